Background: an optimization exercise with open tools, aiming at a short achievable clock period and few clock cycles per item. Do not read the settings as production practice.
Where RTL was checked, it was by simulation tests only, not by an equivalence proof against the original.
Runs are listed by start time; runs that overlapped did not see each other's results, and the first one shown may already differ from the original design.
Some runs may be left out. An edit can pass the tests and still lose a function that they never use.
For runs 2 to 4, only the layout was checked, not whether the RTL still works.

### config.mk
export PLATFORM = sky130hd
export DESIGN_NAME = cpu
export DESIGN_NICKNAME = cpu
export VERILOG_FILES = /design/flow/design.v
export SDC_FILE = /design/flow/constraint.sdc
export NUM_CORES = 4
export LEC_CHECK = 0
export CAP_MARGIN = 20
export CORE_MARGIN = 2
export CORE_UTILIZATION = 40
export PLACE_DENSITY = 0.6
export SLEW_MARGIN = 20
### constraint.sdc
create_clock -name core_clock -period 8.0 [get_ports {clk}]
set_input_delay 1.6000 -clock core_clock [delete_from_list [all_inputs] [get_ports {clk}]]
set_output_delay 1.6000 -clock core_clock [all_outputs]
set_load 0.01 [all_outputs]
### design.v
`default_nettype none
module cpu(
	input clk,
	input rst,
	output reg [31:0] address,
	input [31:0] dataIn,
	output reg [31:0] dataOut,
	output reg writeEnable,
	output reg [3:0] writeMask,
	output reg transactionBegin,
	input transactionEnd
);
localparam registerImmediateOpcode = 19;
localparam luiOpcode = 55;
localparam auipcOpcode = 23;
localparam registerRegisterOpcode = 51;
localparam jalOpcode = 111;
localparam jalrOpcode = 103;
localparam branchOpcode = 99;
localparam loadOpcode = 3;
localparam storeOpcode = 35;
localparam addFunc3 = 0;
localparam subFunc3 = 0;
localparam sllFunc3 = 1;
localparam sltFunc3 = 2;
localparam sltuFunc3 = 3;
localparam xorFunc3 = 4;
localparam srlFunc3 = 5;
localparam sraFunc3 = 5;
localparam orFunc3 = 6;
localparam andFunc3 = 7;
localparam lwFunc3 = 2;
localparam lhFunc3 = 1;
localparam lbFunc3 = 0;
localparam lhuFunc3 = 5;
localparam lbuFunc3 = 4;
localparam swFunc3 = 2;
localparam shFunc3 = 1;
localparam sbFunc3 = 0;
localparam addFunc7 = 0;
localparam subFunc7 = 16;
localparam srlFunc7 = 0;
localparam sraFunc7 = 16;
localparam beqFunc3 = 0;
localparam bneFunc3 = 1;
localparam bltFunc3 = 4;
localparam bltuFunc3 = 6;
localparam bgeFunc3 = 5;
localparam bgeuFunc3 = 7;
localparam registerFileAddress = 27'h7000000;
reg [5:0] state;
reg [7:0] counter;
reg [31:0] programCounter;
reg [31:0] instruction;
reg [31:0] register1;
reg [31:0] register2;
reg branchBit;
reg [31:0] aluOut;
reg [5:0] next_state;
reg [7:0] next_counter;
reg [31:0] next_programCounter;
reg [31:0] next_instruction;
reg [31:0] next_register1;
reg [31:0] next_register2;
reg [31:0] next_address;
reg [31:0] next_dataOut;
reg next_writeEnable;
reg [3:0] next_writeMask;
reg next_branchBit;
reg next_transactionBegin;
reg [31:0] next_aluOut;
always @(posedge clk) begin
	if(rst) begin
		state <= 0;
		counter <= 0;
		programCounter <= 0;
		instruction <= 0;
		register1 <= 0;
		register2 <= 0;
		address <= 0;
		dataOut <= 0;
		writeEnable <= 0;
		writeMask <= 0;
		branchBit <= 0;
		transactionBegin <= 0;
		aluOut <= 0;
	end
	else begin
		state <= next_state;
		counter <= next_counter;
		programCounter <= next_programCounter;
		instruction <= next_instruction;
		register1 <= next_register1;
		register2 <= next_register2;
		address <= next_address;
		dataOut <= next_dataOut;
		writeEnable <= next_writeEnable;
		writeMask <= next_writeMask;
		branchBit <= next_branchBit;
		transactionBegin <= next_transactionBegin;
		aluOut <= next_aluOut;
	end
end
wire [6:0] opcode;
wire [2:0] func3;
wire [6:0] func7;
wire [4:0] rs1;
wire [4:0] rs2;
wire [4:0] rd;
wire [31:0] immediate;
wire [4:0] shiftAmount;
wire [31:0] upperImmediate;
wire [31:0] jumpOffset;
wire [31:0] branchOffset;
wire [31:0] loadOffset;
wire [31:0] storeOffset;
assign opcode = instruction[6:0];   
assign func3 = instruction[14:12];   
assign func7 = instruction[31:25];   
assign rs1 = instruction[19:15];
assign rs2 = instruction[24:20];
assign rd = instruction[11:7];
assign immediate = { {20{instruction[31]}}, instruction[31:20] };   
assign shiftAmount = instruction[24:20];   
assign upperImmediate = { instruction[31:12], 12'h000 };   
assign jumpOffset = { {12{instruction[31]}}, instruction[19:12], instruction[20], instruction[30:21], 1'b0 };   
assign branchOffset = { {20{instruction[31]}}, instruction[7], instruction[30:25], instruction[11:8], 1'b0 };   
assign loadOffset = immediate;   
assign storeOffset = { {21{instruction[31]}}, instruction[30:25], instruction[11:8], instruction[7], 1'b0 };   
localparam start = 0;
localparam instructionFetch = 1;
localparam instructionFetchWait = 2;
localparam readR1 = 3;
localparam readR1Wait = 4;
localparam readR1AndR2 = 5;
localparam readR1AndR2R1 = 6;
localparam readR1AndR2R1Wait = 7;
localparam readR1AndR2Rest = 8;
localparam readR1AndR2R2 = 9;
localparam readR1AndR2R2Wait = 10;
localparam writeBack = 11;
localparam writeBackWait = 12;
localparam advanceProgramCounter = 13;
localparam instructionDispatch = 14;
localparam instructionDispatchR1 = 15;
localparam instructionDispatchR1AndR2 = 16;
localparam registerImmediateStart = 17;
localparam loadUpperImmediateStart = 18;
localparam addUpperImmediateToPCStart = 19;
localparam registerRegisterStart = 20;
localparam jumpAndLinkStart = 21;
localparam jumpAndLinkRegisterStart = 22;
localparam jumpAndLink = 23;
localparam branchStart = 24;
localparam branchCalculateTarget = 25;
localparam branchSetProgramCounter = 26;
localparam loadStart = 27;
localparam loadMemoryAccess = 28;
localparam loadMemoryAccessWait = 29;
localparam storeStart = 30;
localparam storeMemoryAccess = 31;
localparam storeMemoryAccessWait = 32;
always @(*) begin
	next_state = state;
	next_counter = counter + 1;
	next_programCounter = programCounter;
	next_instruction = instruction;
	next_register1 = register1;
	next_register2 = register2;
	next_address = address;
	next_dataOut = dataOut;
	next_writeEnable = writeEnable;
	next_writeMask = writeMask;
	next_branchBit = branchBit;
	next_transactionBegin = transactionBegin;
	next_aluOut = aluOut;
	case(state)
		'd0 : begin  
			next_state = instructionFetch;
		end
		'd1 : begin  
			next_address = programCounter;
			next_writeEnable = 0;
			next_transactionBegin = 1;
			next_state = instructionFetchWait;
		end
		'd2 : begin  
			next_instruction = dataIn;
			next_transactionBegin = 0;
			if(transactionEnd == 1) begin
				next_state = instructionDispatch;
			end
		end
		'd3 : begin  
			if(rs1 == 0) begin
				next_register1 = 0;
				next_state = instructionDispatchR1;
			end
			else begin
				next_address = { registerFileAddress, rs1 };
				next_writeEnable = 0;
				next_transactionBegin = 1;
				next_state = readR1Wait;
			end
		end
		'd4 : begin  
			next_register1 = dataIn;
			next_transactionBegin = 0;
			if(transactionEnd == 1) begin
				next_state = instructionDispatchR1;
			end
		end
		'd5 : begin  
			next_state = readR1AndR2R1;
		end
		'd6 : begin  
			if(rs1 == 0) begin
				next_register1 = 0;
				next_state = readR1AndR2R2;
			end
			else begin
				next_address = { registerFileAddress, rs1 };
				next_writeEnable = 0;
				next_transactionBegin = 1;
				next_state = readR1AndR2R1Wait;
			end
		end
		'd7 : begin  
			next_register1 = dataIn;
			next_transactionBegin = 0;
			if(transactionEnd == 1) begin
				next_state = readR1AndR2Rest;
			end
		end
		'd8 : begin  
			next_state = readR1AndR2R2;
		end
		'd9 : begin  
			if(rs2 == 0) begin
				next_register2 = 0;
				next_state = instructionDispatchR1AndR2;
			end
			else begin
				next_address = { registerFileAddress, rs2 };
				next_writeEnable = 0;
				next_transactionBegin = 1;
				next_state = readR1AndR2R2Wait;
			end
		end
		'd10 : begin  
			next_register2 = dataIn;
			next_transactionBegin = 0;
			if(transactionEnd == 1) begin
				next_state = instructionDispatchR1AndR2;
			end
		end
		'd11 : begin  
			next_address = { registerFileAddress, rd };
			next_dataOut = aluOut;
			next_writeEnable = 1;
			next_writeMask = 4'hf;
			next_transactionBegin = 1;
			next_state = writeBackWait;
		end
		'd12 : begin  
			next_transactionBegin = 0;
			if(transactionEnd == 1) begin
				next_state = advanceProgramCounter;
			end
		end
		'd13 : begin  
			next_programCounter = programCounter + 4;
			next_state = start;
		end
		'd14 : begin  
			if(opcode == registerImmediateOpcode) begin
				next_state = readR1;
			end
			else if(opcode == luiOpcode) begin
				next_state = loadUpperImmediateStart;
			end
			else if(opcode == auipcOpcode) begin
				next_state = addUpperImmediateToPCStart;
			end
			else if(opcode == registerRegisterOpcode) begin
				next_state = readR1AndR2;
			end
			else if(opcode == jalOpcode) begin
				next_state = jumpAndLinkStart;
			end
			else if(opcode == jalrOpcode) begin
				next_state = readR1;
			end
			else if(opcode == branchOpcode) begin
				next_state = readR1AndR2;
			end
			else if(opcode == loadOpcode) begin
				next_state = readR1;
			end
			else if(opcode == storeOpcode) begin
				next_state = readR1AndR2;
			end
			else begin
				next_state = start;
			end
		end
		'd15 : begin  
			if(opcode == registerImmediateOpcode) begin
				next_state = registerImmediateStart;
			end
			else if(opcode == jalrOpcode) begin
				next_state = jumpAndLinkRegisterStart;
			end
			else if(opcode == loadOpcode) begin
				next_state = loadStart;
			end
			else begin
				next_state = start;
			end
		end
		'd16 : begin  
			if(opcode == registerRegisterOpcode) begin
				next_state = registerRegisterStart;
			end
			else if(opcode == branchOpcode) begin
				next_state = branchStart;
			end
			else if(opcode == storeOpcode) begin
				next_state = storeStart;
			end
			else begin
				next_state = start;
			end
		end
		'd17 : begin  
			if(func3 == addFunc3 && func7 == addFunc7) begin
				next_aluOut = register1 + immediate;
			end
			else if(func3 == sltFunc3) begin
				next_aluOut = register1 < immediate ? 0 : 1;
			end
			else if(func3 == sltuFunc3) begin
				next_aluOut = register1 - immediate < 128 ? 0 : 1;
			end
			else if(func3 == andFunc3) begin
				next_aluOut = register1 & immediate;
			end
			else if(func3 == orFunc3) begin
				next_aluOut = register1 | immediate;
			end
			else if(func3 == xorFunc3) begin
				next_aluOut = register1 ^ immediate;
			end
			else if(func3 == sllFunc3) begin
				next_aluOut = register1 << shiftAmount;
			end
			else if(func3 == srlFunc3 && func7 == srlFunc7) begin
				next_aluOut = register1 >> shiftAmount;
			end
			else if(func3 == sraFunc3 && func7 == sraFunc7) begin
				next_aluOut = register1 >>> shiftAmount;
			end
			else begin
				next_aluOut = 0;
			end
			next_state = writeBack;
		end
		'd18 : begin  
			next_aluOut = upperImmediate;
			next_state = writeBack;
		end
		'd19 : begin  
			next_aluOut = upperImmediate + programCounter;
			next_state = writeBack;
		end
		'd20 : begin  
			if(func3 == addFunc3 && func7 == addFunc7) begin
				next_aluOut = register1 + register2;
			end
			else if(func3 == sltFunc3) begin
				next_aluOut = register1 < register2 ? 0 : 1;
			end
			else if(func3 == sltuFunc3) begin
				next_aluOut = register1 - register2 < 128 ? 0 : 1;
			end
			else if(func3 == andFunc3) begin
				next_aluOut = register1 & register2;
			end
			else if(func3 == orFunc3) begin
				next_aluOut = register1 | register2;
			end
			else if(func3 == xorFunc3) begin
				next_aluOut = register1 ^ register2;
			end
			else if(func3 == subFunc3 && func7 == subFunc7) begin
				next_aluOut = register1 - register2;
			end
			else if(func3 == sllFunc3) begin
				next_aluOut = register1 << register2[4:0];
			end
			else if(func3 == srlFunc3 && func7 == srlFunc7) begin
				next_aluOut = register1 >> register2[4:0];
			end
			else if(func3 == sraFunc3 && func7 == sraFunc7) begin
				next_aluOut = register1 >>> register2[4:0];
			end
			else begin
				next_aluOut = 0;
			end
			next_state = writeBack;
		end
		'd21 : begin  
			next_aluOut = programCounter + jumpOffset;
			next_state = jumpAndLink;
		end
		'd22 : begin  
			next_aluOut = register1 + jumpOffset;
			next_state = jumpAndLink;
		end
		'd23 : begin  
			next_programCounter = aluOut;
			next_aluOut = programCounter;
			next_state = writeBack;
		end
		'd24 : begin  
			next_aluOut = register1 - register2;
			next_state = branchCalculateTarget;
		end
		'd25 : begin  
			if(func3 == beqFunc3) begin
				next_branchBit = (aluOut == 0);
			end
			else if(func3 == bneFunc3) begin
				next_branchBit = (aluOut != 0);
			end
			else if(func3 == bltFunc3) begin
				next_branchBit = aluOut[31];
			end
			else if(func3 == bltuFunc3) begin
				next_branchBit = aluOut[31];  
			end
			else if(func3 == bgeFunc3) begin
				next_branchBit = aluOut[31] && (aluOut != 0);
			end
			else if(func3 == bgeuFunc3) begin
				next_branchBit = aluOut[31] && (aluOut != 0);   
			end
			else begin
				next_branchBit = 0;
			end
			next_aluOut = programCounter + branchOffset;
			next_state = branchSetProgramCounter;
		end
		'd26 : begin  
			next_programCounter = branchBit ? programCounter + 4 : aluOut;
			next_state = start;
		end
		'd27 : begin  
			next_aluOut = register1 + loadOffset;
			next_state = loadMemoryAccess;
		end
		'd28 : begin  
			next_address = aluOut;
			next_writeEnable = 0;
			next_transactionBegin = 1;
			next_state = loadMemoryAccessWait;
		end
		'd29 : begin  
			if(func3 == lbFunc3) begin
				next_aluOut = { 24'h000000, dataIn[7:0] };
			end
			else if(func3 == lhFunc3) begin
				next_aluOut = { 16'h0000, dataIn[15:0] };
			end
			else if(func3 == lbuFunc3) begin
				next_aluOut = { {24{dataIn[7]}}, dataIn[7:0] };
			end
			else if(func3 == lhuFunc3) begin
				next_aluOut = { {16{dataIn[15]}}, dataIn[15:0] };
			end
			else if(func3 == lwFunc3) begin
				next_aluOut = dataIn;
			end
			else begin
				next_aluOut = dataIn;
			end
			next_transactionBegin = 0;
			if(transactionEnd == 1) begin
				next_state = writeBack;
			end
		end
		'd30 : begin  
			next_aluOut = register1 + storeOffset;
			next_state = storeMemoryAccess;
		end
		'd31 : begin  
			next_address = aluOut;
			next_dataOut = register2;
			next_writeEnable = 1;
			if(func3 == sbFunc3) begin
				next_writeMask = 1;
			end
			else if(func3 == shFunc3) begin
				next_writeMask = 3;
			end
			else if(func3 == swFunc3) begin
				next_writeMask = 15;
			end
			else begin
				next_writeMask = 0;
			end
			next_transactionBegin = 1;
			next_state = storeMemoryAccessWait;
		end
		'd32 : begin  
			next_transactionBegin = 0;
			if(transactionEnd == 1) begin
				next_state = advanceProgramCounter;
			end
		end
	endcase
end
endmodule
### run.sh
#!/bin/bash
# synth_recipe.tcl (not shown) runs the flow's synth.tcl, then flattens the netlist and writes it again
# the make line also repeats each setting of config.mk as NAME=value (left out here)
make -C /OpenROAD-flow-scripts/flow DESIGN_CONFIG=/design/flow/config.mk WORK_HOME=/design/flow/orfs CLKGATE_MAP_FILE= SYNTH_SCRIPT=/design/flow/synth_recipe.tcl finish
==> flow_summary.json, run 1 <==
{
  "status": "complete, no violations",
  "clk_latency_ns": 0.63,
  "hp-class": "register to register",
  "postRouteAntennaNets": 0,
  "grt_pass1_vias": 35395,
  "syn_to_final_growth_pct": 9.37,
  "ys_warn_count": 1,
  "synthFlopType": "dfxtp_1",
  "crit_type": "register to register",
  "dp_hpwl_mm": 136,
  "finalMaxSlewViolations": 0,
  "tightest_slew_ns": 1.33,
  "crit_path_top_delay_cell": "a2111oi_1",
  "syn_area_um2": 32500,
  "row_count": 104,
  "vias_per_cell": 7.17,
  "synth_edf_count": 0,
  "overflow": 0,
  "min-delay-start": "instruction[1]",
  "finalHoldViolations": 0,
  "startpoint": "state[3]",
  "synth_cell_types": 93,
  "fin_nets": 4720,
  "fin_cells": 5506,
  "critical_path.startpoint_type": "register",
  "clockRootBuffer": "clkbuf_16",
  "drtIter0Drc": 6356,
  "finClkSkew_ns": 0.0543,
  "crit_path_cell_trace": "clkinv_1 -> nor2_1 -> nand2_1 -> mux2_2 -> ha_1 -> inv_1 -> fa_1 -> nand2b_1 -> a21o_1 -> a31o_2 -> a2111oi_1 -> o21a_1 -> o21a_1 -> nor2_1 -> o311a_1 -> nor4_1 -> a2111oi_0 -> a311oi_1",
  "async_flop_share_pct": 0,
  "critPathMaxFanout": 24,
  "clk_pin_slew_ns": 0.07,
  "drive_gt1_share_pct": 9.06,
  "grt_max_degree": 98,
  "fin_crit_ns": 6.41,
  "rsz0062_at_grt": "no",
  "fin_crit_sh_pct": 80.1,
  "synth_top_area_share_pct": 14.5,
  "fin_area_um2": 35500,
  "fp.dieH_um": 289,
  "required_ns": 8.50,
  "wl_mm": 185,
  "setup_viol_count_final": 0,
  "gr-usage-all-layers_pct": 42.7,
  "setup_tns_ns": 0,
  "postCtsHoldBufs": 0,
  "synth_seq_cells": 236,
  "ctsLongestPathBuffers": 3,
  "firstDrtPassIters": 9,
  "r2r_start": "state[3]",
  "wl_per_cell_um": 33.7,
  "htree_levels": 1,
  "dp_cells": 5445,
  "cts_tree": "yes",
  "core_region_area_um2": 80400,
  "synth_top_cell_by_area": "dfxtp_1",
  "max_freq_mhz": 156,
  "cp.arrival_ns": 6.90,
  "maxSlewHeadroom_pct": 10.6,
  "grt_first_pass_wirelength_mm": 261,
  "rrSetupSlack_ns": 1.59,
  "io_pins": 105,
  "synth_cells": 4520,
  "slowest_delay_ns": 0.95,
  "placed_area_um2": 34600,
  "drv_cap": 0,
  "die_w_um": 289,
  "drcViolationCount": 0,
  "start_util_pct": 40.4,
  "post_cts_buffers": 0,
  "clock_sinks": 236,
  "antenna_found_initial": 16,
  "endpoint_kind": "register",
  "seq_area_frac_synth_pct": 14.5,
  "vias": 39480,
  "cts_made_buffers": 29,
  "post_cts_resized": 0,
  "die_area_um2": 83500,
  "syn_nets": 4824,
  "gp_congestion": 1.16,
  "syn_avg_cell_area_um2": 7.19,
  "ys_top_cells_by_area": "dfxtp_1 15%, ha_1 10%, mux4_2 8.4%",
  "place.port_buffers": 104
}
-- worst paths after layout --
check,cells past startpoint,end
worst max-delay path,18,aluOut[25]
worst min-delay path,2,instruction[1]
worst max register to register,18,aluOut[25]
worst min register to register,2,instruction[1]
-- area by class of cell --
type	instances	area (µm²)
multi-input cells	3738	25800
clock buffers	42	825
flip-flops and latches	236	4750
diodes	8	20.0
clock inverters	11	113
well taps	1060	1330
inverters	168	631
repair buffers	243	2090
fillers	8436	44900
-- cell usage in the layout, fill, tap and decap left out, types with 92 or more instances in the layout --
| cell type | netlist | final |
|---|---|---|
| o21ai_0 | 343 | 343 |
| mux4_2 | 121 | 121 |
| buf_4 | 2 | 139 |
| nand2_1 | 473 | 473 |
| a22oi_1 | 126 | 126 |
| xnor2_1 | 105 | 105 |
| a211oi_1 | 94 | 93 |
| ha_1 | 263 | 263 |
| inv_1 | 160 | 159 |
| a21oi_1 | 421 | 419 |
| dfxtp_1 | 236 | 224 |
| nor3_1 | 98 | 92 |
| clkdlybuf4s50_1 | 0 | 103 |
| nor2_1 | 549 | 541 |
-- through the flow --
| stage | setup slack, ns | hold slack [ns] | util [%] |
|---|---|---|---|
| after floorplan | 2.89 | 0.436 | - |
| after global placement | 2.06 | 0.446 | 43.0 |
| after detailed placement | 1.91 | 0.449 | 43.0 |
| after CTS | 1.86 | 0.458 | 44.1 |
| after global routing | 1.38 | 0.496 | 44.1 |
| final | 1.59 | 0.456 | 44.2 |
-- critical path, delay by kind of cell (launching register included) --
kind	cells	cell delay, ns
AOI/OAI and AO/OA	8	2.48
adders and majority gates	2	0.58
buffers and inverters	2	0.58
DFF	1	0.92
muxes	1	0.37
and+or+nand+nor	5	1.35
-- Yosys cell counts, types with 11 or more instances --
library cell / instances
nor2_1: 549
nand2_1: 473
a21oi_1: 421
o21ai_0: 343
clkbuf_1: 316
ha_1: 263
dfxtp_1: 236
inv_1: 160
a22oi_1: 126
mux4_2: 121
xnor2_1: 105
nor3_1: 98
a211oi_1: 94
nand3_1: 84
mux2i_1: 83
a221oi_1: 78
a21o_1: 60
o22ai_1: 51
a31oi_1: 50
nor4_1: 47
o211ai_1: 46
xor2_1: 42
a311oi_1: 41
nand2b_1: 39
nand4_1: 39
nor2b_1: 36
o21bai_1: 34
o221ai_1: 34
buf_1: 33
buf_2: 25
o31ai_1: 25
a2111oi_0: 23
and3_1: 23
o21a_1: 19
mux2_2: 18
or3_1: 18
o2111ai_1: 16
or2_2: 14
or4_1: 14
a22o_1: 13
a32o_1: 12
and2_1: 12
a221o_1: 11
a32oi_1: 11
-- sequential cells by signal, summed over array words and instances, names as in the netlist --
name	cells
branchBit	1
address	32
writeEnable	1
register1	32
transactionBegin	1
state	6
dataOut	32
instruction	32
programCounter	32
writeMask	3
register2	32
aluOut	32
-- per-layer routing --
layer	part of all wire, %	track usage [%]	up-vias
li1	-	-	16701
met1	38	55.0	18812
met2	40	60.9	3165
met3	13	12.6	786
met4	8.7	29.6	16
met5	0.052	0	-
-- kinds of logic (layout without fill, tap and decap cells) --
family	count (synthesis)	in the layout	synth area share, %
fa+ha+maj	269	269	10.5
simple gates	1480	1480	20.3
mux	222	222	11.6
xor+xnor	147	147	3.96
other cells	0	8	0
flops	236	236	14.5
buf+inv	546	464	6.46
compound gates	1620	1620	32.7
Testbench counts, summed over its fixed seeds: cycles 524,533, transactions 96,000.
Power of run 1 is not shown: the default activity estimate is doubtful for this run.
==> inputs of run 2 (changes only) <==
==> design.v (replaced) <==
`default_nettype none
module cpu(
	input clk,
	input rst,
	output reg [31:0] address,
	input [31:0] dataIn,
	output reg [31:0] dataOut,
	output reg writeEnable,
	output reg [3:0] writeMask,
	output reg transactionBegin,
	input transactionEnd
);
localparam [6:0] OPIMM = 7'd19;
localparam [6:0] LUI   = 7'd55;
localparam [6:0] AUIPC = 7'd23;
localparam [6:0] OP    = 7'd51;
localparam [6:0] JAL   = 7'd111;
localparam [6:0] JALR  = 7'd103;
localparam [6:0] BR    = 7'd99;
localparam [6:0] LD    = 7'd3;
localparam [6:0] ST    = 7'd35;
localparam [26:0] RF   = 27'h7000000;    
reg phF, phA, phB, phM, phW, phX;
reg [31:0] pc;      
reg [31:0] pc4;     
reg [31:0] pcB;     
reg [31:0] jt;      
reg [31:0] ir;      
reg [31:0] r1;      
reg [31:0] imm;     
reg [31:0] moff;    
wire [6:0] op  = ir[6:0];
wire [2:0] f3  = ir[14:12];
wire [6:0] f7  = ir[31:25];
wire [4:0] rs2 = ir[24:20];
wire [4:0] rd  = ir[11:7];
wire iOPIMM = op == OPIMM;
wire iAUIPC = op == AUIPC;
wire iOP    = op == OP;
wire iJAL   = op == JAL;
wire iJALR  = op == JALR;
wire iBR    = op == BR;
wire iLD    = op == LD;
wire iST    = op == ST;
wire [31:0] Bimm = { {20{ir[31]}}, ir[7], ir[30:25], ir[11:8], 1'b0 };
wire [31:0] Jimm = { {12{ir[31]}}, ir[19:12], ir[20], ir[30:21], 1'b0 };
wire [31:0] Uimm = { ir[31:12], 12'h000 };
wire [31:0] rdAddr = { RF, rd };
wire [6:0] dop  = dataIn[6:0];
wire [4:0] drs1 = dataIn[19:15];
wire [4:0] drs2 = dataIn[24:20];
wire [4:0] drd  = dataIn[11:7];
wire [31:0] dI  = { {20{dataIn[31]}}, dataIn[31:20] };
wire [31:0] dS2 = { {20{dataIn[31]}}, dataIn[30:25], dataIn[11:7], 1'b0 };
wire [31:0] a = phA ? dataIn : r1;
wire [31:0] b = phB ? dataIn : imm;
wire [32:0] diff = {1'b0, a} - {1'b0, b};
wire [31:0] sum = a + b;
wire lt = diff[32];
wire smallDiff = diff[31:7] == 25'd0;
wire [4:0] sh = b[4:0];
wire [31:0] maddr = a + moff;
reg [31:0] alu;
always @(*) begin
	case (f3)
		3'd0: alu = (f7 == 7'd0) ? sum : (iOP && f7 == 7'd16) ? diff[31:0] : 32'd0;
		3'd1: alu = a << sh;
		3'd2: alu = {31'd0, ~lt};
		3'd3: alu = {31'd0, ~smallDiff};
		3'd4: alu = a ^ b;
		3'd5: alu = (f7 == 7'd0 || f7 == 7'd16) ? a >> sh : 32'd0;
		3'd6: alu = a | b;
		default: alu = a & b;
	endcase
end
reg flag;
always @(*) begin
	case (f3)
		3'd0: flag = a == b;
		3'd1: flag = a != b;
		3'd2, 3'd3: flag = 1'b0;
		default: flag = diff[31];
	endcase
end
reg [3:0] smask;
always @(*) begin
	case (f3)
		3'd0: smask = 4'b0001;
		3'd1: smask = 4'b0011;
		3'd2: smask = 4'b1111;
		default: smask = 4'b0000;
	endcase
end
reg [31:0] ldata;
always @(*) begin
	case (f3)
		3'd0: ldata = { 24'd0, dataIn[7:0] };
		3'd1: ldata = { 16'd0, dataIn[15:0] };
		3'd4: ldata = { {24{dataIn[7]}}, dataIn[7:0] };
		3'd5: ldata = { {16{dataIn[15]}}, dataIn[15:0] };
		default: ldata = dataIn;
	endcase
end
wire [31:0] pcB_now = pc + Bimm;
wire [31:0] brTarget = phX ? pcB_now : pcB;
reg nF, nA, nB, nM, nW, nX;
reg nbeg, nwe;
reg [3:0] nwm;
reg [31:0] naddr, ndout;
task automatic exec;
	begin
		if (iOPIMM || iOP) begin
			nW = 1; nbeg = 1; naddr = rdAddr; ndout = alu; nwe = 1; nwm = 4'hf;
		end
		else if (iLD) begin
			nM = 1; nbeg = 1; naddr = maddr; nwe = 0;
		end
		else if (iST) begin
			nM = 1; nbeg = 1; naddr = maddr; ndout = b; nwe = 1; nwm = smask;
		end
		else if (iBR) begin
			nF = 1; nbeg = 1; naddr = flag ? pc4 : brTarget; nwe = 0;
		end
		else if (iJALR) begin
			nW = 1; nbeg = 1; naddr = rdAddr; ndout = pc; nwe = 1; nwm = 4'hf;
		end
		else begin
			nF = 1; nbeg = 1; naddr = pc; nwe = 0;
		end
	end
endtask
always @(*) begin
	nF = 0; nA = 0; nB = 0; nM = 0; nW = 0; nX = 0;
	nbeg = 0; nwe = 0; nwm = 4'hf;
	naddr = rdAddr;
	ndout = alu;
	if (phF) begin
		if (dop == OPIMM || dop == LD || dop == JALR || dop == OP || dop == BR || dop == ST) begin
			if (drs1 != 5'd0) begin
				nA = 1; nbeg = 1; naddr = { RF, drs1 }; nwe = 0;
			end
			else if (dop == LD) begin
				nM = 1; nbeg = 1; naddr = dI; nwe = 0;
			end
			else if (dop == JALR) begin
				nW = 1; nbeg = 1; naddr = { RF, drd }; ndout = pc; nwe = 1;
			end
			else if (dop == OPIMM) begin
				nX = 1;
			end
			else if (drs2 != 5'd0) begin
				nB = 1; nbeg = 1; naddr = { RF, drs2 }; nwe = 0;
			end
			else begin
				nX = 1;
			end
		end
		else if (dop == LUI) begin
			nW = 1; nbeg = 1; naddr = { RF, drd }; ndout = { dataIn[31:12], 12'h000 }; nwe = 1;
		end
		else if (dop == JAL) begin
			nW = 1; nbeg = 1; naddr = { RF, drd }; ndout = pc; nwe = 1;
		end
		else if (dop == AUIPC) begin
			nX = 1;
		end
		else begin
			nF = 1; nbeg = 1; naddr = pc; nwe = 0;
		end
	end
	else if (phA) begin
		if ((iOP || iBR || iST) && rs2 != 5'd0) begin
			nB = 1; nbeg = 1; naddr = { RF, rs2 }; nwe = 0;
		end
		else exec;
	end
	else if (phB) begin
		exec;
	end
	else if (phX) begin
		if (iAUIPC) begin
			nW = 1; nbeg = 1; naddr = rdAddr; ndout = pc + Uimm; nwe = 1;
		end
		else exec;
	end
	else if (phM) begin
		if (iLD) begin
			nW = 1; nbeg = 1; naddr = rdAddr; ndout = ldata; nwe = 1;
		end
		else begin
			nF = 1; nbeg = 1; naddr = pc4; nwe = 0;
		end
	end
	else begin  
		nF = 1; nbeg = 1; naddr = (iJAL || iJALR) ? jt + 32'd4 : pc4; nwe = 0;
	end
end
always @(posedge clk) begin
	if (rst) begin
		phF <= 1; phA <= 0; phB <= 0; phM <= 0; phW <= 0; phX <= 0;
		transactionBegin <= 1;
		address <= 0;
		dataOut <= 0;
		writeEnable <= 0;
		writeMask <= 0;
		pc <= 0;
		pc4 <= 0;
		pcB <= 0;
		jt <= 0;
		ir <= 0;
		r1 <= 0;
		imm <= 0;
		moff <= 0;
	end
	else begin
		address <= naddr;
		dataOut <= ndout;
		writeEnable <= nwe;
		writeMask <= nwm;
		if (transactionBegin) begin
			transactionBegin <= 0;
		end
		else if (phX || transactionEnd) begin
			transactionBegin <= nbeg;
			phF <= nF; phA <= nA; phB <= nB; phM <= nM; phW <= nW; phX <= nX;
		end
		if (transactionBegin && phF) pc <= address;
		pc4 <= pc + 32'd4;
		pcB <= pcB_now;
		jt <= (iJAL ? pc : r1) + Jimm;
		if (phF) begin
			ir <= dataIn;
			r1 <= 0;
			imm <= (dop == OPIMM) ? dI : 32'd0;
			moff <= (dop == ST) ? dS2 : dI;
		end
		if (phA) r1 <= dataIn;
	end
end
endmodule
==> flow_summary.json, run 2 <==
{
  "core_region_area_um2": 77500,
  "finClkSkew_ns": 0.0774,
  "grt_pass1_vias": 34100,
  "wl_per_cell_um": 33.7,
  "setup_tns_ns": 0,
  "setup_viol_count_final": 0,
  "max_freq_mhz": 150,
  "firstDrtPassIters": 8,
  "critPathMaxFanout": 11,
  "hp-class": "register to register",
  "cts_made_buffers": 38,
  "fin_crit_sh_pct": 83.3,
  "drive_gt1_share_pct": 8.57,
  "syn_area_um2": 31300,
  "r2r_cells": 14,
  "maxSlewHeadroom_pct": 14.7,
  "cts_tree": "yes",
  "wl_mm": 182,
  "synth_top_cell_by_area": "dfxtp_1",
  "crit_type": "input pin to register",
  "io_pins": 105,
  "gp_congestion": 1.08,
  "vias_per_cell": 6.90,
  "synthTopCellsByCount": "483 x nor2_1, 434 x nand2_1, 433 x a21oi_1",
  "r2r_start": "phA",
  "clock_sinks": 289,
  "drtIter0Drc": 5813,
  "postCtsHoldBufs": 0,
  "nFillCells": 8019,
  "drcViolationCount": 0,
  "grt_max_degree": 86,
  "critical_path.startpoint_type": "input pin",
  "ctsLongestPathBuffers": 3,
  "fin_nets": 4587,
  "rrSetupSlack_ns": 1.77,
  "post-place-ws_ns": 0.949,
  "syn_to_final_growth_pct": 11.9,
  "vias": 37379,
  "antenna_found_initial": 12,
  "cp.arrival_ns": 7.11,
  "synth_top_area_share_pct": 18.5,
  "overflow": 0,
  "cp-endpoint": "address[27]",
  "clk_pin_slew_ns": 0.06,
  "fp.dieH_um": 284,
  "row_count": 102,
  "syn_nets": 4607,
  "status": "complete, no violations",
  "die_area_um2": 80600,
  "die_w_um": 284,
  "grt_first_pass_wirelength_mm": 256,
  "async_flop_share_pct": 0,
  "final_common_cell": "nor2_1",
  "synth_seq_cells": 289,
  "synth.most_common_cell": "nor2_1",
  "postRouteAntennaNets": 0,
  "dp_hpwl_mm": 138,
  "synthFlopType": "dfxtp_1",
  "rsz0062_at_grt": "no",
  "htree_levels": 2,
  "min-delay-start": "pc[10]",
  "seq_area_frac_synth_pct": 18.5,
  "synth_edf_count": 0,
  "post_cts_resized": 0,
  "start_util_pct": 40.4,
  "endpoint_kind": "register",
  "drv_cap": 0,
  "layout_setup_ws_ns": 1.34,
  "finalMaxSlewViolations": 0,
  "clockRootBuffer": "clkbuf_16",
  "required_ns": 8.45,
  "ys_top_cells_by_area": "dfxtp_1 18%, ha_1 8.3%, mux2i_1 7.1%",
  "fin_crit_ns": 6.66,
  "gr-usage-all-layers_pct": 43.3,
  "place.port_buffers": 104,
  "tightest_slew_ns": 1.26,
  "ys_warn_count": 1,
  "timing.rr.end": "address[27]",
  "syn_avg_cell_area_um2": 7.19,
  "finalHoldViolations": 0,
  "post_cts_buffers": 0,
  "clk_latency_ns": 0.63,
  "synth_cell_types": 102,
  "startpoint": "dataIn[4]",
  "synth_cells": 4357,
  "final_cell_mix": "476 x nor2_1, 434 x nand2_1, 432 x a21oi_1"
}
## run 2: changes by cell type in the layout (fill, tap and decap cells not counted), sizes merged, moves of 38 or more
cell and delta:
mux2 +52, o21ai -103, nor2 -64, mux4 -114, ha -54, a22oi -55, dfxtp +53, mux2i +140
nand2 -38
## run 2: cell type report
class,instances,area (µm²),share of cell area (%)
Clock inverter,17,231,0.661
Inverter,150,563,1.61
Sequential cell,289,5800,16.5
Timing Repair Buffer,269,2290,6.53
Tap cell,1040,1300,3.71
Multi-Input combinational cell,3589,23700,67.7
Antenna cell,11,27.5,0.0786
Clock buffer,52,1090,3.12
## run 2: per-stage QoR
step                      std cells  util [%]  area, µm²  hold WS [ns]
after global placement         5336      43.5      33700         0.444
after floorplan                4357         -      31300         0.436
after CTS                      5406      45.2      35000         0.466
final                          5417      45.2      35000         0.463
after global routing           5407      45.2      35000         0.489
after detailed placement       5337      43.5      33700         0.456
## run 2: worst max-delay path, cell delays in order
cell	delay [ns]
clkdlybuf4s50_1	0.63
mux2i_1	0.90
ha_1	0.45
inv_2	0.11
a2111oi_4	0.49
a21oi_2	0.16
a31oi_1	0.63
a211o_1	0.36
and4_4	0.30
or3_1	0.60
nand2_1	0.41
o221ai_1	0.32
a211oi_1	0.11
## run 2: worst min path at each step
stage | to | slack [ns] | cells after the start
after global routing | pc[10] | 0.49 | 2
after detailed placement | pc[17] | 0.46 | 2
after CTS | pc[10] | 0.47 | 2
after global placement | pc[9] | 0.44 | 2
final | pc[10] | 0.46 | 2
after floorplan | imm[30] | 0.44 | 2
## run 2: layer usage
metal | vias up | routed length (µm) | GRT usage, %
li1 | 16055 | - | -
met1 | 17711 | 69800 | 55.5
met2 | 2893 | 70900 | 60.3
met3 | 708 | 25600 | 15.0
met4 | 12 | 16100 | 30.2
met5 | - | 69 | 0
## run 2: kinds of logic after synthesis
family          share of synthesized area [%]
compound gates                           31.1
xor+xnor                                 4.47
fa+ha+maj                                8.73
buf+inv                                  6.03
flops                                    18.5
mux                                      10.2
simple gates                             21.0
Power of run 2 is not shown: the default activity estimate is doubtful for this run.
==> inputs of run 3 (changes only) <==
--- a/config.mk
+++ b/config.mk
@@ -5,8 +5,11 @@
 export SDC_FILE = /design/flow/constraint.sdc
 export NUM_CORES = 4
 export LEC_CHECK = 0
+export ABC_CLOCK_PERIOD_IN_PS = 2500
 export CAP_MARGIN = 20
 export CORE_MARGIN = 2
 export CORE_UTILIZATION = 40
 export PLACE_DENSITY = 0.6
+export SETUP_SLACK_MARGIN = 5
 export SLEW_MARGIN = 20
+export TNS_END_PERCENT = 100
==> flow_summary.json, run 3 <==
{
  "fin_cells": 5772,
  "cts_made_buffers": 38,
  "synth_cells": 4357,
  "final_common_cell": "nor2_1",
  "htree_levels": 2,
  "drive_gt1_share_pct": 30.6,
  "fin_crit_ns": 4.71,
  "grt_max_degree": 90,
  "wl_per_cell_um": 33.8,
  "setup_viol_count_final": 0,
  "gp_congestion": 1.15,
  "gr-usage-all-layers_pct": 45.7,
  "rrSetupSlack_ns": 3.43,
  "place.port_buffers": 104,
  "io_pins": 105,
  "seq_area_um2": 5870,
  "hp-class": "register to register",
  "cp.arrival_ns": 5.13,
  "seq_area_frac_synth_pct": 18.5,
  "firstDrtPassIters": 10,
  "clock_sinks": 289,
  "status": "complete, no violations",
  "clk_pin_slew_ns": 0.06,
  "nFillCells": 7224,
  "die_area_um2": 80600,
  "crit_type": "input pin to register",
  "ys_top_cells_by_area": "dfxtp_1 18%, ha_1 8.3%, mux2i_1 7.1%",
  "rsz0062_at_grt": "yes",
  "r2r_start": "phB",
  "synthTopCellsByCount": "483 x nor2_1, 434 x nand2_1, 433 x a21oi_1",
  "final_cell_mix": "444 x nor2_1, 421 x buf_4, 412 x nand2_1",
  "critPathMaxFanout": 6,
  "fin_crit_sh_pct": 58.9,
  "syn_nets": 4607,
  "drtIter0Drc": 6219,
  "timing.rr.end": "dataOut[24]",
  "vias_per_cell": 7.00,
  "wl_met3_mm": 29.2,
  "setup_tns_ns": 0,
  "dp_cells": 5324,
  "syn_to_final_growth_pct": 38.9,
  "fp.dieH_um": 284,
  "overflow": 0,
  "drt-met1-wl_mm": 71.0,
  "syn_area_um2": 31300,
  "synthFlopType": "dfxtp_1",
  "die_w_um": 284,
  "grt_first_pass_wirelength_mm": 270,
  "antenna_found_initial": 8,
  "hold_path_depth": 2,
  "maxSlewHeadroom_pct": 7.96,
  "top_layer_used": "met5",
  "synth_top_cell_by_area": "dfxtp_1",
  "endpoint_kind": "register",
  "tightest_slew_ns": 1.36,
  "cts_tree": "yes",
  "clk_latency_ns": 0.63,
  "synth_top_area_share_pct": 18.5,
  "syn_avg_cell_area_um2": 7.19,
  "max_freq_mhz": 212,
  "dr_wl_met2_mm": 75.1,
  "grt_pass1_vias": 36697,
  "multi_input_area_um2": 28600,
  "ctsLongestPathBuffers": 3,
  "clockRootBuffer": "clkbuf_16",
  "postCtsHoldBufs": 0,
  "ys_warn_count": 1,
  "synth_cell_types": 102,
  "async_flop_share_pct": 0,
  "wl_mm": 195,
  "r2r_cells": 18,
  "critical_path.startpoint_type": "input pin",
  "fin_nets": 4952,
  "core_region_area_um2": 77500,
  "synth_seq_cells": 289,
  "drv_cap": 0,
  "required_ns": 8.42,
  "synth.most_common_cell": "nor2_1",
  "finClkSkew_ns": 0.0512,
  "vias": 40419,
  "finalMaxSlewViolations": 0,
  "row_count": 102,
  "drcViolationCount": 0,
  "min-delay-start": "address[17]",
  "synth_edf_count": 0,
  "dp_hpwl_mm": 138,
  "postRouteAntennaNets": 0,
  "min_to": "pc[17]",
  "start_util_pct": 40.4,
  "finalHoldViolations": 0
}
## run 3: cell types whose count changed in the layout (fill, tap and decap cells not counted), sizes merged, moves of 5 or more
cell           delta
clkinvlp          +9
clkdlybuf4s50   -102
inv              -12
clkdlybuf4s15     +5
dlygate4sd2      +70
buf             +386
diode             -7
bufbuf            +5
## run 3: layout make-up
| type | count | area share, % |
|---|---|---|
| well taps | 1040 | 2.99 |
| flip-flops and latches | 289 | 13.5 |
| clock buffers | 52 | 2.44 |
| multi-input cells | 3589 | 65.6 |
| diodes | 4 | 0.0230 |
| inverters | 150 | 1.49 |
| clock inverters | 14 | 0.569 |
| repair buffers | 634 | 13.4 |
## run 3: cells by family after synthesis
| kind of cell | count (synthesis) | share of synthesized area, % |
|---|---|---|
| mux | 300 | 10.2 |
| flops | 289 | 18.5 |
| buf+inv | 479 | 6.03 |
| simple gates | 1436 | 21.0 |
| fa+ha+maj | 215 | 8.73 |
| compound gates | 1478 | 31.1 |
| xor+xnor | 160 | 4.47 |
## run 3: what timing repair did
action,in CTS,in global routing
cloned,9,0
pin swaps,243,181
setup endpoints to repair,262,106
resized for setup,973,320
setup buffers,253,115
## run 3: through the flow
step / worst slack [ns] / cell area [µm²] / utilization, % / hold WS [ns]
2_1_floorplan: 2.82 / 32100 / - / 0.436
3_3_place_gp: 0.910 / 34100 / 44.1 / 0.445
3_5_place_dp: 0.944 / 34100 / 44.1 / 0.452
4_1_cts: 3.44 / 41200 / 53.2 / 0.458
5_1_grt: 3.24 / 43500 / 56.2 / 0.473
6_report: 3.29 / 43500 / 56.2 / 0.452
## run 3: worst max-delay path by stage
| stage | from | to | slack (ns) | depth (start not counted) |
|---|---|---|---|---|
| after detailed placement | dataIn[0] | dataOut[24] | 0.94 | 15 |
| final | dataIn[0] | dataOut[16] | 3.29 | 15 |
| after floorplan | dataIn[0] | address[8] | 2.82 | 18 |
| after CTS | dataIn[0] | dataOut[24] | 3.44 | 16 |
| after global placement | dataIn[0] | dataOut[24] | 0.91 | 15 |
| after global routing | dataIn[20] | address[31] | 3.24 | 15 |
## run 3: layer usage
layer  up-vias  track usage (%)
li1      16809                -
met1     19083             56.8
met2      3520             63.6
met3       995             17.6
met4        12             33.5
met5         -            0.179
## run 3: worst max-delay path: stages
cell	delay (ns)
buf_12	0.11
mux2i_4	0.21
inv_6	0.07
ha_4	0.17
fa_2	0.38
o21bai_4	0.19
a221o_1	0.28
nand3_2	0.14
a311oi_4	0.47
o21ai_0	0.14
nand2_1	0.17
nand3_2	0.14
a31oi_4	0.31
o221ai_2	0.13
o211ai_1	0.61
Power of run 3 is not shown: the default activity estimate is doubtful for this run.
==> inputs of run 4 (changes only) <==
--- a/design.v
+++ b/design.v
@@ -29,6 +29,7 @@
 reg [31:0] r1;      
 reg [31:0] imm;     
 reg [31:0] moff;    
+reg [31:0] saddr;   
 wire [6:0] op  = ir[6:0];
 wire [2:0] f3  = ir[14:12];
 wire [6:0] f7  = ir[31:25];
@@ -52,36 +53,64 @@
 wire [4:0] drd  = dataIn[11:7];
 wire [31:0] dI  = { {20{dataIn[31]}}, dataIn[31:20] };
 wire [31:0] dS2 = { {20{dataIn[31]}}, dataIn[30:25], dataIn[11:7], 1'b0 };
-wire [31:0] a = phA ? dataIn : r1;
-wire [31:0] b = phB ? dataIn : imm;
-wire [32:0] diff = {1'b0, a} - {1'b0, b};
-wire [31:0] sum = a + b;
-wire lt = diff[32];
-wire smallDiff = diff[31:7] == 25'd0;
-wire [4:0] sh = b[4:0];
-wire [31:0] maddr = a + moff;
-reg [31:0] alu;
-always @(*) begin
-	case (f3)
-		3'd0: alu = (f7 == 7'd0) ? sum : (iOP && f7 == 7'd16) ? diff[31:0] : 32'd0;
-		3'd1: alu = a << sh;
-		3'd2: alu = {31'd0, ~lt};
-		3'd3: alu = {31'd0, ~smallDiff};
-		3'd4: alu = a ^ b;
-		3'd5: alu = (f7 == 7'd0 || f7 == 7'd16) ? a >> sh : 32'd0;
-		3'd6: alu = a | b;
-		default: alu = a & b;
-	endcase
-end
-reg flag;
-always @(*) begin
-	case (f3)
-		3'd0: flag = a == b;
-		3'd1: flag = a != b;
-		3'd2, 3'd3: flag = 1'b0;
-		default: flag = diff[31];
-	endcase
-end
+function smallDiff;
+	input [31:0] a;
+	input [31:0] b;
+	reg [31:0] y;
+	reg [7:0] lo;
+	reg [31:0] p;
+	reg [31:0] o;
+	begin
+		y = ~b;
+		lo = {1'b0, a[6:0]} + {1'b0, y[6:0]} + 8'd1;
+		p = a ^ y;
+		o = a | y;
+		smallDiff = (lo[7] == p[7]) && (p[31:8] == o[30:7]);
+	end
+endfunction
+function [31:0] aluF;
+	input [31:0] a;
+	input [31:0] b;
+	input [2:0] f3;
+	input [6:0] f7;
+	input isOP;
+	begin
+		case (f3)
+			3'd0: aluF = (f7 == 7'd0) ? a + b : (isOP && f7 == 7'd16) ? a - b : 32'd0;
+			3'd1: aluF = a << b[4:0];
+			3'd2: aluF = {31'd0, ~(a < b)};
+			3'd3: aluF = {31'd0, ~smallDiff(a, b)};
+			3'd4: aluF = a ^ b;
+			3'd5: aluF = (f7 == 7'd0 || f7 == 7'd16) ? a >> b[4:0] : 32'd0;
+			3'd6: aluF = a | b;
+			default: aluF = a & b;
+		endcase
+	end
+endfunction
+function flagF;
+	input [31:0] a;
+	input [31:0] b;
+	input [2:0] f3;
+	reg [31:0] d;
+	begin
+		d = a - b;
+		case (f3)
+			3'd0: flagF = a == b;
+			3'd1: flagF = a != b;
+			3'd2, 3'd3: flagF = 1'b0;
+			default: flagF = d[31];
+		endcase
+	end
+endfunction
+wire [31:0] aluA = aluF(dataIn, imm, f3, f7, iOP);
+wire [31:0] aluB = aluF(r1, dataIn, f3, f7, iOP);
+wire [31:0] aluX = aluF(r1, imm, f3, f7, iOP);
+wire flagA = flagF(dataIn, imm, f3);
+wire flagB = flagF(r1, dataIn, f3);
+wire flagX = flagF(r1, imm, f3);
+wire [31:0] maddrA = dataIn + moff;
+wire [31:0] maddrX = r1 + moff;
+wire [31:0] pcB_now = pc + Bimm;
 reg [3:0] smask;
 always @(*) begin
 	case (f3)
@@ -101,39 +130,15 @@
 		default: ldata = dataIn;
 	endcase
 end
-wire [31:0] pcB_now = pc + Bimm;
-wire [31:0] brTarget = phX ? pcB_now : pcB;
 reg nF, nA, nB, nM, nW, nX;
 reg nbeg, nwe;
 reg [3:0] nwm;
 reg [31:0] naddr, ndout;
-task automatic exec;
-	begin
-		if (iOPIMM || iOP) begin
-			nW = 1; nbeg = 1; naddr = rdAddr; ndout = alu; nwe = 1; nwm = 4'hf;
-		end
-		else if (iLD) begin
-			nM = 1; nbeg = 1; naddr = maddr; nwe = 0;
-		end
-		else if (iST) begin
-			nM = 1; nbeg = 1; naddr = maddr; ndout = b; nwe = 1; nwm = smask;
-		end
-		else if (iBR) begin
-			nF = 1; nbeg = 1; naddr = flag ? pc4 : brTarget; nwe = 0;
-		end
-		else if (iJALR) begin
-			nW = 1; nbeg = 1; naddr = rdAddr; ndout = pc; nwe = 1; nwm = 4'hf;
-		end
-		else begin
-			nF = 1; nbeg = 1; naddr = pc; nwe = 0;
-		end
-	end
-endtask
 always @(*) begin
 	nF = 0; nA = 0; nB = 0; nM = 0; nW = 0; nX = 0;
 	nbeg = 0; nwe = 0; nwm = 4'hf;
 	naddr = rdAddr;
-	ndout = alu;
+	ndout = pc;
 	if (phF) begin
 		if (dop == OPIMM || dop == LD || dop == JALR || dop == OP || dop == BR || dop == ST) begin
 			if (drs1 != 5'd0) begin
@@ -169,30 +174,74 @@
 		end
 	end
 	else if (phA) begin
+		nbeg = 1;
 		if ((iOP || iBR || iST) && rs2 != 5'd0) begin
-			nB = 1; nbeg = 1; naddr = { RF, rs2 }; nwe = 0;
-		end
-		else exec;
+			nB = 1; naddr = { RF, rs2 }; nwe = 0;
+		end
+		else if (iOPIMM || iOP) begin
+			nW = 1; naddr = rdAddr; ndout = aluA; nwe = 1;
+		end
+		else if (iLD) begin
+			nM = 1; naddr = maddrA; nwe = 0;
+		end
+		else if (iST) begin
+			nM = 1; naddr = maddrA; ndout = 32'd0; nwe = 1; nwm = smask;
+		end
+		else if (iBR) begin
+			nF = 1; naddr = flagA ? pc4 : pcB; nwe = 0;
+		end
+		else if (iJALR) begin
+			nW = 1; naddr = rdAddr; ndout = pc; nwe = 1;
+		end
+		else begin
+			nF = 1; naddr = pc; nwe = 0;
+		end
 	end
 	else if (phB) begin
-		exec;
+		nbeg = 1;
+		if (iST) begin
+			nM = 1; naddr = saddr; ndout = dataIn; nwe = 1; nwm = smask;
+		end
+		else if (iBR) begin
+			nF = 1; naddr = flagB ? pc4 : pcB; nwe = 0;
+		end
+		else if (iOP) begin
+			nW = 1; naddr = rdAddr; ndout = aluB; nwe = 1;
+		end
+		else begin
+			nF = 1; naddr = pc; nwe = 0;
+		end
 	end
 	else if (phX) begin
+		nbeg = 1;
 		if (iAUIPC) begin
-			nW = 1; nbeg = 1; naddr = rdAddr; ndout = pc + Uimm; nwe = 1;
-		end
-		else exec;
+			nW = 1; naddr = rdAddr; ndout = pc + Uimm; nwe = 1;
+		end
+		else if (iOPIMM || iOP) begin
+			nW = 1; naddr = rdAddr; ndout = aluX; nwe = 1;
+		end
+		else if (iST) begin
+			nM = 1; naddr = maddrX; ndout = imm; nwe = 1; nwm = smask;
+		end
+		else if (iBR) begin
+			nF = 1; naddr = flagX ? pc4 : pcB_now; nwe = 0;
+		end
+		else begin
+			nF = 1; naddr = pc; nwe = 0;
+		end
 	end
 	else if (phM) begin
+		nbeg = 1;
 		if (iLD) begin
-			nW = 1; nbeg = 1; naddr = rdAddr; ndout = ldata; nwe = 1;
-		end
-		else begin
-			nF = 1; nbeg = 1; naddr = pc4; nwe = 0;
+			nW = 1; naddr = rdAddr; ndout = ldata; nwe = 1;
+		end
+		else begin
+			nF = 1; naddr = pc4; nwe = 0;
 		end
 	end
 	else begin  
-		nF = 1; nbeg = 1; naddr = (iJAL || iJALR) ? jt + 32'd4 : pc4; nwe = 0;
+		nbeg = 1;
+		nF = 1; naddr = (iJAL || iJALR) ? jt + 32'd4 : pc4; nwe = 0;
 	end
 end
 always @(posedge clk) begin
@@ -211,6 +260,7 @@
 		r1 <= 0;
 		imm <= 0;
 		moff <= 0;
+		saddr <= 0;
 	end
 	else begin
 		address <= naddr;
@@ -227,6 +277,7 @@
 		if (transactionBegin && phF) pc <= address;
 		pc4 <= pc + 32'd4;
 		pcB <= pcB_now;
+		saddr <= maddrX;
 		jt <= (iJAL ? pc : r1) + Jimm;
 		if (phF) begin
 			ir <= dataIn;
--- a/config.mk
+++ b/config.mk
@@ -8,8 +8,8 @@
 export ABC_CLOCK_PERIOD_IN_PS = 2500
 export CAP_MARGIN = 20
 export CORE_MARGIN = 2
-export CORE_UTILIZATION = 40
-export PLACE_DENSITY = 0.6
+export CORE_UTILIZATION = 25
+export PLACE_DENSITY = 0.45
 export SETUP_SLACK_MARGIN = 5
 export SLEW_MARGIN = 20
 export TNS_END_PERCENT = 100
==> flow_summary.json, run 4 <==
{
  "die_area_um2": 214000,
  "critPathMaxFanout": 17,
  "syn_to_final_growth_pct": 39.6,
  "syn_nets": 7782,
  "antenna_found_initial": 64,
  "seq_area_um2": 6660,
  "final_cell_mix": "752 x nor2_1, 655 x buf_4, 597 x a21oi_1",
  "clk_latency_ns": 0.78,
  "finalMaxSlewViolations": 0,
  "clock_sinks": 321,
  "timing.hold.ws_ns": 0.482,
  "gp_congestion": 1.05,
  "overflow": 0,
  "synth_cells": 7214,
  "async_flop_share_pct": 0,
  "drtIter0Drc": 11036,
  "row_count": 168,
  "tightest_slew_ns": 1.29,
  "status": "complete, no violations",
  "finalHoldViolations": 0,
  "drt-met1-wl_mm": 160,
  "postCtsHoldBufs": 0,
  "wl_per_cell_um": 42.8,
  "cts_made_buffers": 50,
  "synthTopCellsByCount": "800 x nor2_1, 740 x a21oi_1, 534 x nand2_1",
  "gr-usage-all-layers_pct": 40.0,
  "drv_cap": 0,
  "fin_crit_ns": 4.73,
  "fin_crit_sh_pct": 59.1,
  "ys_warn_count": 1,
  "synth_top_cell_by_area": "ha_1",
  "fin_nets": 8266,
  "maxSlewHeadroom_pct": 13.6,
  "max_freq_mhz": 211,
  "postRouteAntennaNets": 0,
  "seq_area_frac_synth_pct": 12.2,
  "finClkSkew_ns": 0.0904,
  "dr_wl_met2_mm": 186,
  "drcViolationCount": 0,
  "ctsLongestPathBuffers": 3,
  "endpoint_kind": "register",
  "setup_viol_count_final": 0,
  "io_pins": 105,
  "hp-class": "register to register",
  "syn_avg_cell_area_um2": 7.29,
  "ys_top_cells_by_area": "ha_1 12%, dfxtp_1 12%, a21oi_1 7.0%",
  "cts_tree": "yes",
  "wl_met3_mm": 54.6,
  "synth_edf_count": 0,
  "start_util_pct": 25.1,
  "grt_pass1_vias": 65003,
  "setup_tns_ns": 0,
  "wl_mm": 453,
  "nFillCells": 22083,
  "syn_area_um2": 52600,
  "clockRootBuffer": "clkbuf_16",
  "cp.arrival_ns": 5.32,
  "htree_levels": 2,
  "core_region_area_um2": 209000,
  "fp.dieH_um": 463,
  "post-place-ws_ns": 1.14,
  "vias": 70764,
  "grt_max_degree": 163,
  "die_w_um": 463,
  "clk_pin_slew_ns": 0.07,
  "final_common_cell": "nor2_1",
  "rsz0062_at_grt": "yes",
  "grt_first_pass_wirelength_mm": 593,
  "top_layer_used": "met5",
  "critical_path.startpoint_type": "register",
  "layout_setup_ws_ns": 3.27,
  "place.port_buffers": 104,
  "synthFlopType": "dfxtp_1",
  "firstDrtPassIters": 8,
  "synth_cell_types": 101,
  "crit_type": "register to register",
  "vias_per_cell": 6.69,
  "multi_input_area_um2": 49500,
  "dp_hpwl_mm": 310,
  "synth_seq_cells": 321,
  "required_ns": 8.59,
  "synth.most_common_cell": "nor2_1",
  "drive_gt1_share_pct": 30.5,
  "synth_top_area_share_pct": 12.4
}
-- run 4: changes by cell type after synthesis, sizes merged, moves of 66 or more --
cell and change:
nor2 +315, ha +313, a21oi +308, o21ai +278
clkbuf +226, mux4 +156, nor3 +122, a21o +106
nand2 +99, inv +84, buf +67, xor2 +66
-- run 4: path summary, 6_finish.rpt --
kind	end	start	cells past startpoint	slack [ns]
setup / recovery	address[30]	r1[20]	14	3.27
hold / removal	pc[12]	address[12]	2	0.48
setup reg to reg	address[30]	r1[20]	14	3.27
hold reg to reg	pc[12]	address[12]	2	0.48
-- run 4: per-stage QoR --
step	cells	util [%]	area (µm²)
finish	10571	35.1	73400
global route	10545	35.0	73300
CTS	10336	33.2	69400
detailed placement	9844	27.8	58200
global placement	9842	27.8	58100
floorplan	7214	-	53500
-- run 4: layout make-up --
| cell class | instances | share of cell area [%] |
|---|---|---|
| clock inverters | 18 | 0.276 |
| multi-input cells | 6039 | 67.5 |
| clock buffers | 73 | 1.99 |
| flip-flops and latches | 321 | 9.07 |
| inverters | 235 | 1.49 |
| diodes | 29 | 0.0989 |
| repair buffers | 1048 | 14.8 |
| well taps | 2805 | 4.78 |
| repair inverters | 3 | 0.0460 |
-- run 4: what timing repair did --
item | 4_1_cts | 5_1_grt
gates resized for setup | 1483 | 514
pin swaps | 360 | 289
gates cloned | 34 | 8
setup endpoints to repair | 247 | 127
setup buffers | 367 | 192
-- run 4: worst max-delay path, stage by stage, from the launching register on --
cell       delay (ns)
dfxtp_4          0.61
inv_1            0.26
ha_1             0.41
nor4_2           0.33
nand2_1          0.16
or4b_1           0.60
a211oi_4         0.49
o211ai_1         0.29
and3_4           0.30
buf_12           0.14
buf_16           0.14
o311ai_2         0.21
nor3_1           0.09
or3_1            0.34
o2bb2ai_1        0.13
-- run 4: cells by family (layout without fill, tap and decap cells) --
logic type / Yosys count / count (layout) / synth area share [%]
flops: 321 / 321 / 12.2
xor+xnor: 291 / 291 / 4.85
fa+ha+maj: 533 / 533 / 12.8
other cells: 0 / 29 / 0
mux: 460 / 460 / 12.8
simple gates: 2195 / 2198 / 19.2
compound gates: 2557 / 2557 / 31.7
buf+inv: 857 / 1377 / 6.38
-- run 4: routing by layer --
metal	GRT usage (%)	vias up
met3	12.5	2025
met4	36.3	32
li1	-	27990
met5	0	-
met1	46.6	34626
met2	58.6	6091
Power of run 4 is not shown: the default activity estimate is doubtful for this run.
==> inputs of run 5 (changes only) <==
--- a/design.v
+++ b/design.v
@@ -28,7 +28,9 @@
 reg [31:0] ir;      
 reg [31:0] r1;      
 reg [31:0] imm;     
-reg [31:0] moff;    
+reg [31:0] opA;     
+reg [31:0] r1x;     
+reg [31:0] r1s;     
 reg [31:0] saddr;   
 wire [6:0] op  = ir[6:0];
 wire [2:0] f3  = ir[14:12];
@@ -52,20 +54,13 @@
 wire [4:0] drs2 = dataIn[24:20];
 wire [4:0] drd  = dataIn[11:7];
 wire [31:0] dI  = { {20{dataIn[31]}}, dataIn[31:20] };
-wire [31:0] dS2 = { {20{dataIn[31]}}, dataIn[30:25], dataIn[11:7], 1'b0 };
 function smallDiff;
 	input [31:0] a;
 	input [31:0] b;
-	reg [31:0] y;
-	reg [7:0] lo;
-	reg [31:0] p;
-	reg [31:0] o;
+	reg [32:0] d;
 	begin
-		y = ~b;
-		lo = {1'b0, a[6:0]} + {1'b0, y[6:0]} + 8'd1;
-		p = a ^ y;
-		o = a | y;
-		smallDiff = (lo[7] == p[7]) && (p[31:8] == o[30:7]);
+		d = {1'b0, a} - {1'b0, b};
+		smallDiff = d[31:7] == 25'd0;
 	end
 endfunction
 function [31:0] aluF;
@@ -88,28 +83,76 @@
 	end
 endfunction
 function flagF;
-	input [31:0] a;
-	input [31:0] b;
+	input eq;
+	input neg;
 	input [2:0] f3;
-	reg [31:0] d;
 	begin
-		d = a - b;
 		case (f3)
-			3'd0: flagF = a == b;
-			3'd1: flagF = a != b;
+			3'd0: flagF = eq;
+			3'd1: flagF = ~eq;
 			3'd2, 3'd3: flagF = 1'b0;
-			default: flagF = d[31];
+			default: flagF = neg;
 		endcase
 	end
 endfunction
-wire [31:0] aluA = aluF(dataIn, imm, f3, f7, iOP);
-wire [31:0] aluB = aluF(r1, dataIn, f3, f7, iOP);
-wire [31:0] aluX = aluF(r1, imm, f3, f7, iOP);
-wire flagA = flagF(dataIn, imm, f3);
-wire flagB = flagF(r1, dataIn, f3);
-wire flagX = flagF(r1, imm, f3);
-wire [31:0] maddrA = dataIn + moff;
-wire [31:0] maddrX = r1 + moff;
+function [31:0] rev;
+	input [31:0] x;
+	integer i;
+	begin
+		for (i = 0; i < 32; i = i + 1) rev[i] = x[31 - i];
+	end
+endfunction
+wire [31:0] Iimm  = { {20{ir[31]}}, ir[31:20] };
+wire [31:0] S2imm = { {20{ir[31]}}, ir[30:25], ir[11:7], 1'b0 };
+wire f7ok = f7 == 7'd0 || f7 == 7'd16;
+wire subB = iBR || (iOP && (f3 == 3'd2 || f3 == 3'd3 || (f3 == 3'd0 && f7 == 7'd16)));
+wire dsubB = (dop == BR) || (dop == OP && (dataIn[14:12] == 3'd2 || dataIn[14:12] == 3'd3 ||
+             (dataIn[14:12] == 3'd0 && dataIn[31:25] == 7'd16)));
+wire [4:0] shamtA = iOPIMM ? ir[24:20] : 5'd0;
+wire bZero = iOPIMM ? (ir[31:20] == 12'd0) : 1'b1;
+wire [32:0] sumA = {1'b0, dataIn} + {1'b0, opA};
+wire [31:0] pA = dataIn ^ opA;
+wire [31:0] oA = dataIn | opA;
+wire [7:0] loA = {1'b0, dataIn[6:0]} + {1'b0, opA[6:0]};
+wire smallA = (loA[7] == pA[7]) && (pA[31:8] == oA[30:7]);    
+wire [31:0] shlA = dataIn << shamtA;
+wire [31:0] shrA = dataIn >> shamtA;
+reg [31:0] aluA;
+always @(*) begin
+	case (f3)
+		3'd0: aluA = (f7 == 7'd0 || (iOP && f7 == 7'd16)) ? sumA[31:0] : 32'd0;
+		3'd1: aluA = shlA;
+		3'd2: aluA = {31'd0, sumA[32] | bZero};
+		3'd3: aluA = {31'd0, ~smallA};
+		3'd4: aluA = pA;
+		3'd5: aluA = f7ok ? shrA : 32'd0;
+		3'd6: aluA = oA;
+		default: aluA = dataIn & opA;
+	endcase
+end
+wire flagA = flagF(dataIn == 32'd0, dataIn[31], f3);
+wire [32:0] sumB = {1'b0, r1x} + {1'b0, dataIn};
+wire [31:0] pB = r1x ^ dataIn;
+wire [31:0] gB = r1x & dataIn;
+wire [7:0] loB = {1'b0, r1x[6:0]} + {1'b0, dataIn[6:0]};
+wire onesB = (loB[7] == ~pB[7]) && (gB[30:7] == ~pB[31:8]);    
+wire [31:0] shB = r1s << dataIn[4:0];
+reg [31:0] aluB;
+always @(*) begin
+	case (f3)
+		3'd0: aluB = (f7 == 7'd0) ? sumB[31:0] : (f7 == 7'd16) ? ~sumB[31:0] : 32'd0;
+		3'd1: aluB = shB;
+		3'd2: aluB = {31'd0, ~sumB[32]};
+		3'd3: aluB = {31'd0, ~onesB};
+		3'd4: aluB = r1 ^ dataIn;
+		3'd5: aluB = f7ok ? rev(shB) : 32'd0;
+		3'd6: aluB = r1 | dataIn;
+		default: aluB = r1 & dataIn;
+	endcase
+end
+wire flagB = flagF(r1 == dataIn, ~sumB[31], f3);
+wire [31:0] aluX = aluF(32'd0, imm, f3, f7, iOP);
+wire flagX = flagF(imm == 32'd0, imm[31], f3);
 wire [31:0] pcB_now = pc + Bimm;
 reg [3:0] smask;
 always @(*) begin
@@ -182,10 +225,10 @@
 			nW = 1; naddr = rdAddr; ndout = aluA; nwe = 1;
 		end
 		else if (iLD) begin
-			nM = 1; naddr = maddrA; nwe = 0;
+			nM = 1; naddr = sumA[31:0]; nwe = 0;
 		end
 		else if (iST) begin
-			nM = 1; naddr = maddrA; ndout = 32'd0; nwe = 1; nwm = smask;
+			nM = 1; naddr = sumA[31:0]; ndout = 32'd0; nwe = 1; nwm = smask;
 		end
 		else if (iBR) begin
 			nF = 1; naddr = flagA ? pc4 : pcB; nwe = 0;
@@ -221,7 +264,7 @@
 			nW = 1; naddr = rdAddr; ndout = aluX; nwe = 1;
 		end
 		else if (iST) begin
-			nM = 1; naddr = maddrX; ndout = imm; nwe = 1; nwm = smask;
+			nM = 1; naddr = S2imm; ndout = 32'd0; nwe = 1; nwm = smask;
 		end
 		else if (iBR) begin
 			nF = 1; naddr = flagX ? pc4 : pcB_now; nwe = 0;
@@ -259,7 +302,9 @@
 		ir <= 0;
 		r1 <= 0;
 		imm <= 0;
-		moff <= 0;
+		opA <= 0;
+		r1x <= 0;
+		r1s <= 0;
 		saddr <= 0;
 	end
 	else begin
@@ -277,15 +322,24 @@
 		if (transactionBegin && phF) pc <= address;
 		pc4 <= pc + 32'd4;
 		pcB <= pcB_now;
-		saddr <= maddrX;
+		saddr <= r1 + S2imm;
+		if (iOPIMM) opA <= (f3 == 3'd2 || f3 == 3'd3) ? 32'd0 - Iimm : Iimm;
+		else if (iLD) opA <= Iimm;
+		else if (iST) opA <= S2imm;
+		else opA <= 32'd0;
 		jt <= (iJAL ? pc : r1) + Jimm;
 		if (phF) begin
 			ir <= dataIn;
 			r1 <= 0;
 			imm <= (dop == OPIMM) ? dI : 32'd0;
-			moff <= (dop == ST) ? dS2 : dI;
+			r1x <= {32{dsubB}};
+			r1s <= 0;
+		end
+		if (phA) begin
+			r1 <= dataIn;
+			r1x <= subB ? ~dataIn : dataIn;
+			r1s <= (f3 == 3'd5) ? rev(dataIn) : dataIn;
 		end
-		if (phA) r1 <= dataIn;
 	end
 end
 endmodule
==> flow_summary.json, run 5 <==
{
  "synth_top_family_by_area": "compound AO/OA/AOI/OAI gates",
  "endpoint_kind": "register",
  "postCtsHoldBufs": 0,
  "required_ns": 8.55,
  "io_pins": 105,
  "synthTopCellsByCount": "564 x nand2_1, 551 x a21oi_1, 514 x nor2_1",
  "dp_cells": 7720,
  "final_common_cell": "nand2_1",
  "r2r_cells": 13,
  "setup_viol_count_final": 0,
  "firstDrtPassIters": 10,
  "fp.dieH_um": 411,
  "synth_edf_count": 0,
  "max_freq_mhz": 245,
  "nFillCells": 17159,
  "fin_area_um2": 58600,
  "place.port_buffers": 104,
  "gp_congestion": 1.06,
  "synthFlopType": "dfxtp_1",
  "synth_seq_cells": 386,
  "start_util_pct": 25.2,
  "fin_crit_sh_pct": 51.1,
  "ctsLongestPathBuffers": 3,
  "finClkSkew_ns": 0.0583,
  "status": "complete, no violations",
  "clockRootBuffer": "clkbuf_16",
  "drv_cap": 0,
  "vias": 53699,
  "seq_area_frac_synth_pct": 18.6,
  "htree_levels": 2,
  "drtIter0Drc": 8712,
  "setup_tns_ns": 0,
  "rsz0062_at_grt": "yes",
  "hp-class": "register to register",
  "synth_cell_types": 87,
  "grt_max_degree": 83,
  "synth_xor_area_share_pct": 5.81,
  "synth_cells": 5656,
  "synth-compound-area-share_pct": 30.4,
  "fin_crit_ns": 4.09,
  "core_region_area_um2": 165000,
  "die_area_um2": 169000,
  "drcViolationCount": 0,
  "async_flop_share_pct": 0,
  "final_cell_mix": "536 x nand2_1, 481 x nor2_1, 476 x buf_4",
  "dp_hpwl_mm": 208,
  "synthMuxAreaShare_pct": 10.2,
  "syn_nets": 6001,
  "antenna_found_initial": 28,
  "gr-usage-all-layers_pct": 34.3,
  "clock_sinks": 386,
  "wl_per_cell_um": 37.1,
  "grt_pass1_vias": 48826,
  "cts_made_buffers": 55,
  "drive_gt1_share_pct": 28.9,
  "vias_per_cell": 6.48,
  "fin_cells": 8291,
  "postRouteAntennaNets": 0,
  "synthSimpleGateAreaFrac_pct": 18.9,
  "fin_nets": 6387,
  "placed_area_um2": 45900,
  "grt_first_pass_wirelength_mm": 410,
  "hold_path_depth": 2,
  "synth_top_cell_by_area": "dfxtp_1",
  "synth_top_area_share_pct": 18.6,
  "cp.arrival_ns": 4.64,
  "finalHoldViolations": 0,
  "timing.hold.ws_ns": 0.460,
  "tightest_slew_ns": 1.25,
  "ys_warn_count": 1,
  "critical_path.startpoint_type": "register",
  "syn_to_final_growth_pct": 41.3,
  "clk_latency_ns": 0.72,
  "yosys.area_share.adder_pct": 9.89,
  "overflow": 0,
  "die_w_um": 411,
  "maxSlewHeadroom_pct": 16.4,
  "finalMaxSlewViolations": 0,
  "clk_pin_slew_ns": 0.06,
  "crit_type": "register to register",
  "cts_tree": "yes",
  "syn_area_um2": 41500,
  "syn_avg_cell_area_um2": 7.33,
  "row_count": 149,
  "critPathMaxFanout": 7,
  "synth.most_common_cell": "nand2_1",
  "ys_top_cells_by_area": "dfxtp_1 19%, ha_1 8.4%, a21oi_1 6.6%",
  "wl_mm": 307
}
## run 5: changes by cell type in the layout (fill, tap and decap cells not counted), moves of 44 or more
cell,change
a211oi_1,-53
a21o_1,-67
a21oi_1,-127
a21oi_2,-44
buf_4,-179
dfxtp_1,+99
ha_1,-210
mux4_2,-124
nand2b_1,-44
nor2_1,-271
nor3_1,-50
o21ai_0,-83
xor2_1,-47
## run 5: what timing repair did
| action | in CTS | in global routing |
|---|---|---|
| gates cloned | 23 | 4 |
| setup endpoints to repair | 301 | 173 |
| gates resized for setup | 1151 | 446 |
| buffers inserted | 281 | 146 |
| pin swaps | 258 | 263 |
## run 5: final timing paths
| path | slack, ns | end | startpoint |
|---|---|---|---|
| setup / recovery | 3.91 | address[26] | r1[15] |
| hold reg to reg | 0.46 | pc[26] | address[26] |
| setup reg to reg | 3.91 | address[26] | r1[15] |
| hold / removal | 0.46 | pc[26] | address[26] |
## run 5: cells by family after synthesis
| family | Yosys count |
|---|---|
| AND/OR/NAND/NOR | 1717 |
| buffers and inverters | 666 |
| multiplexers | 364 |
| AO/OA/AOI/OAI | 1938 |
| adder cells (fa/ha/maj) | 310 |
| flip-flops | 386 |
| XOR/XNOR | 275 |
## run 5: layout make-up
cell class | count | area [µm²] | share of cell area [%]
Timing Repair Buffer | 798 | 8410 | 14.4
Inverter | 192 | 868 | 1.48
Antenna cell | 15 | 37.5 | 0.0640
Multi-Input combinational cell | 4608 | 36800 | 62.8
Tap cell | 2189 | 2740 | 4.67
Timing Repair inverter | 1 | 7.51 | 0.0128
Clock inverter | 29 | 368 | 0.628
Sequential cell | 386 | 7840 | 13.4
Clock buffer | 73 | 1560 | 2.66
## run 5: layer usage
metal,track usage [%],up-vias,part of all wire (%)
met3,14.4,1345,14
li1,-,21793,-
met5,1.19,-,0.19
met2,48.4,4342,39
met4,24.1,30,9.4
met1,41.7,26189,37
## run 5: per-stage QoR
stage | setup slack (ns) | utilization (%)
6_report | 3.91 | 35.6
3_5_place_dp | 1.63 | 27.9
5_1_grt | 3.91 | 35.5
3_3_place_gp | 1.41 | 27.9
2_1_floorplan | 3.56 | -
4_1_cts | 3.95 | 33.5
## run 5: worst max-delay path, cell delays in order (launching register included)
cell	delay, ns
dfxtp_1	0.76
inv_1	0.46
ha_4	0.37
nor4_4	0.36
nand4_1	0.27
o21a_1	0.26
o21ai_2	0.17
nand2_1	0.09
o31a_4	0.24
buf_6	0.16
buf_8	0.13
mux2_4	0.30
a221oi_2	0.23
o22ai_1	0.12
Testbench counts for the RTL of run 5, summed over its fixed seeds: cycles 242,681, transactions 96,000.
Power of run 5 is not shown: the default activity estimate is doubtful for this run.
==> inputs of run 6 (changes only) <==
==> design.v (replaced) <==
`default_nettype none
module cpu(
	input clk,
	input rst,
	output reg [31:0] address,
	input [31:0] dataIn,
	output reg [31:0] dataOut,
	output reg writeEnable,
	output reg [3:0] writeMask,
	output reg transactionBegin,
	input transactionEnd
);
localparam [6:0] OPIMM = 7'd19;
localparam [6:0] LUI   = 7'd55;
localparam [6:0] AUIPC = 7'd23;
localparam [6:0] OP    = 7'd51;
localparam [6:0] JAL   = 7'd111;
localparam [6:0] JALR  = 7'd103;
localparam [6:0] BR    = 7'd99;
localparam [6:0] LD    = 7'd3;
localparam [6:0] ST    = 7'd35;
localparam [26:0] RF   = 27'h7000000;    
reg phF, phA, phB, phM, phW, phZ, phY;
reg [31:0] pc;      
reg [31:0] pc4;     
reg [31:0] pcB;     
reg [31:0] jbase;   
reg [31:0] j4;      
reg [31:0] eaddr;   
reg [31:0] t1, t0;  
reg sx7, sx15;      
reg [31:0] ir;      
reg [31:0] r1;      
reg [31:0] r1s;     
reg [31:0] imm;     
reg [31:0] r2x;     
reg zcin;           
reg brFlag;         
wire [6:0] op  = ir[6:0];
wire [2:0] f3  = ir[14:12];
wire [6:0] f7  = ir[31:25];
wire [4:0] rs2 = ir[24:20];
wire [4:0] rd  = ir[11:7];
wire iOPIMM = op == OPIMM;
wire iAUIPC = op == AUIPC;
wire iOP    = op == OP;
wire iJAL   = op == JAL;
wire iJALR  = op == JALR;
wire iBR    = op == BR;
wire iLD    = op == LD;
wire iST    = op == ST;
wire [31:0] Bimm  = { {20{ir[31]}}, ir[7], ir[30:25], ir[11:8], 1'b0 };
wire [31:0] Jimm  = { {12{ir[31]}}, ir[19:12], ir[20], ir[30:21], 1'b0 };
wire [31:0] Uimm  = { ir[31:12], 12'h000 };
wire [31:0] S2imm = { {20{ir[31]}}, ir[30:25], ir[11:7], 1'b0 };
wire [31:0] rdAddr = { RF, rd };
wire f7ok = f7 == 7'd0 || f7 == 7'd16;
wire zOp = f3 == 3'd0 || f3 == 3'd2 || f3 == 3'd3;
wire subOp = f3 == 3'd2 || f3 == 3'd3 || (f3 == 3'd0 && f7 == 7'd16);
wire [6:0] dop  = dataIn[6:0];
wire [2:0] df3  = dataIn[14:12];
wire [4:0] drs1 = dataIn[19:15];
wire [4:0] drs2 = dataIn[24:20];
wire [4:0] drd  = dataIn[11:7];
wire [31:0] dI  = { {20{dataIn[31]}}, dataIn[31:20] };
wire [31:0] dS2 = { {20{dataIn[31]}}, dataIn[30:25], dataIn[11:7], 1'b0 };
wire dImmSub = dop == OPIMM && (df3 == 3'd2 || df3 == 3'd3);
wire dOpSub = (dop == OP && (df3 == 3'd2 || df3 == 3'd3 || (df3 == 3'd0 && dataIn[31:25] == 7'd16))) ||
              dop == BR;
function [31:0] rev;
	input [31:0] x;
	integer i;
	begin
		for (i = 0; i < 32; i = i + 1) rev[i] = x[31 - i];
	end
endfunction
function flagF;
	input eq;
	input neg;
	input [2:0] f3;
	begin
		case (f3)
			3'd0: flagF = eq;
			3'd1: flagF = ~eq;
			3'd2, 3'd3: flagF = 1'b0;
			default: flagF = neg;
		endcase
	end
endfunction
wire logicOp = f3 == 3'd4 || f3 == 3'd6 || f3 == 3'd7;
function [63:0] logicT;    
	input [31:0] k;
	input [2:0] f3;
	begin
		case (f3)
			3'd4: logicT = {~k, k};
			3'd6: logicT = {32'hffffffff, k};
			default: logicT = {k, 32'd0};
		endcase
	end
endfunction
wire flagA = flagF(dataIn == 32'd0, dataIn[31], f3);
wire [31:0] dB = r1 - dataIn;
wire flagB = flagF(r1 == dataIn, dB[31], f3);
wire [31:0] perBit = (dataIn & t1) | (~dataIn & t0) |
                     ({32{sx7 & dataIn[7]}} & 32'hffffff00) | ({32{sx15 & dataIn[15]}} & 32'hffff0000);
wire [33:0] zfull = {1'b0, r1, 1'b1} + {1'b0, r2x, zcin};
wire [31:0] zsum = zfull[32:1];
wire zcout = zfull[33];
wire [31:0] zp = r1 ^ r2x;
wire [31:0] zo = r1 | r2x;
wire [7:0] zlo = {1'b0, r1[6:0]} + {1'b0, r2x[6:0]} + {7'd0, zcin};
wire zsmall = (zlo[7] == zp[7]) && (zp[31:8] == zo[30:7]);
wire [31:0] zsh = r1s << (iOPIMM ? ir[24:20] : r2x[4:0]);
reg [31:0] aluZ;
always @(*) begin
	case (f3)
		3'd0: aluZ = (f7 == 7'd0 || (iOP && f7 == 7'd16)) ? zsum : 32'd0;
		3'd1: aluZ = zsh;
		3'd2: aluZ = {31'd0, zcout};
		3'd3: aluZ = {31'd0, ~zsmall};
		3'd5: aluZ = f7ok ? rev(zsh) : 32'd0;
		3'd4, 3'd6: aluZ = imm;
		default: aluZ = 32'd0;
	endcase
end
reg [3:0] smask;
always @(*) begin
	case (f3)
		3'd0: smask = 4'b0001;
		3'd1: smask = 4'b0011;
		3'd2: smask = 4'b1111;
		default: smask = 4'b0000;
	endcase
end
wire [31:0] pcB_now = pc + Bimm;
reg nF, nA, nB, nM, nW, nZ, nY;
reg nbeg, nwe;
reg [3:0] nwm;
reg [31:0] naddr, ndout;
reg [31:0] ea, zaddr, zdata;
reg [63:0] tt;
always @(*) begin
	nF = 0; nA = 0; nB = 0; nM = 0; nW = 0; nZ = 0; nY = 0;
	nbeg = 1; nwe = 0; nwm = 4'hf;
	if (phF) begin
		if (dop == OPIMM || dop == LD || dop == JALR || dop == OP || dop == BR || dop == ST) begin
			if (drs1 != 5'd0) nA = 1;
			else if (dop == LD) nM = 1;
			else if (dop == JALR) begin nW = 1; nwe = 1; end
			else if (dop != OPIMM && drs2 != 5'd0) nB = 1;
			else begin nZ = 1; nbeg = 0; end
		end
		else if (dop == LUI || dop == JAL) begin nW = 1; nwe = 1; end
		else if (dop == AUIPC) begin nZ = 1; nbeg = 0; end
		else nF = 1;
	end
	else if (phA) begin
		if ((iOP || iBR || iST) && rs2 != 5'd0) nB = 1;
		else if (((iOPIMM || iOP) && logicOp) || iJALR) begin nW = 1; nwe = 1; end
		else if (iBR) begin
			nY = ~f3[1] | f3[2]; nF = ~nY; nbeg = nF;
		end
		else begin nZ = 1; nbeg = 0; end
	end
	else if (phB) begin
		if (iST) begin nM = 1; nwe = 1; nwm = smask; end
		else if (iBR) begin nY = ~f3[1] | f3[2]; nF = ~nY; nbeg = nF; end
		else if (logicOp) begin nW = 1; nwe = 1; end
		else begin nZ = 1; nbeg = 0; end
	end
	else if (phZ) begin
		if (iLD) nM = 1;
		else if (iST) begin nM = 1; nwe = 1; nwm = smask; end
		else if (iBR) nF = 1;
		else begin nW = 1; nwe = 1; end
	end
	else if (phM) begin
		if (iLD) begin nW = 1; nwe = 1; end
		else nF = 1;
	end
	else nF = 1;    
	if (phF) begin
		if (dop == OPIMM || dop == LD || dop == JALR || dop == OP || dop == BR || dop == ST) begin
			if (drs1 != 5'd0) naddr = { RF, drs1 };
			else if (dop == LD) naddr = dI;
			else if (dop == JALR) naddr = { RF, drd };
			else naddr = { RF, drs2 };
		end
		else if (dop == LUI || dop == JAL) naddr = { RF, drd };
		else naddr = pc;
	end
	else if (phZ) naddr = zaddr;
	else if (phY) naddr = brFlag ? pc4 : pcB;
	else if (phW && (iJAL || iJALR)) naddr = jbase + j4;
	else naddr = eaddr;
	if (phF) ndout = (dop == LUI) ? { dataIn[31:12], 12'h000 } : pc;
	else if (phZ) ndout = zdata;
	else ndout = perBit;
	if (iLD || iST) zaddr = zsum;
	else if (iBR) zaddr = (f3 == 3'd0) ? pc4 : pcB_now;    
	else zaddr = rdAddr;
	if (iAUIPC) zdata = pc + Uimm;
	else if (iST) zdata = 32'd0;
	else zdata = aluZ;
	if (phA) ea = ((iOP || iBR || iST) && rs2 != 5'd0) ? { RF, rs2 } : iBR ? pcB_now : rdAddr;
	else if (phB) ea = iST ? r1 + S2imm : iBR ? pcB_now : rdAddr;
	else if (phM) ea = iLD ? rdAddr : pc4;
	else ea = pc4;
	if (phA) tt = iJALR ? {pc, pc} : logicT(imm, f3);
	else if (phB) tt = iST ? {32'hffffffff, 32'd0} : logicT(r1, f3);
	else begin
		case (f3)
			3'd0, 3'd4: tt = {32'h000000ff, 32'd0};
			3'd1, 3'd5: tt = {32'h0000ffff, 32'd0};
			default: tt = {32'hffffffff, 32'd0};
		endcase
	end
end
always @(posedge clk) begin
	if (rst) begin
		phF <= 1; phA <= 0; phB <= 0; phM <= 0; phW <= 0; phZ <= 0; phY <= 0;
		transactionBegin <= 1;
		address <= 0;
		dataOut <= 0;
		writeEnable <= 0;
		writeMask <= 0;
		pc <= 0;
		pc4 <= 0;
		pcB <= 0;
		jbase <= 0;
		j4 <= 0;
		eaddr <= 0;
		t1 <= 0;
		t0 <= 0;
		sx7 <= 0;
		sx15 <= 0;
		ir <= 0;
		r1 <= 0;
		r1s <= 0;
		imm <= 0;
		r2x <= 0;
		zcin <= 0;
		brFlag <= 0;
	end
	else begin
		address <= naddr;
		dataOut <= ndout;
		writeEnable <= nwe;
		writeMask <= nwm;
		if (transactionBegin) begin
			transactionBegin <= 0;
		end
		else if (phZ || phY || transactionEnd) begin
			transactionBegin <= nbeg;
			phF <= nF; phA <= nA; phB <= nB; phM <= nM; phW <= nW; phZ <= nZ; phY <= nY;
		end
		if (transactionBegin && phF) pc <= address;
		pc4 <= pc + 32'd4;
		pcB <= pcB_now;
		jbase <= iJAL ? pc : r1;
		j4 <= Jimm + 32'd4;
		eaddr <= ea;
		{t1, t0} <= tt;
		sx7 <= phM && iLD && f3 == 3'd4;
		sx15 <= phM && iLD && f3 == 3'd5;
		brFlag <= phA ? flagA : flagB;
		if (phF) begin
			ir <= dataIn;
			r1 <= 0;
			r1s <= 0;
			imm <= (dop == OPIMM) ? dI : 32'd0;
			if (dop == OPIMM) r2x <= dImmSub ? ~dI : dI;
			else if (dop == LD) r2x <= dI;
			else if (dop == ST) r2x <= dS2;
			else r2x <= {32{dOpSub}};
			zcin <= dImmSub | dOpSub;
		end
		if (phA) begin
			r1 <= dataIn;
			r1s <= (f3 == 3'd5) ? rev(dataIn) : dataIn;
		end
		if (phB) r2x <= subOp ? ~dataIn : dataIn;
	end
end
endmodule
==> flow_summary.json, run 6 <==
{
  "dp_hpwl_mm": 135,
  "seq_area_frac_synth_pct": 27.5,
  "clk_pin_slew_ns": 0.07,
  "final_cell_mix": "494 x nand2_1, 396 x nor2_1, 374 x dfxtp_1",
  "synth.most_common_cell": "nand2_1",
  "syn_to_final_growth_pct": 36.7,
  "syn_area_um2": 33700,
  "nFillCells": 13886,
  "synth_cell_types": 96,
  "die_w_um": 371,
  "wl_per_cell_um": 30.5,
  "rsz0062_at_grt": "yes",
  "syn_nets": 4638,
  "maxSlewHeadroom_pct": 25.8,
  "ys_top_cells_by_area": "dfxtp_1 28%, ha_1 7.4%, a21oi_1 6.5%",
  "ctsLongestPathBuffers": 3,
  "critical_path.startpoint_type": "register",
  "synth_top_cell_by_area": "dfxtp_1",
  "timing.hold.ws_ns": 0.436,
  "antenna_found_initial": 12,
  "gr-usage-all-layers_pct": 27.5,
  "vias": 37292,
  "final_common_cell": "nand2_1",
  "required_ns": 8.55,
  "synth_edf_count": 0,
  "clk_latency_ns": 0.71,
  "critPathMaxFanout": 7,
  "drcViolationCount": 0,
  "ys_warn_count": 1,
  "clockRootBuffer": "clkbuf_16",
  "synthTopCellsByCount": "521 x nand2_1, 464 x dfxtp_1, 438 x a21oi_1",
  "row_count": 134,
  "start_util_pct": 25.2,
  "drtIter0Drc": 4326,
  "synthFlopType": "dfxtp_1",
  "hp-class": "register to register",
  "grt_max_degree": 131,
  "io_pins": 105,
  "setup_viol_count_final": 0,
  "max_freq_mhz": 284,
  "seq_area_um2": 9490,
  "tightest_slew_ns": 1.11,
  "dp_cells": 6077,
  "vias_per_cell": 5.76,
  "fin_crit_sh_pct": 44.0,
  "cts_tree": "yes",
  "finClkSkew_ns": 0.0256,
  "gp_congestion": 1.02,
  "fp.dieH_um": 371,
  "fin_cells": 6474,
  "drv_cap": 0,
  "synth_cells": 4399,
  "firstDrtPassIters": 5,
  "synth_top_area_share_pct": 27.5,
  "place.port_buffers": 104,
  "postRouteAntennaNets": 0,
  "clock_sinks": 464,
  "placed_area_um2": 37100,
  "cts_made_buffers": 59,
  "die_area_um2": 138000,
  "htree_levels": 2,
  "crit_type": "register to register",
  "status": "complete, no violations",
  "finalMaxSlewViolations": 0,
  "setup_tns_ns": 0,
  "async_flop_share_pct": 0,
  "fin_nets": 4888,
  "overflow": 0,
  "postCtsHoldBufs": 0,
  "multi_input_area_um2": 26300,
  "endpoint_kind": "register",
  "core_region_area_um2": 134000,
  "grt_pass1_vias": 35239,
  "wl_mm": 197,
  "finalHoldViolations": 0,
  "cp.arrival_ns": 4.08,
  "syn_avg_cell_area_um2": 7.67,
  "grt_first_pass_wirelength_mm": 272,
  "fin_crit_ns": 3.52,
  "fin_area_um2": 46100,
  "drive_gt1_share_pct": 27.1,
  "synth_seq_cells": 464
}
run 6: cell count changes after synthesis, sizes merged, moves of 49 or more:
cell	change
a21oi	-113
o21ai	-110
clkbuf	-92
mux2i	-91
nor2	-87
ha	-81
dfxtp	+78
nor3	-67
o211ai	-66
a221oi	-60
mux2	-52
nand3	-52
o221ai	-50
inv	-49
run 6: layout make-up:
| cell class | instances | area share [%] |
|---|---|---|
| repair buffers | 532 | 11.6 |
| inverters | 137 | 1.31 |
| well taps | 1768 | 4.80 |
| multi-input cells | 3455 | 57.0 |
| clock inverters | 34 | 1.06 |
| flip-flops and latches | 464 | 20.6 |
| clock buffers | 78 | 3.69 |
| diodes | 6 | 0.0326 |
run 6: cells by family after synthesis:
kind of cell             after synthesis  synth area share (%)
buffers and inverters                481                  5.68
XOR/XNOR                             243                  6.31
AND/OR/NAND/NOR                     1392                  18.4
AO/OA/AOI/OAI                       1398                  26.3
adder cells (fa/ha/maj)              204                  7.68
flip-flops                           464                  27.5
multiplexers                         217                  8.08
run 6: per-layer routing:
layer	track usage, %	up-vias	wire length, µm
met5	0.280	-	104
met4	15.6	14	12600
met3	5.83	525	17800
met2	43.0	2030	87300
met1	35.0	18359	79600
li1	-	16364	-
run 6: critical path, cell delays in order (launching register included):
cell and delay, ns:
dfxtp_4 0.36, nor4bb_4 0.27, buf_4 0.18, nand2_8 0.10
mux2i_4 0.31, buf_12 0.16, buf_16 0.13, mux4_2 0.59
a221oi_4 0.27, mux2_4 0.20, o22ai_2 0.13, a221oi_2 0.52
a21oi_1 0.14
run 6: timing repair:
action                     4_1_cts  5_1_grt
gates resized for setup        925      287
gates cloned                    10        2
setup endpoints to repair      380      147
buffers inserted               203       64
pin swaps                      197      184
run 6: final timing paths:
check | slack [ns] | cells past startpoint | end | start
max | 4.48 | 12 | dataOut[22] | ir[2]
min | 0.44 | 2 | pc[13] | address[13]
max reg2reg | 4.48 | 12 | dataOut[22] | ir[2]
min reg2reg | 0.44 | 2 | pc[13] | address[13]
run 6: through the flow:
stage / setup slack, ns / util (%)
CTS: 4.52 / 33.1
detailed placement: 2.92 / 27.8
finish: 4.48 / 34.5
floorplan: 4.46 / -
global route: 4.45 / 34.5
global placement: 2.91 / 27.8
Testbench counts for the RTL of run 6, summed over its fixed seeds: cycles 257,999, transactions 96,000.
Power of run 6 is not shown: the default activity estimate is doubtful for this run.
==> inputs of run 7 (changes only) <==
--- a/design.v
+++ b/design.v
@@ -20,7 +20,8 @@
 localparam [6:0] LD    = 7'd3;
 localparam [6:0] ST    = 7'd35;
 localparam [26:0] RF   = 27'h7000000;    
-reg phF, phA, phB, phM, phW, phZ, phY;
+reg phF, phA, phB, phM, phW, phZ, phY, phP;
+reg fresh;          
 reg [31:0] pc;      
 reg [31:0] pc4;     
 reg [31:0] pcB;     
@@ -35,6 +36,7 @@
 reg [31:0] imm;     
 reg [31:0] r2x;     
 reg zcin;           
+reg [4:0] zsa;      
 reg brFlag;         
 wire [6:0] op  = ir[6:0];
 wire [2:0] f3  = ir[14:12];
@@ -57,6 +59,9 @@
 wire f7ok = f7 == 7'd0 || f7 == 7'd16;
 wire zOp = f3 == 3'd0 || f3 == 3'd2 || f3 == 3'd3;
 wire subOp = f3 == 3'd2 || f3 == 3'd3 || (f3 == 3'd0 && f7 == 7'd16);
+wire [31:0] Iimm = { {20{ir[31]}}, ir[31:20] };
+wire immSub = iOPIMM && (f3 == 3'd2 || f3 == 3'd3);
+wire opSub = (iOP && subOp) || iBR;
 wire [6:0] dop  = dataIn[6:0];
 wire [2:0] df3  = dataIn[14:12];
 wire [4:0] drs1 = dataIn[19:15];
@@ -64,9 +69,6 @@
 wire [4:0] drd  = dataIn[11:7];
 wire [31:0] dI  = { {20{dataIn[31]}}, dataIn[31:20] };
 wire [31:0] dS2 = { {20{dataIn[31]}}, dataIn[30:25], dataIn[11:7], 1'b0 };
-wire dImmSub = dop == OPIMM && (df3 == 3'd2 || df3 == 3'd3);
-wire dOpSub = (dop == OP && (df3 == 3'd2 || df3 == 3'd3 || (df3 == 3'd0 && dataIn[31:25] == 7'd16))) ||
-              dop == BR;
 function [31:0] rev;
 	input [31:0] x;
 	integer i;
@@ -111,7 +113,7 @@
 wire [31:0] zo = r1 | r2x;
 wire [7:0] zlo = {1'b0, r1[6:0]} + {1'b0, r2x[6:0]} + {7'd0, zcin};
 wire zsmall = (zlo[7] == zp[7]) && (zp[31:8] == zo[30:7]);
-wire [31:0] zsh = r1s << (iOPIMM ? ir[24:20] : r2x[4:0]);
+wire [31:0] zsh = r1s << zsa;
 reg [31:0] aluZ;
 always @(*) begin
 	case (f3)
@@ -134,14 +136,14 @@
 	endcase
 end
 wire [31:0] pcB_now = pc + Bimm;
-reg nF, nA, nB, nM, nW, nZ, nY;
+reg nF, nA, nB, nM, nW, nZ, nY, nP;
 reg nbeg, nwe;
 reg [3:0] nwm;
 reg [31:0] naddr, ndout;
 reg [31:0] ea, zaddr, zdata;
 reg [63:0] tt;
 always @(*) begin
-	nF = 0; nA = 0; nB = 0; nM = 0; nW = 0; nZ = 0; nY = 0;
+	nF = 0; nA = 0; nB = 0; nM = 0; nW = 0; nZ = 0; nY = 0; nP = 0;
 	nbeg = 1; nwe = 0; nwm = 4'hf;
 	if (phF) begin
 		if (dop == OPIMM || dop == LD || dop == JALR || dop == OP || dop == BR || dop == ST) begin
@@ -149,7 +151,7 @@
 			else if (dop == LD) nM = 1;
 			else if (dop == JALR) begin nW = 1; nwe = 1; end
 			else if (dop != OPIMM && drs2 != 5'd0) nB = 1;
-			else begin nZ = 1; nbeg = 0; end
+			else begin nP = 1; nbeg = 0; end
 		end
 		else if (dop == LUI || dop == JAL) begin nW = 1; nwe = 1; end
 		else if (dop == AUIPC) begin nZ = 1; nbeg = 0; end
@@ -179,6 +181,7 @@
 		if (iLD) begin nW = 1; nwe = 1; end
 		else nF = 1;
 	end
+	else if (phP) begin nZ = 1; nbeg = 0; end
 	else nF = 1;    
 	if (phF) begin
 		if (dop == OPIMM || dop == LD || dop == JALR || dop == OP || dop == BR || dop == ST) begin
@@ -219,7 +222,9 @@
 end
 always @(posedge clk) begin
 	if (rst) begin
-		phF <= 1; phA <= 0; phB <= 0; phM <= 0; phW <= 0; phZ <= 0; phY <= 0;
+		phF <= 1; phA <= 0; phB <= 0; phM <= 0; phW <= 0; phZ <= 0; phY <= 0; phP <= 0;
+		fresh <= 0;
+		zsa <= 0;
 		transactionBegin <= 1;
 		address <= 0;
 		dataOut <= 0;
@@ -251,9 +256,9 @@
 		if (transactionBegin) begin
 			transactionBegin <= 0;
 		end
-		else if (phZ || phY || transactionEnd) begin
+		else if (phZ || phY || phP || transactionEnd) begin
 			transactionBegin <= nbeg;
-			phF <= nF; phA <= nA; phB <= nB; phM <= nM; phW <= nW; phZ <= nZ; phY <= nY;
+			phF <= nF; phA <= nA; phB <= nB; phM <= nM; phW <= nW; phZ <= nZ; phY <= nY; phP <= nP;
 		end
 		if (transactionBegin && phF) pc <= address;
 		pc4 <= pc + 32'd4;
@@ -270,17 +275,24 @@
 			r1 <= 0;
 			r1s <= 0;
 			imm <= (dop == OPIMM) ? dI : 32'd0;
-			if (dop == OPIMM) r2x <= dImmSub ? ~dI : dI;
-			else if (dop == LD) r2x <= dI;
-			else if (dop == ST) r2x <= dS2;
-			else r2x <= {32{dOpSub}};
-			zcin <= dImmSub | dOpSub;
+			zsa <= (dop == OPIMM) ? dataIn[24:20] : 5'd0;
 		end
 		if (phA) begin
 			r1 <= dataIn;
 			r1s <= (f3 == 3'd5) ? rev(dataIn) : dataIn;
 		end
-		if (phB) r2x <= subOp ? ~dataIn : dataIn;
+		fresh <= phF && transactionEnd;
+		if (fresh) begin
+			if (iOPIMM) r2x <= immSub ? ~Iimm : Iimm;
+			else if (iLD) r2x <= Iimm;
+			else if (iST) r2x <= S2imm;
+			else r2x <= {32{opSub}};
+			zcin <= immSub | opSub;
+		end
+		if (phB) begin
+			r2x <= subOp ? ~dataIn : dataIn;
+			zsa <= dataIn[4:0];
+		end
 	end
 end
 endmodule
==> flow_summary.json, run 7 <==
{
  "status": "complete, no violations",
  "clk_pin_slew_ns": 0.06,
  "fin_crit_sh_pct": 38.9,
  "critical_path.startpoint_type": "input pin",
  "drcViolationCount": 0,
  "drive_gt1_share_pct": 23.9,
  "syn_area_um2": 33900,
  "synthMuxAreaShare_pct": 7.35,
  "synth-compound-area-share_pct": 26.7,
  "endpoint_kind": "register",
  "tightest_slew_ns": 1.28,
  "ys_top_cells_by_area": "dfxtp_1 28%, ha_1 7.3%, a21oi_1 6.7%",
  "ys_warn_count": 1,
  "drtIter0Drc": 4398,
  "syn_to_final_growth_pct": 30.3,
  "synthTopCellsByCount": "571 x nand2_1, 471 x dfxtp_1, 457 x a21oi_1",
  "final_common_cell": "nand2_1",
  "synth.most_common_cell": "nand2_1",
  "setup_viol_count_final": 0,
  "gp_congestion": 0.964,
  "clk_latency_ns": 0.71,
  "min-delay-start": "address[11]",
  "firstDrtPassIters": 6,
  "maxSlewHeadroom_pct": 13.7,
  "synth_top_area_share_pct": 27.8,
  "die_area_um2": 139000,
  "wl_mm": 188,
  "start_util_pct": 25.1,
  "rrSetupSlack_ns": 4.95,
  "path_buf_inv": 3,
  "grt_pass1_vias": 34072,
  "hold_path_depth": 2,
  "crit_type": "input pin to register",
  "async_flop_share_pct": 0,
  "gr-usage-all-layers_pct": 26.0,
  "vias_per_cell": 5.69,
  "postCtsHoldBufs": 0,
  "max_freq_mhz": 321,
  "r2r_start": "r1[2]",
  "timing.rr.end": "dataOut[5]",
  "synth_top_family_by_area": "compound AO/OA/AOI/OAI gates",
  "syn_nets": 4660,
  "r2r_cells": 10,
  "crit_path_cell_trace": "clkdlybuf4s15_1 -> buf_8 -> buf_4 -> nand2_1 -> nor4_1 -> o31ai_1 -> a21oi_1",
  "synth_seq_cells": 471,
  "vias": 36390,
  "finClkSkew_ns": 0.0339,
  "cp.arrival_ns": 3.72,
  "finalMaxSlewViolations": 0,
  "io_pins": 105,
  "overflow": 0,
  "core_region_area_um2": 135000,
  "synth_top_cell_by_area": "dfxtp_1",
  "hp-class": "register to register",
  "min_to": "pc[11]",
  "yosys.area_share.adder_pct": 7.63,
  "finalHoldViolations": 0,
  "critPathMaxFanout": 5,
  "antenna_found_initial": 7,
  "cts_made_buffers": 59,
  "dp_hpwl_mm": 133,
  "synth_edf_count": 0,
  "synth_cell_types": 100,
  "synthSimpleGateAreaFrac_pct": 18.7,
  "wl_per_cell_um": 29.4,
  "required_ns": 8.60,
  "crit_path_top_delay_cell": "nor4_1",
  "ctsLongestPathBuffers": 3,
  "setup_tns_ns": 0,
  "fin_crit_ns": 3.12,
  "clockRootBuffer": "clkbuf_16",
  "synth_xor_area_share_pct": 6.24,
  "path_delay_family": "simple AND/OR/NAND/NOR gates",
  "place.port_buffers": 104,
  "cts_tree": "yes",
  "htree_levels": 2,
  "grt_max_degree": 173,
  "final_cell_mix": "551 x nand2_1, 407 x a21oi_1, 395 x nor2_1",
  "seq_area_frac_synth_pct": 27.8,
  "rsz0062_at_grt": "yes",
  "drv_cap": 0,
  "clock_sinks": 471,
  "slowest_delay_ns": 1.04,
  "grt_first_pass_wirelength_mm": 261,
  "fp.dieH_um": 372,
  "fin_nets": 4799,
  "syn_avg_cell_area_um2": 7.68,
  "die_w_um": 372,
  "row_count": 135,
  "synthFlopType": "dfxtp_1",
  "synth_cells": 4421,
  "postRouteAntennaNets": 0
}
-- run 7: timing repair --
action | 4_1_cts | 5_1_grt
cloned | 2 | 4
pin swaps | 92 | 116
gates resized for setup | 731 | 264
hold endpoints to repair | 0 | 0
setup endpoints to repair | 325 | 135
setup buffers | 115 | 69
-- run 7: layout make-up --
cell class / instances / area, µm²
antenna: 2 / 5.00
clock buffer: 80 / 1720
clock inverter: 29 / 423
fill: 14222 / 90900
inverter: 134 / 567
multi-input combinational: 3462 / 25500
sequential: 471 / 9650
tap: 1781 / 2230
timing repair buffer: 432 / 4160
-- run 7: worst max path at each step --
stage,startpoint,slack [ns],depth (start not counted),endpoint
detailed placement,dataIn[1],2.58,9,address[2]
CTS,ir[6],4.94,9,address[4]
finish,dataIn[4],4.88,7,phZ
floorplan,dataIn[27],4.63,10,brFlag
global route,r1[2],4.87,12,address[13]
global placement,dataIn[0],2.61,9,address[4]
-- run 7: logic make-up (layout without fill, tap and decap cells) --
| logic type | after synthesis | in the layout |
|---|---|---|
| fa+ha+maj | 204 | 204 |
| buf+inv | 488 | 675 |
| mux | 202 | 202 |
| flops | 471 | 471 |
| compound gates | 1396 | 1396 |
| simple gates | 1418 | 1418 |
| other cells | 0 | 2 |
| xor+xnor | 242 | 242 |
-- run 7: worst register-to-register path: stages (launching register included) --
cell and delay (ns):
dfxtp_2 0.32, buf_8 0.14, ha_4 0.26, a211oi_4 0.36
a21oi_1 0.12, nor2_1 0.26, xor2_1 0.64, o221ai_1 0.23
o21ai_1 0.31, a21o_1 0.18, a21oi_1 0.08
-- run 7: routing by layer --
metal	routed length, µm	global-route usage, %	part of all wire [%]	vias to the layer above
met1	79900	34.9	43	17945
met3	15200	4.35	8.1	423
met4	11700	13.7	6.2	4
li1	-	-	-	16258
met2	80900	39.8	43	1760
met5	27	0	0.014	-
-- run 7: metrics by stage --
stage | hold WS (ns) | utilization (%) | instances | setup slack (ns) | area [µm²]
final | 0.450 | 32.7 | 6391 | 4.88 | 44200
after global routing | 0.466 | 32.7 | 6390 | 4.87 | 44200
after CTS | 0.458 | 31.4 | 6316 | 4.94 | 42400
after detailed placement | 0.449 | 27.6 | 6090 | 2.58 | 37300
after global placement | 0.460 | 27.6 | 6090 | 2.61 | 37300
after floorplan | 0.453 | - | 4421 | 4.63 | 34500
Testbench counts for the RTL of run 7, summed over its fixed seeds: cycles 259,151, transactions 96,000.
Power of run 7 is not shown: the default activity estimate is doubtful for this run.
==> inputs of run 8 (changes only) <==
==> flow/run.sh (new file) <==
#!/bin/bash
# The standard layout (standard.sh: ORFS synthesis to final layout),
# with ORFS's timing repair aimed further below the clock period: the repair
# margin SETUP_SLACK_MARGIN is raised from 5 ns to 6 ns. Everything else,
# including the synthesis, the clock period and the constraints, is the
# standard flow's. The full output of the flow goes to flow.log.
set -euo pipefail
sed 's/SETUP_SLACK_MARGIN=[0-9.]*/SETUP_SLACK_MARGIN=6/' standard.sh > standard_margin.sh
grep -q 'SETUP_SLACK_MARGIN=6' standard_margin.sh
bash standard_margin.sh > flow.log 2>&1
==> standard.sh (new file) <==
#!/bin/bash
# synth_recipe.tcl (not shown) runs the flow's synth.tcl, then flattens the netlist and writes it again
# the make line also repeats each setting of config.mk as NAME=value (left out here)
make -C /OpenROAD-flow-scripts/flow DESIGN_CONFIG=/design/flow/config.mk WORK_HOME=/design/flow/orfs CLKGATE_MAP_FILE= SYNTH_SCRIPT=/design/flow/synth_recipe.tcl "${@:-finish}"
removed: run.sh
==> flow_summary.json, run 8 <==
{
  "setup_viol_count_final": 0,
  "finalMaxSlewViolations": 0,
  "gp_congestion": 0.988,
  "drcViolationCount": 0,
  "syn_nets": 4660,
  "seq_area_frac_synth_pct": 27.8,
  "synth_cells": 4421,
  "clk_pin_slew_ns": 0.06,
  "syn_avg_cell_area_um2": 7.68,
  "overflow": 0,
  "cp.arrival_ns": 3.71,
  "row_count": 135,
  "postCtsHoldBufs": 0,
  "clockRootBuffer": "clkbuf_16",
  "finClkSkew_ns": 0.0339,
  "required_ns": 8.61,
  "die_area_um2": 139000,
  "ys_warn_count": 1,
  "ys_top_cells_by_area": "dfxtp_1 28%, ha_1 7.3%, a21oi_1 6.7%",
  "ctsLongestPathBuffers": 3,
  "syn_area_um2": 33900,
  "synth_cell_types": 100,
  "drive_gt1_share_pct": 42.5,
  "cts_made_buffers": 60,
  "antenna_found_initial": 11,
  "fin_nets": 5152,
  "maxSlewHeadroom_pct": 31.3,
  "fin_crit_ns": 3.10,
  "endpoint_kind": "register",
  "drtIter0Drc": 4629,
  "synth_edf_count": 0,
  "cts_tree": "yes",
  "dp_hpwl_mm": 134,
  "critical_path.startpoint_type": "input pin",
  "wl_per_cell_um": 30.9,
  "synth.most_common_cell": "nand2_1",
  "nFillCells": 13501,
  "htree_levels": 2,
  "start_util_pct": 25.1,
  "max_freq_mhz": 323,
  "fp.dieH_um": 372,
  "wl_mm": 208,
  "syn_to_final_growth_pct": 56.3,
  "synthFlopType": "dfxtp_1",
  "fin_crit_sh_pct": 38.7,
  "grt_pass1_vias": 36391,
  "grt_first_pass_wirelength_mm": 282,
  "clock_sinks": 471,
  "critPathMaxFanout": 3,
  "grt_max_degree": 74,
  "gr-usage-all-layers_pct": 28.5,
  "clk_latency_ns": 0.72,
  "final_common_cell": "nand2_1",
  "setup_tns_ns": 0,
  "rsz0062_at_grt": "yes",
  "vias_per_cell": 5.80,
  "tightest_slew_ns": 1.03,
  "io_pins": 105,
  "synth_seq_cells": 471,
  "synth_top_cell_by_area": "dfxtp_1",
  "finalHoldViolations": 0,
  "synthTopCellsByCount": "571 x nand2_1, 471 x dfxtp_1, 457 x a21oi_1",
  "hp-class": "register to register",
  "place.port_buffers": 104,
  "postRouteAntennaNets": 0,
  "core_region_area_um2": 135000,
  "crit_type": "input pin to register",
  "drv_cap": 0,
  "die_w_um": 372,
  "async_flop_share_pct": 0,
  "final_cell_mix": "502 x nand2_1, 390 x buf_4, 366 x nor2_1",
  "synth_top_area_share_pct": 27.8,
  "status": "complete, no violations",
  "vias": 39087,
  "firstDrtPassIters": 6
}
[run 8: cell count changes in the layout (fill, tap and decap cells not counted), moves of 41 or more]
| cell | change |
|---|---|
| buf_4 | +142 |
| buf_12 | +62 |
| buf_6 | +182 |
| a21oi_1 | -140 |
| o21ai_0 | -57 |
| nand2_1 | -49 |
| dlygate4sd2_1 | -43 |
| nor3_1 | -41 |
| a21oi_2 | +110 |
| dfxtp_4 | +51 |
| dfxtp_1 | -59 |
[run 8: worst max-delay path, cell delays in order]
cell	delay (ns)
buf_6	0.07
buf_12	0.10
inv_6	0.04
ha_4	0.25
nand4_1	0.20
nor4_4	0.30
buf_4	0.19
nand4_1	0.09
nor4_2	0.29
xnor2_1	0.09
or3_1	0.30
a31oi_1	0.17
[run 8: cell type report]
type                    instances  area [µm²]  share of cell area (%)
clock inverters                24         367                   0.691
repair buffers                783        8800                    16.6
inverters                     134         624                    1.18
diodes                          2        5.00                 0.00943
clock buffers                  85        1760                    3.32
well taps                    1781        2230                    4.20
multi-input cells            3463       29400                    55.5
flip-flops and latches        471        9850                    18.6
[run 8: final timing paths]
path                                   from         to  slack (ns)  cells after the start
worst max-delay path             dataIn[26]     brFlag        4.90                     12
worst min-delay path            address[13]     pc[13]        0.45                      2
worst max register to register        ir[8]  eaddr[31]        4.91                     14
worst min register to register  address[13]     pc[13]        0.45                      2
[run 8: through the flow]
stage               hold WS [ns]  area (µm²)  setup slack (ns)  cells  util [%]
finish                     0.452       53100              4.90   6743      39.3
global route               0.471       53000              4.80   6741      39.3
CTS                        0.465       49700              4.77   6576      36.8
detailed placement         0.469       38200              3.07   6079      28.3
global placement           0.466       38200              3.16   6079      28.3
floorplan                  0.449       36500              4.63   4421         -
[run 8: logic make-up (layout without fill, tap and decap cells)]
logic type	Yosys count	after routing	synth area share, %
compound gates	1396	1396	26.7
flops	471	471	27.8
simple gates	1418	1419	18.7
fa+ha+maj	204	204	7.63
buf+inv	488	1026	5.68
mux	202	202	7.35
other cells	0	2	0
xor+xnor	242	242	6.24
[run 8: repair_timing]
item                                    in CTS  in global routing
endpoints found under the setup margin     538                432
cloned                                      24                  8
buffers inserted                           364                157
pin swaps                                  367                296
resized for setup                         1809                441
[run 8: layer usage]
metal  track usage [%]  part of all wire, %  vias up
li1                  -                    -    16986
met5                 0                0.033        -
met1              36.5                   40    19161
met4              18.0                  8.1       10
met2              43.5                   43     2270
met3              5.87                  9.2      660
Power of run 8 is not shown: the default activity estimate is doubtful for this run.
==> inputs of run 9 (changes only) <==
==> flow/run.sh (replaced) <==
#!/bin/bash
# The standard layout (standard.sh: ORFS synthesis to final layout),
# with ORFS's timing repair aimed further below the clock period: the repair
# margin SETUP_SLACK_MARGIN is raised from 5 ns to 8 ns. Everything else,
# including the synthesis, the clock period and the constraints, is the
# standard flow's. The full output of the flow goes to flow.log.
set -euo pipefail
sed 's/SETUP_SLACK_MARGIN=[0-9.]*/SETUP_SLACK_MARGIN=8/' standard.sh > standard_margin.sh
grep -q 'SETUP_SLACK_MARGIN=8' standard_margin.sh
bash standard_margin.sh > flow.log 2>&1
==> flow_summary.json, run 9 <==
{
  "clk_pin_slew_ns": 0.06,
  "synth-compound-area-share_pct": 26.7,
  "clock_sinks": 471,
  "wl_mm": 226,
  "die_area_um2": 139000,
  "rsz0062_at_grt": "yes",
  "place.port_buffers": 104,
  "fin_area_um2": 56700,
  "clk_latency_ns": 0.71,
  "ctsLongestPathBuffers": 3,
  "finClkSkew_ns": 0.0292,
  "syn_nets": 4660,
  "endpoint_kind": "register",
  "wl_per_cell_um": 32.9,
  "row_count": 135,
  "seq_area_frac_synth_pct": 27.8,
  "final_cell_mix": "468 x nand2_1, 378 x buf_4, 331 x dfxtp_1",
  "wl_met3_mm": 21.3,
  "htree_levels": 2,
  "nFillCells": 12968,
  "fin_cells": 6862,
  "vias": 40804,
  "synth.most_common_cell": "nand2_1",
  "syn_area_um2": 33900,
  "cts_made_buffers": 59,
  "crit_type": "register to register",
  "required_ns": 8.58,
  "top_layer_used": "met5",
  "setup_viol_count_final": 0,
  "synthSimpleGateAreaFrac_pct": 18.7,
  "finalHoldViolations": 0,
  "synthMuxAreaShare_pct": 7.35,
  "synth_cells": 4421,
  "synth_seq_cells": 471,
  "drtIter0Drc": 4942,
  "tightest_slew_ns": 1.08,
  "final_common_cell": "nand2_1",
  "grt_max_degree": 60,
  "layout_setup_ws_ns": 4.92,
  "io_pins": 105,
  "synth_top_family_by_area": "compound AO/OA/AOI/OAI gates",
  "gp_congestion": 0.956,
  "cpMostUsedCell": "a21oi_4",
  "die_w_um": 372,
  "ys_top_cells_by_area": "dfxtp_1 28%, ha_1 7.3%, a21oi_1 6.7%",
  "slowest_delay_ns": 0.37,
  "synthFlopType": "dfxtp_1",
  "firstDrtPassIters": 6,
  "drive_gt1_share_pct": 46.9,
  "dr_wl_met2_mm": 96.2,
  "drv_cap": 0,
  "syn_to_final_growth_pct": 67.2,
  "cp.arrival_ns": 3.65,
  "critPathMaxFanout": 2,
  "crit_path_top_delay_cell": "dfxtp_4",
  "placed_area_um2": 38300,
  "async_flop_share_pct": 0,
  "ys_warn_count": 1,
  "gr-usage-all-layers_pct": 31.1,
  "critical_path.startpoint_type": "register",
  "overflow": 0,
  "dp_cells": 6082,
  "fp.dieH_um": 372,
  "fin_nets": 5271,
  "drt-met1-wl_mm": 87.1,
  "start_util_pct": 25.1,
  "crit_path_cell_trace": "ha_4 -> inv_2 -> fa_2 -> nand2b_4 -> a21oi_4 -> o41a_1 -> buf_12 -> a21oi_4 -> o221ai_4 -> a211o_1 -> a221oi_4 -> xor2_2 -> buf_4 -> o32ai_2",
  "syn_avg_cell_area_um2": 7.68,
  "setup_tns_ns": 0,
  "postCtsHoldBufs": 0,
  "synth_top_area_share_pct": 27.8,
  "synth_cell_types": 100,
  "grt_first_pass_wirelength_mm": 305,
  "vias_per_cell": 5.95,
  "maxSlewHeadroom_pct": 28.2,
  "postRouteAntennaNets": 0,
  "fin_crit_ns": 3.08,
  "grt_pass1_vias": 38131,
  "synth_top_cell_by_area": "dfxtp_1",
  "synth_edf_count": 0,
  "max_freq_mhz": 325,
  "clockRootBuffer": "clkbuf_16",
  "drcViolationCount": 0,
  "post-place-ws_ns": 2.55,
  "synthTopCellsByCount": "571 x nand2_1, 471 x dfxtp_1, 457 x a21oi_1",
  "fin_crit_sh_pct": 38.5,
  "finalMaxSlewViolations": 0,
  "core_region_area_um2": 135000,
  "antenna_found_initial": 10,
  "cts_tree": "yes",
  "status": "complete, no violations",
  "dp_hpwl_mm": 135,
  "yosys.area_share.adder_pct": 7.63,
  "hp-class": "register to register",
  "synth_xor_area_share_pct": 6.24
}
==> run 9: cell count changes in the layout (fill, tap and decap cells not counted), moves of 15 or more <==
cell and change:
buf_6 +25, nor2_4 +52, nand2_2 +15, a21oi_1 -20
buf_16 +64, nor2_2 +26, nand2_1 -34, buf_12 +33
a21oi_2 +17, nor2_1 -76, nand2_4 +18
==> run 9: worst paths after layout <==
check,from,end,slack [ns],depth (start not counted)
hold reg to reg,address[22],pc[22],0.48,2
hold / removal,address[22],pc[22],0.48,2
setup reg to reg,ir[8],eaddr[25],4.92,14
setup / recovery,ir[8],eaddr[25],4.92,14
==> run 9: per-layer routing <==
metal  global-route usage [%]  vias to the layer above
met2                     47.2                     2634
li1                         -                    17257
met3                     6.46                      878
met4                     23.9                        2
met5                        0                        -
met1                     38.5                    20033
==> run 9: cells by family (layout without fill, tap and decap cells) <==
family                     count (synthesis)  after routing
adders and majority gates                204            204
xor gates and xnor gates                 242            242
buffers and inverters                    488           1138
AOI/OAI and AO/OA                       1396           1396
DFF                                      471            471
muxes                                    202            202
and+or+nand+nor                         1418           1424
other                                      0              4
==> run 9: final cells by class <==
cell class                      instances  area (µm²)  share of cell area [%]
Antenna cell                            4        10.0                  0.0176
Clock buffer                           87        1780                    3.13
Clock inverter                         19         275                   0.485
Inverter                              134         661                    1.16
Multi-Input combinational cell       3468       30400                    53.5
Sequential cell                       471        9840                    17.3
Tap cell                             1781        2230                    3.93
Timing Repair Buffer                  897       11600                    20.4
Timing Repair inverter                  1        16.3                  0.0287
==> run 9: per-stage QoR <==
stage / hold WS, ns / util (%)
floorplan: 0.449 / -
global placement: 0.464 / 28.4
detailed placement: 0.467 / 28.4
CTS: 0.474 / 39.0
global route: 0.503 / 42.0
finish: 0.482 / 42.0
==> run 9: critical path: cells and delay by family (launching register included) <==
kind | cells | cell delay, ns
compound gates | 7 | 1.50
xor+xnor | 1 | 0.19
fa+ha+maj | 2 | 0.39
buf+inv | 3 | 0.34
flops | 1 | 0.37
simple gates | 1 | 0.16
==> run 9: timing repair <==
action,CTS,global route
setup buffers,415,162
endpoints found under the setup margin,541,541
pin swaps,435,330
gates cloned,91,2
resized for setup,2040,594
Power of run 9 is not shown: the default activity estimate is doubtful for this run.
==> inputs of run 10 (changes only) <==
--- a/design.v
+++ b/design.v
@@ -33,6 +33,7 @@
 reg [31:0] ir;      
 reg [31:0] r1;      
 reg [31:0] r1s;     
+reg zx;             
 reg [31:0] imm;     
 reg [31:0] r2x;     
 reg zcin;           
@@ -114,6 +115,16 @@
 wire [7:0] zlo = {1'b0, r1[6:0]} + {1'b0, r2x[6:0]} + {7'd0, zcin};
 wire zsmall = (zlo[7] == zp[7]) && (zp[31:8] == zo[30:7]);
 wire [31:0] zsh = r1s << zsa;
+reg [31:0] aluI;
+always @(*) begin
+	case (f3)
+		3'd0: aluI = (f7 == 7'd0) ? Iimm : 32'd0;
+		3'd2: aluI = {31'd0, Iimm == 32'd0};                                     
+		3'd3: aluI = {31'd0, ~(Iimm == 32'd0 || (ir[31:27] == 5'h1f && ir[26:20] != 7'd0))};   
+		3'd4, 3'd6: aluI = Iimm;
+		default: aluI = 32'd0;
+	endcase
+end
 reg [31:0] aluZ;
 always @(*) begin
 	case (f3)
@@ -135,7 +146,19 @@
 		default: smask = 4'b0000;
 	endcase
 end
-wire [31:0] pcB_now = pc + Bimm;
+function [31:0] addSx;
+	input [31:0] x;
+	input [15:0] o;
+	input s;
+	reg [16:0] lo;
+	begin
+		lo = {1'b0, x[15:0]} + {1'b0, o};
+		addSx[15:0] = lo[15:0];
+		addSx[31:16] = lo[16] ? (s ? x[31:16] : x[31:16] + 16'd1) : (s ? x[31:16] - 16'd1 : x[31:16]);
+	end
+endfunction
+wire [31:0] pcB_now = addSx(pc, Bimm[15:0], ir[31]);
+wire [31:0] sAddr_now = addSx(r1, S2imm[15:0], ir[31]);
 reg nF, nA, nB, nM, nW, nZ, nY, nP;
 reg nbeg, nwe;
 reg [3:0] nwm;
@@ -150,7 +173,8 @@
 			if (drs1 != 5'd0) nA = 1;
 			else if (dop == LD) nM = 1;
 			else if (dop == JALR) begin nW = 1; nwe = 1; end
-			else if (dop != OPIMM && drs2 != 5'd0) nB = 1;
+			else if (dop == OPIMM) begin nZ = 1; nbeg = 0; end
+			else if (drs2 != 5'd0) nB = 1;
 			else begin nP = 1; nbeg = 0; end
 		end
 		else if (dop == LUI || dop == JAL) begin nW = 1; nwe = 1; end
@@ -201,13 +225,14 @@
 	else if (phZ) ndout = zdata;
 	else ndout = perBit;
 	if (iLD || iST) zaddr = zsum;
-	else if (iBR) zaddr = (f3 == 3'd0) ? pc4 : pcB_now;    
+	else if (iBR) zaddr = (f3 == 3'd0) ? pc4 : pcB;    
 	else zaddr = rdAddr;
 	if (iAUIPC) zdata = pc + Uimm;
 	else if (iST) zdata = 32'd0;
+	else if (zx) zdata = aluI;
 	else zdata = aluZ;
 	if (phA) ea = ((iOP || iBR || iST) && rs2 != 5'd0) ? { RF, rs2 } : iBR ? pcB_now : rdAddr;
-	else if (phB) ea = iST ? r1 + S2imm : iBR ? pcB_now : rdAddr;
+	else if (phB) ea = iST ? sAddr_now : iBR ? pcB_now : rdAddr;
 	else if (phM) ea = iLD ? rdAddr : pc4;
 	else ea = pc4;
 	if (phA) tt = iJALR ? {pc, pc} : logicT(imm, f3);
@@ -224,6 +249,7 @@
 	if (rst) begin
 		phF <= 1; phA <= 0; phB <= 0; phM <= 0; phW <= 0; phZ <= 0; phY <= 0; phP <= 0;
 		fresh <= 0;
+		zx <= 0;
 		zsa <= 0;
 		transactionBegin <= 1;
 		address <= 0;
@@ -282,6 +308,7 @@
 			r1s <= (f3 == 3'd5) ? rev(dataIn) : dataIn;
 		end
 		fresh <= phF && transactionEnd;
+		zx <= phF && dop == OPIMM && drs1 == 5'd0;
 		if (fresh) begin
 			if (iOPIMM) r2x <= immSub ? ~Iimm : Iimm;
 			else if (iLD) r2x <= Iimm;
==> flow_summary.json, run 10 <==
{
  "synth_edf_count": 0,
  "die_w_um": 367,
  "drtIter0Drc": 5011,
  "syn_to_final_growth_pct": 72.2,
  "place.port_buffers": 104,
  "cp.arrival_ns": 3.81,
  "setup_viol_count_final": 0,
  "clk_latency_ns": 0.68,
  "setup_tns_ns": 0,
  "synth_cell_types": 99,
  "fin_crit_sh_pct": 41.4,
  "fin_nets": 5213,
  "fin_area_um2": 56600,
  "core_region_area_um2": 131000,
  "seq_area_frac_synth_pct": 28.7,
  "finClkSkew_ns": 0.0263,
  "critical_path.startpoint_type": "register",
  "max_freq_mhz": 302,
  "vias_per_cell": 5.92,
  "io_pins": 105,
  "hp-class": "register to register",
  "rsz0062_at_grt": "yes",
  "start_util_pct": 25.1,
  "critPathMaxFanout": 3,
  "syn_avg_cell_area_um2": 7.62,
  "finalHoldViolations": 0,
  "syn_nets": 4527,
  "clk_pin_slew_ns": 0.06,
  "ys_top_cells_by_area": "dfxtp_1 29%, ha_1 6.6%, a21oi_1 6.5%",
  "die_area_um2": 134000,
  "antenna_found_initial": 9,
  "crit_type": "register to register",
  "synth_seq_cells": 472,
  "clock_sinks": 472,
  "dp_hpwl_mm": 130,
  "syn_area_um2": 32900,
  "overflow": 0,
  "required_ns": 8.50,
  "grt_max_degree": 57,
  "cts_tree": "yes",
  "fin_crit_ns": 3.31,
  "status": "complete, no violations",
  "row_count": 133,
  "htree_levels": 2,
  "grt_pass1_vias": 37774,
  "postRouteAntennaNets": 0,
  "tightest_slew_ns": 1.05,
  "final_cell_mix": "422 x nand2_1, 413 x buf_4, 335 x nor2_1",
  "synth_cells": 4314,
  "gr-usage-all-layers_pct": 31.9,
  "synth_top_cell_by_area": "dfxtp_1",
  "wl_per_cell_um": 33.4,
  "ys_warn_count": 1,
  "cts_made_buffers": 56,
  "grt_first_pass_wirelength_mm": 306,
  "final_common_cell": "nand2_1",
  "maxSlewHeadroom_pct": 30.3,
  "timing.hold.ws_ns": 0.476,
  "synth.most_common_cell": "nand2_1",
  "synthFlopType": "dfxtp_1",
  "firstDrtPassIters": 9,
  "vias": 40248,
  "async_flop_share_pct": 0,
  "placed_area_um2": 37100,
  "drv_cap": 0,
  "ctsLongestPathBuffers": 3,
  "wl_mm": 227,
  "endpoint_kind": "register",
  "synth_top_area_share_pct": 28.7,
  "gp_congestion": 0.980,
  "clockRootBuffer": "clkbuf_16",
  "fp.dieH_um": 367,
  "drive_gt1_share_pct": 48.6,
  "finalMaxSlewViolations": 0,
  "drcViolationCount": 0,
  "synthTopCellsByCount": "528 x nand2_1, 472 x dfxtp_1, 431 x nor2_1"
}
==> run 10: worst max-delay path, stage by stage, from the launching register on <==
cell      delay [ns]
dfxtp_4         0.38
fa_2            0.40
a211oi_4        0.28
o211a_4         0.29
buf_6           0.12
buf_6           0.12
or4_4           0.15
a31oi_4         0.10
a222oi_1        0.40
nand2b_1        0.14
a21oi_2         0.21
xnor2_2         0.16
o21ai_2         0.22
o311ai_4        0.17
==> run 10: layout make-up <==
| class | count | area (µm²) |
|---|---|---|
| fill | 12496 | 74300 |
| multi-input combinational | 3336 | 28900 |
| timing repair buffer | 1005 | 13000 |
| sequential | 472 | 9830 |
| tap | 1755 | 2200 |
| clock buffer | 79 | 1670 |
| inverter | 128 | 608 |
| clock inverter | 19 | 359 |
| timing repair inverter | 1 | 7.51 |
| antenna | 2 | 5.00 |
==> run 10: worst paths after layout <==
path	slack (ns)	start	cells past startpoint	end
worst max-delay path	4.69	r1[0]	13	address[29]
worst min-delay path	0.48	address[26]	2	pc[26]
worst max register to register	4.69	r1[0]	13	address[29]
worst min register to register	0.48	address[26]	2	pc[26]
==> run 10: cell families (layout without fill, tap and decap cells) <==
group | after synthesis | count (layout) | synth area share (%)
and+or+nand+nor | 1419 | 1424 | 19.4
AOI/OAI and AO/OA | 1310 | 1312 | 25.9
buffers and inverters | 513 | 1232 | 6.33
DFF | 472 | 472 | 28.7
xor gates and xnor gates | 219 | 219 | 5.83
muxes | 203 | 203 | 6.90
adders and majority gates | 178 | 178 | 6.89
other | 0 | 2 | 0
==> run 10: timing repair <==
action	4_1_cts	5_1_grt
setup buffers	491	190
hold endpoints to repair	0	0
pin swaps	445	443
setup endpoints to repair	542	542
resized for setup	2066	586
gates cloned	94	5
hold buffers	0	0
==> run 10: through the flow <==
stage          util, %  setup slack, ns  cells
2_1_floorplan        -             4.64   4314
3_3_place_gp      28.4             2.90   5916
3_5_place_dp      28.4             2.89   5916
4_1_cts           40.0             4.67   6599
5_1_grt           43.2             4.67   6796
6_report          43.2             4.69   6797
==> run 10: layer usage <==
| layer | up-vias | track usage, % | share of wire, % |
|---|---|---|---|
| met5 | - | 0 | 0.028 |
| met3 | 916 | 6.94 | 10 |
| met4 | 8 | 26.0 | 10 |
| met2 | 2763 | 47.2 | 42 |
| li1 | 16919 | - | - |
| met1 | 19642 | 39.7 | 38 |
Testbench counts for the RTL of run 10, summed over its fixed seeds: cycles 258,280, transactions 96,000.
Power of run 10 is not shown: the default activity estimate is doubtful for this run.
==> inputs of run 11 (changes only) <==
==> run.sh (new file) <==
#!/bin/bash
# synth_recipe.tcl (not shown) runs the flow's synth.tcl, then flattens the netlist and writes it again
# the make line also repeats each setting of config.mk as NAME=value (left out here)
make -C /OpenROAD-flow-scripts/flow DESIGN_CONFIG=/design/flow/config.mk WORK_HOME=/design/flow/orfs CLKGATE_MAP_FILE= SYNTH_SCRIPT=/design/flow/synth_recipe.tcl finish
removed: flow/run.sh
removed: standard.sh
==> flow_summary.json, run 11 <==
{
  "postCtsHoldBufs": 0,
  "tightest_slew_ns": 1.18,
  "critical_path.startpoint_type": "register",
  "postRouteAntennaNets": 0,
  "wl_mm": 190,
  "die_area_um2": 134000,
  "place.port_buffers": 104,
  "maxSlewHeadroom_pct": 21.3,
  "overflow": 0,
  "seq_area_frac_synth_pct": 28.7,
  "cp.arrival_ns": 3.85,
  "vias_per_cell": 5.69,
  "final_common_cell": "nand2_1",
  "crit_type": "register to register",
  "io_pins": 105,
  "rsz0062_at_grt": "yes",
  "synthTopCellsByCount": "528 x nand2_1, 472 x dfxtp_1, 431 x nor2_1",
  "gp_congestion": 0.990,
  "syn_to_final_growth_pct": 32.7,
  "syn_avg_cell_area_um2": 7.62,
  "core_region_area_um2": 131000,
  "clock_sinks": 472,
  "fin_crit_sh_pct": 41.1,
  "finish.utilization_pct": 33.3,
  "dp_cells": 5932,
  "cts_tree": "yes",
  "synth_seq_cells": 472,
  "synth_top_area_share_pct": 28.7,
  "firstDrtPassIters": 6,
  "htree_levels": 2,
  "required_ns": 8.57,
  "setup_tns_ns": 0,
  "status": "complete, no violations",
  "vias": 35829,
  "die_w_um": 367,
  "antenna_found_initial": 12,
  "fp.dieH_um": 367,
  "max_freq_mhz": 304,
  "syn_nets": 4527,
  "gr-usage-all-layers_pct": 26.9,
  "clk_latency_ns": 0.69,
  "nFillCells": 13772,
  "dp_hpwl_mm": 130,
  "drtIter0Drc": 4377,
  "synth_top_cell_by_area": "dfxtp_1",
  "endpoint_kind": "register",
  "setup_viol_count_final": 0,
  "rrSetupSlack_ns": 4.71,
  "drive_gt1_share_pct": 24.1,
  "synth.most_common_cell": "nand2_1",
  "cts_made_buffers": 57,
  "drv_cap": 0,
  "finalHoldViolations": 0,
  "drcViolationCount": 0,
  "start_util_pct": 25.1,
  "finalMaxSlewViolations": 0,
  "grt_first_pass_wirelength_mm": 262,
  "clk_pin_slew_ns": 0.06,
  "synth_cells": 4314,
  "grt_max_degree": 182,
  "synthFlopType": "dfxtp_1",
  "ys_top_cells_by_area": "dfxtp_1 29%, ha_1 6.6%, a21oi_1 6.5%",
  "critPathMaxFanout": 2,
  "fin_crit_ns": 3.29,
  "hp-class": "register to register",
  "row_count": 133,
  "synth_edf_count": 0,
  "grt_pass1_vias": 33227,
  "synth_cell_types": 99,
  "fin_cells": 6293,
  "finClkSkew_ns": 0.0125,
  "ctsLongestPathBuffers": 3,
  "ys_warn_count": 1,
  "final_cell_mix": "510 x nand2_1, 418 x nor2_1, 391 x dfxtp_1",
  "fin_nets": 4707,
  "async_flop_share_pct": 0,
  "syn_area_um2": 32900,
  "wl_per_cell_um": 30.2,
  "clockRootBuffer": "clkbuf_16"
}
## run 11: cell counts after synthesis
Identical to the previous run, type by type.
## run 11: layout make-up
type                            count  area (µm²)  share of cell area (%)
Timing Repair Buffer              503        4860                    11.1
Multi-Input combinational cell   3332       24400                    55.9
Clock inverter                     23         303                   0.694
Inverter                          128         581                    1.33
Clock buffer                       79        1670                    3.83
Antenna cell                        1        2.50                 0.00573
Sequential cell                   472        9640                    22.1
Tap cell                         1755        2200                    5.03
## run 11: timing repair
item | CTS | global route
setup buffers | 172 | 78
gates resized for setup | 740 | 250
cloned | 6 | 2
endpoints found under the setup margin | 308 | 113
pin swaps | 143 | 173
## run 11: worst max-delay path, stage by stage, from the launching register on
cell,delay [ns]
dfxtp_2,0.32
buf_6,0.13
fa_2,0.39
a211oi_4,0.28
o211a_4,0.26
nor2_4,0.07
o41ai_4,0.26
nor2_2,0.09
o31a_1,0.31
xor2_4,0.20
a221o_1,0.42
a221oi_4,0.36
nor2_1,0.07
## run 11: worst paths after layout
kind,start,endpoint,depth (start not counted)
hold reg to reg,pc[16],jbase[16],2
setup reg to reg,r1[0],dataOut[21],12
setup / recovery,r1[0],dataOut[21],12
hold / removal,pc[16],jbase[16],2
## run 11: logic make-up after synthesis
logic type | count (synthesis) | share of synthesized area, %
buf+inv | 513 | 6.33
fa+ha+maj | 178 | 6.89
xor+xnor | 219 | 5.83
simple gates | 1419 | 19.4
compound gates | 1310 | 25.9
mux | 203 | 6.90
flops | 472 | 28.7
## run 11: through the flow
step	instance area (µm²)	hold WS (ns)	setup WS (ns)
final	43600	0.454	4.71
after global placement	36000	0.445	3.15
after detailed placement	36000	0.445	3.14
after floorplan	33500	0.445	4.64
after CTS	41900	0.456	4.53
after global routing	43600	0.488	4.66
## run 11: routing by layer
layer	track usage [%]	vias to the layer above	wire length (µm)
met4	12.4	6	10600
met5	0	-	41
li1	-	15853	-
met1	35.8	17698	79500
met3	5.37	416	17500
met2	41.6	1856	82600
Power of run 11 is not shown: the default activity estimate is doubtful for this run.
==> inputs of run 12 (changes only) <==
==> design.v: back to that of run 7 <==
==> flow/run.sh (new file) <==
#!/bin/bash
# The standard layout (standard.sh: ORFS synthesis to final layout),
# with ORFS's timing repair aimed further below the clock period: the repair
# margin SETUP_SLACK_MARGIN is raised from 5 ns to 10 ns. Everything else,
# including the synthesis, the clock period and the constraints, is the
# standard flow's. The full output of the flow goes to flow.log.
set -euo pipefail
sed 's/SETUP_SLACK_MARGIN=[0-9.]*/SETUP_SLACK_MARGIN=10/' standard.sh > standard_margin.sh
grep -q 'SETUP_SLACK_MARGIN=10' standard_margin.sh
bash standard_margin.sh > flow.log 2>&1
==> standard.sh (new file) <==
#!/bin/bash
# synth_recipe.tcl (not shown) runs the flow's synth.tcl, then flattens the netlist and writes it again
# the make line also repeats each setting of config.mk as NAME=value (left out here)
make -C /OpenROAD-flow-scripts/flow DESIGN_CONFIG=/design/flow/config.mk WORK_HOME=/design/flow/orfs CLKGATE_MAP_FILE= SYNTH_SCRIPT=/design/flow/synth_recipe.tcl "${@:-finish}"
removed: run.sh
==> flow_summary.json, run 12 <==
{
  "synth-compound-area-share_pct": 26.7,
  "synthTopCellsByCount": "571 x nand2_1, 471 x dfxtp_1, 457 x a21oi_1",
  "antenna_found_initial": 10,
  "cts_made_buffers": 59,
  "setup_viol_count_final": 0,
  "htree_levels": 2,
  "hp-class": "register to register",
  "min-delay-start": "address[22]",
  "yosys.area_share.adder_pct": 7.63,
  "syn_avg_cell_area_um2": 7.68,
  "syn_nets": 4660,
  "fp.dieH_um": 372,
  "endpoint_kind": "register",
  "gp_congestion": 0.956,
  "fin_nets": 5271,
  "syn_to_final_growth_pct": 67.2,
  "synth_cells": 4421,
  "die_area_um2": 139000,
  "finalHoldViolations": 0,
  "required_ns": 8.58,
  "synth_edf_count": 0,
  "clock_sinks": 471,
  "grt_pass1_vias": 38131,
  "wl_mm": 226,
  "finClkSkew_ns": 0.0292,
  "syn_area_um2": 33900,
  "grt_use_met1_pct": 38.5,
  "drcViolationCount": 0,
  "wl_per_cell_um": 32.9,
  "place.port_buffers": 104,
  "synth.most_common_cell": "nand2_1",
  "max_freq_mhz": 325,
  "drv_cap": 0,
  "synth_top_cell_by_area": "dfxtp_1",
  "postCtsHoldBufs": 0,
  "maxSlewHeadroom_pct": 28.2,
  "fin_crit_sh_pct": 38.5,
  "vias": 40804,
  "rsz0062_at_grt": "yes",
  "ys_top_cells_by_area": "dfxtp_1 28%, ha_1 7.3%, a21oi_1 6.7%",
  "post-place-ws_ns": 2.55,
  "final_common_cell": "nand2_1",
  "vias_per_cell": 5.95,
  "gr-usage-all-layers_pct": 31.1,
  "tightest_slew_ns": 1.08,
  "core_region_area_um2": 135000,
  "startpoint": "ir[8]",
  "layout_setup_ws_ns": 4.92,
  "overflow": 0,
  "drtIter0Drc": 4942,
  "firstDrtPassIters": 6,
  "clockRootBuffer": "clkbuf_16",
  "critical_path.startpoint_type": "register",
  "drive_gt1_share_pct": 46.9,
  "io_pins": 105,
  "grt_max_degree": 60,
  "synth_seq_cells": 471,
  "final_cell_mix": "468 x nand2_1, 378 x buf_4, 331 x dfxtp_1",
  "row_count": 135,
  "multi_input_area_um2": 30400,
  "grt_use_met3_pct": 6.46,
  "clk_latency_ns": 0.71,
  "postRouteAntennaNets": 0,
  "cp.arrival_ns": 3.65,
  "fin_crit_ns": 3.08,
  "clk_pin_slew_ns": 0.06,
  "die_w_um": 372,
  "start_util_pct": 25.1,
  "synth_top_area_share_pct": 27.8,
  "synthMuxAreaShare_pct": 7.35,
  "synthFlopType": "dfxtp_1",
  "nFillCells": 12968,
  "crit_type": "register to register",
  "cts_tree": "yes",
  "grt_first_pass_wirelength_mm": 305,
  "synthSimpleGateAreaFrac_pct": 18.7,
  "synth_xor_area_share_pct": 6.24,
  "async_flop_share_pct": 0,
  "seq_area_frac_synth_pct": 27.8,
  "synth_top_family_by_area": "compound AO/OA/AOI/OAI gates",
  "grt-busiest-layer": "met2",
  "dp_hpwl_mm": 135,
  "synth_cell_types": 100,
  "critPathMaxFanout": 2,
  "ys_warn_count": 1,
  "grtUsageMet2_pct": 47.2,
  "finalMaxSlewViolations": 0,
  "r2r_start": "ir[8]",
  "status": "complete, no violations",
  "seq_area_um2": 9840,
  "setup_tns_ns": 0,
  "ctsLongestPathBuffers": 3
}
-- run 12: final cells by class --
type                       instances  area share [%]
multi-input combinational       3468            53.5
timing repair buffer             897            20.4
sequential                       471            17.3
tap                             1781            3.93
clock buffer                      87            3.13
inverter                         134            1.16
clock inverter                    19           0.485
timing repair inverter             1          0.0287
antenna                            4          0.0176
-- run 12: metal layers --
layer | vias up | wire (µm)
li1 | 17257 | -
met1 | 20033 | 87100
met2 | 2634 | 96200
met3 | 878 | 21300
met4 | 2 | 21100
met5 | - | 11
-- run 12: cell families (layout without fill, tap and decap cells) --
| kind of cell | Yosys count | count (layout) |
|---|---|---|
| buf+inv | 488 | 1138 |
| other cells | 0 | 4 |
| fa+ha+maj | 204 | 204 |
| simple gates | 1418 | 1424 |
| xor+xnor | 242 | 242 |
| compound gates | 1396 | 1396 |
| flops | 471 | 471 |
| mux | 202 | 202 |
-- run 12: repair_timing --
| action | 4_1_cts | 5_1_grt |
|---|---|---|
| setup endpoints to repair | 541 | 541 |
| buffers inserted | 415 | 162 |
| cloned | 91 | 2 |
| pin swaps | 435 | 330 |
| resized for setup | 2040 | 594 |
-- run 12: path summary, 6_finish.rpt --
path	endpoint	cells after the start	slack [ns]
worst max-delay path	eaddr[25]	14	4.92
worst min-delay path	pc[22]	2	0.48
worst max register to register	eaddr[25]	14	4.92
worst min register to register	pc[22]	2	0.48
-- run 12: through the flow --
step | hold slack (ns) | utilization, % | instance area (µm²) | instances
finish | 0.482 | 42.0 | 56700 | 6862
global route | 0.503 | 42.0 | 56700 | 6859
CTS | 0.474 | 39.0 | 52800 | 6694
detailed placement | 0.467 | 28.4 | 38300 | 6082
global placement | 0.464 | 28.4 | 38300 | 6082
floorplan | 0.449 | - | 36600 | 4421
-- run 12: critical path, stage by stage, from the launching register on --
cell,delay (ns)
dfxtp_4,0.37
ha_4,0.16
inv_2,0.05
fa_2,0.23
nand2b_4,0.16
a21oi_4,0.06
o41a_1,0.36
buf_12,0.15
a21oi_4,0.19
o221ai_4,0.14
a211o_1,0.35
a221oi_4,0.34
xor2_2,0.19
buf_4,0.14
o32ai_2,0.06
Testbench counts for the RTL of run 12, summed over its fixed seeds: cycles 259,151, transactions 96,000.
Power of run 12 is not shown: the default activity estimate is doubtful for this run.

## separate check: timing with driven ports
Ports are ideal in the flow. The routed layouts listed here were re-timed in OpenROAD.
Step 1 sets driving cells, clkbuf_16 on the clock port and buf_2 on the other inputs (assumed; they add their load-dependent delay and slew).
Step 2 moves the port delays by t, midway between the first and last clock arrival at a register: inputs arrive t later, outputs are due t later. That takes back most of the time a late clock gives input paths.
Three values: ideal ports, drivers, drivers and shift; two values: the first two.
| run | t, ns | slack for setup (ns) | worst setup path at the end | clock arrival spread, ns | worst register clock-pin slew, ns |
|---|---|---|---|---|---|
| run 1 | 0.670 | 1.594 / 1.594 / 1.594 | register to register | 0.054 / 0.054 | 0.07 / 0.07 |
| run 2 | 0.670 | 1.336 / 1.373 / 0.703 | input to register | 0.078 / 0.078 | 0.08 / 0.08 |
| run 3 | 0.683 | 3.289 / 3.314 / 2.630 | input to register | 0.051 / 0.051 | 0.08 / 0.08 |
| run 4 | 0.832 | 3.269 / 3.269 / 2.523 | input to register | 0.090 / 0.090 | 0.08 / 0.08 |
| run 5 | 0.771 | 3.913 / 3.847 / 3.076 | input to register | 0.060 / 0.060 | 0.07 / 0.07 |
| run 6 | 0.778 | 4.478 / 4.478 / 3.961 | input to register | 0.027 / 0.027 | 0.07 / 0.07 |
| run 7 | 0.766 | 4.884 / 4.935 / 4.169 | input to register | 0.034 / 0.035 | 0.07 / 0.07 |
| run 8 | 0.778 | 4.902 / 4.906 / 4.162 | input to register | 0.034 / 0.033 | 0.07 / 0.07 |
| run 9 | 0.776 | 4.922 / 4.922 / 4.219 | input to register | 0.029 / 0.029 | 0.07 / 0.07 |
| run 10 | 0.749 | 4.687 / 4.687 / 4.234 | input to register | 0.027 / 0.026 | 0.07 / 0.07 |
| run 11 | 0.754 | 4.712 / 4.712 / 4.222 | input to register | 0.012 / 0.013 | 0.07 / 0.07 |
| run 12 | 0.776 | 4.922 / 4.922 / 4.219 | input to register | 0.029 / 0.029 | 0.07 / 0.07 |
After both steps setup and hold are still met in every run listed. The setup slack of run 5, which loses most, moves by -0.066 ns with the drivers and by -0.837 ns with both steps.
